This is an optimization exercise on Yosys and OpenROAD, whose aim is small area, not a production implementation. In this exercise RTL edits were held to simulation tests only and were not proved equivalent to the original. Order is by start time. A run may have started before the one above it ended, and the first run may already hold edits. Some runs may be left out. An edit can pass the tests and still lose a function that they never use. Power and IR drop assume default switching activity.

===== flow/constraint.sdc =====
create_clock -name core_clock -period 13.0 [get_ports {CLK}]
set_input_delay 2.6000 -clock core_clock [delete_from_list [all_inputs] [get_ports {CLK}]]
set_output_delay 2.6000 -clock core_clock [all_outputs]
set_load 0.01 [all_outputs]

===== flow/run.sh =====
#!/bin/bash
# synth_recipe.tcl (not shown) runs the flow's synth.tcl, then flattens the netlist and writes it again
# the make line also repeats each setting of config.mk as NAME=value (left out here)
make -C /OpenROAD-flow-scripts/flow DESIGN_CONFIG=/design/flow/config.mk WORK_HOME=/design/flow/orfs CLKGATE_MAP_FILE= SYNTH_SCRIPT=/design/flow/synth_recipe.tcl finish

===== flow/design.v =====
`timescale 1ns / 1ps
module ALU(
  input [2:0] ALUOp,
  input [31:0] SrcDataA,
  input [31:0] SrcDataB,
  output reg[31:0] result
  );
  reg [31:0] A;
  reg [31:0] B;
  always@(*)
  begin
    A = SrcDataA;
    B = SrcDataB;  
    case(ALUOp)
      3'b000: result <= A + B;
      3'b001: result <= A - B;
      3'b010: result <= (A <B) ? 1:0;
      3'b011: result <= (((A < B) && (A[31] == B[31])) || ((A[31] == 1 && B[31] == 0))) ? 1 : 0;
      3'b100: result <= A<<B;
      3'b101: result <= A>>B;
      3'b110: result <= A|B;
      3'b111: result <= A&B;
    endcase
  end
endmodule
`timescale 1ns / 1ps
module Branch_Control(
  input [1:0]J,
  input ALUOut,
  output reg Flash,
  output reg [1:0] PCSrc
  );
  always@(*) begin
    case(J)
      2'b00: Flash = 1'b0;
      2'b10: Flash = 1'b1;
      2'b11: Flash = ALUOut ? 1'b1 : 1'b0;
      default: Flash = 1'b0;
    endcase
  end
  always@(*) begin
    case(J)
      2'b00: PCSrc = 2'b00;
      2'b10: PCSrc = 2'b10;
      2'b11: PCSrc = ALUOut ? 2'b01 : 2'b00;
      default: PCSrc = 2'b00;
    endcase
  end
endmodule
module BypassContral(
  input [4:0] ID_EX_Reg_RS,
  input [4:0] ID_EX_Reg_RT,
  input [4:0] EX_MEM_Reg_RD,
  input EX_MEM_RegWre,
  input [4:0] MEM_WB_Reg_RD,
  input  MEM_WB_RegWre,
  output [1:0] ForwardA,
  output [1:0] ForwardB
  );
  assign ForwardA = ((EX_MEM_Reg_RD == ID_EX_Reg_RS) && (EX_MEM_Reg_RD != 5'b0)
                      && EX_MEM_RegWre) ? 2'b01 :  
                    ((MEM_WB_Reg_RD == ID_EX_Reg_RS) && (MEM_WB_Reg_RD != 5'b0)
                      && MEM_WB_RegWre) ? 2'b10 :  
                    2'b00;  
  assign ForwardB = ((EX_MEM_Reg_RD == ID_EX_Reg_RT) && (EX_MEM_Reg_RD != 5'b0)
                      && EX_MEM_RegWre) ? 2'b01 :
                    ((MEM_WB_Reg_RD == ID_EX_Reg_RT) && (MEM_WB_Reg_RD != 5'b0)
                      && MEM_WB_RegWre) ? 2'b10 :
                    2'b00;
endmodule
`timescale 1ns / 1ps
module CU(
  input [5:0] OpCode,
  output RegWre,   
  output RegDst,   
  output [1:0] J,
  output MEM_Read,   
  output MEM_Write,   
  output MEMtoReg,   
  output ExtSign,   
  output [2:0] ALUOp
  );
  wire exception;
  assign exception = 
    (OpCode == 6'b000000 ||   
     OpCode == 6'b000001 ||   
     OpCode == 6'b000010 ||   
     OpCode == 6'b000011 ||   
     OpCode == 6'b000100 ||   
     OpCode == 6'b000101 ||   
     OpCode == 6'b000110 ||   
     OpCode == 6'b000111 ||   
     OpCode == 6'b001000 ||   
     OpCode == 6'b001001 ||   
     OpCode == 6'b010000 ||   
     OpCode == 6'b010001 ||   
     OpCode == 6'b100000 ||   
     OpCode == 6'b100001 ||   
     OpCode == 6'b100010 ||   
     OpCode == 6'b100011)     
     ? 1'b0 : 1'b1;
  assign RegWre =
         (exception ||
          OpCode == 6'b010000 ||
          OpCode == 6'b100010 ||
          OpCode == 6'b100011) ? 1'b0 : 1'b1;
  assign RegDst = 
          exception ? 1'b0 :
          (OpCode == 6'b000001 ||
           OpCode == 6'b000011 ||
           OpCode == 6'b100001 ||
           OpCode == 6'b100010 ||
           OpCode == 6'b100011) ? 1'b1 : 1'b0;
  assign J =
          exception ? 2'b00 :
          (OpCode == 6'b100010) ? 2'b10 :
          (OpCode == 6'b100011) ? 2'b11 : 2'b00;
  assign MEM_Read = 
          exception ? 1'b0 :
          (OpCode == 6'b010001) ? 1'b1 : 1'b0;
  assign MEM_Write = 
          exception ? 1'b0 :
          (OpCode == 6'b010000) ? 1'b1 : 1'b0;
  assign MEMtoReg = 
          exception ? 1'b0 :
          (OpCode == 6'b010000 ||
           OpCode == 6'b010001) ? 1'b1 : 1'b0;
  assign ExtSign = 
          exception ? 1'b0 :
          (OpCode == 6'b000001 ||
           OpCode == 6'b000011 ||
           OpCode == 6'b100001) ? 1'b1 : 1'b0;
  assign ALUOp[2:0] = 
          exception ? 3'b000 :
          (OpCode == 6'b000000 ||
           OpCode == 6'b000001 ||
           OpCode == 6'b010000 ||
           OpCode == 6'b010001 ||
           OpCode == 6'b100000 ||
           OpCode == 6'b100001 ||
           OpCode == 6'b100010) ? 3'b000 :
          (OpCode == 6'b000010 ||
           OpCode == 6'b000011) ? 3'b001 :
          (OpCode == 6'b000100 ||
           OpCode == 6'b100011) ? 3'b010 :
          (OpCode == 6'b000101) ? 3'b011 :
          (OpCode == 6'b000110) ? 3'b100 :
          (OpCode == 6'b000111) ? 3'b101 :
          (OpCode == 6'b001000) ? 3'b110 :
          (OpCode == 6'b001001) ? 3'b111 : 3'b000;
endmodule
`timescale 1ns / 1ps
module DataMem(   
  input CLK,
  input RST,
  input read,   
  input write,  
  input [4:0] addr,
  input [31:0] wData,
  output [31:0] rData
  );
  parameter RAM_SIZE = 32;
  reg [31:0] ram [RAM_SIZE-1:0];  
  assign rData = (read && (addr < RAM_SIZE))?ram[addr] : 32'b0;
  integer i;
  always@(posedge CLK or negedge RST)
  begin
    if(~RST)
      begin
        for(i = 0; i < RAM_SIZE; i = i + 1)
          ram[i] <= 32'h00000000;
      end
    else begin
      if(write && (addr < RAM_SIZE))
        begin
          ram[addr] <= wData;
        end
    end
  end
endmodule
`timescale 1ns / 1ps
module EX_MEM_Reg(
   input CLK,
   input RST,
   input [1:0] MEM_Signal,
   input [1:0] MEM_WB_Signal,
   input [31:0] ALUOut,
   input [4:0] EX_Reg_RD,
   output reg EX_MEM_Write_Con,
   output reg EX_MEM_Read_Con,
   output reg [31:0] EX_MEM_ALUOut,
   output reg EX_MEM_MEMtoReg,
   output reg EX_MEM_RegWre,
   output reg [4:0] EX_MEM_Reg_RD
   );
   always@(posedge CLK or negedge RST)
   begin
    if(~RST)
      begin
        EX_MEM_Write_Con <= 0;
        EX_MEM_Read_Con <= 0;
        EX_MEM_ALUOut <= 32'b0;
        EX_MEM_MEMtoReg <= 0;
        EX_MEM_RegWre <= 0;
        EX_MEM_Reg_RD <= 5'b0;
      end
    else
      begin
        EX_MEM_Read_Con <= MEM_Signal[1];
        EX_MEM_Write_Con <= MEM_Signal[0];
        EX_MEM_ALUOut <= ALUOut;
        EX_MEM_MEMtoReg <= MEM_WB_Signal[1];
        EX_MEM_RegWre <= MEM_WB_Signal[0];
        EX_MEM_Reg_RD <= EX_Reg_RD;
      end
   end
endmodule  
`timescale 1ns / 1ps
module Hazard_Detection(
  input [4:0] ID_Reg_RS,
  input [4:0] ID_Reg_RT,
  input [4:0] ID_EX_Addr,
  output stall);
  assign stall = (((ID_Reg_RS == ID_EX_Addr) || (ID_Reg_RT == ID_EX_Addr))
                  && (ID_EX_Addr != 5'b0)) ? 1'b1 : 1'b0;
  endmodule
`timescale 1ns / 1ps
module ID_EX_Reg(
  input CLK,
  input RST,
  input [3:0]MEM_WB_Con,   
  input [2:0] ALUOp,
  input [4:0] ID_Reg_RS,
  input [4:0] ID_Reg_RT,
  input [4:0] ID_Reg_RD,
  input [31:0] ID_immediate,
  input [31:0] DataBusA,
  input [31:0] DataBusB,
  output reg [1:0] MEM_Con,
  output reg [1:0] WB_Con,
  output reg [2:0] ALUCon,
  output reg [4:0] ID_EX_Reg_RS,    
  output reg [4:0] ID_EX_Reg_RT,    
  output reg [4:0] ID_EX_Reg_RD,
  output reg [31:0] ID_EX_Reg_immediate,
  output reg [31:0] ID_EX_DataBusA,
  output reg [31:0] ID_EX_DataBusB
  );
  always@(posedge CLK or negedge RST)
  begin
    if(~RST)
      begin
        MEM_Con <= 2'b0;
        WB_Con <= 3'b0;
        ALUCon <= 3'b0;
        ID_EX_Reg_RS <= 5'b0;
        ID_EX_Reg_RT <= 5'b0;
        ID_EX_Reg_RD <= 5'b0;
        ID_EX_Reg_immediate <= 32'b0;
        ID_EX_DataBusA <= 32'b0;
        ID_EX_DataBusB <= 32'b0;
      end
    else
      begin
        MEM_Con <= MEM_WB_Con[3:2];
        WB_Con <= MEM_WB_Con[1:0];
        ALUCon <= ALUOp;
        ID_EX_Reg_RS <= ID_Reg_RS;
        ID_EX_Reg_RT <= ID_Reg_RT;
        ID_EX_Reg_RD <= ID_Reg_RD;
        ID_EX_Reg_immediate <= ID_immediate;
        ID_EX_DataBusA <= DataBusA;
        ID_EX_DataBusB <= DataBusB;
      end
  end
endmodule   
`timescale 1ns / 1ps
module ID(
  input CLK,
  input RST,
  input Flash,
  input [31:0] InsCode,
  output reg[5:0] op,
  output reg[4:0] rs,
  output reg[4:0] rt,
  output reg[4:0] rd,
  output reg[15:0] ID_immediate
  );
  always@(posedge CLK or negedge RST)
  begin
    if(~RST)
      begin
        op <= 6'b0;
        rs <= 5'b0;
        rt <= 5'b0;
        rd <= 5'b0;
        ID_immediate <= 16'b0;
      end
    else
      begin
        if(~Flash)
          begin
            op <= InsCode[31:26];
            rs <= InsCode[25:21];
            rt <= InsCode[20:16];
            rd <= InsCode[15:11];
            ID_immediate <= InsCode[15:0];
          end
        else
          begin
            op <= 6'b0;
            rs <= 5'b0;
            rt <= 5'b0;
            rd <= 5'b0;
            ID_immediate <= 16'b0;
          end
      end
  end
endmodule
`timescale 1ns / 1ps
module IR(
  input CLK,
  input [31:0] ins,
  output reg[31:0] IRIns
  );
  always@(posedge CLK)
  begin
        IRIns <= ins;
  end
endmodule  
`timescale 1ns / 1ps
module MEM_WB_Reg(
  input CLK,
  input RST,
  input MEM_WB_RegWre,
  input [4:0] MEM_Reg_RD,
  input [31:0] MEM_ALU_DataBus,
  output reg WB_RegWre,
  output reg [31:0] WB_DataBus,
  output reg [4:0] WB_Reg_RD
  );
  always@(posedge CLK or negedge RST)
  begin
    if(~RST)
      begin
        WB_RegWre <= 0;
        WB_DataBus <= 32'b0;
        WB_Reg_RD <= 5'b0;
      end
    else
      begin
        WB_RegWre <= MEM_WB_RegWre;
        WB_Reg_RD <= MEM_Reg_RD;
        WB_DataBus <= MEM_ALU_DataBus;
      end
  end
endmodule
`timescale 1ns / 1ps
module PC(
  input CLK,
  input RST,
  input stall,   
  input [31:0] nextPC,   
  output reg[31:0] currPC
  );
  always@(posedge CLK or negedge RST)
  begin
    if(~RST) begin
      currPC <= 0;
    end
  else
    begin
      if(~stall)
        begin
          currPC <= nextPC;
        end
      else
        begin
          currPC <= currPC;
        end
    end
  end
endmodule
`timescale 1ns / 1ps
module pcAdder (
  input RST,
  input [1:0] PCSrc,   
  input [31:0] offset,  
  input [31:0] currPC,
  output reg [31:0] nextPC
  );
  always@(*)
  begin
    if(~RST)
      begin
        nextPC <= 0;
      end
    else
      begin
        case(PCSrc)
          2'b00: nextPC = currPC + 4;
          2'b01: nextPC = currPC + 4 + offset;
          2'b10: nextPC = {14'b0, offset[15:0], 2'b00};
          default: nextPC = currPC + 4;
        endcase
      end
  end
endmodule
`timescale 1ns / 1ps
module RegFile(
  input CLK,
  input RST,
  input [4:0] rs,
  input [4:0] rt,
  input [4:0] write,   
  input [31:0] writeData,   
  input RegWre,   
  input [4:0] rd,
  input RegDst,
  output [31:0] readData1, 
  output [31:0] readData2,
  output reg [4:0] addr
  );
  reg [31:0] register[31:1];   
  integer i;
  assign readData1 = (rs==5'b0)? 32'b0 : register[rs];
  assign readData2 = (rt==5'b0)? 32'b0 : register[rt];
  always@(negedge CLK or negedge RST)
  begin
    if(~RST)
      begin
        for(i = 1; i < 32; i = i + 1) register[i] <= 32'b0;
      end
    else begin
      if(RegWre && write != 5'b0)
        begin 
          register[write] = writeData;
        end
    end
  end
  always@(*)
  begin
    case(RegDst)
      1'b0: addr <= rd;
      1'b1: addr <= rt;
      default: addr <= rd;
    endcase
  end
endmodule  
`timescale 1ns / 1ps
module Extend_Unit(
  input [15:0] EU_immediate, 
  input ExtSign,   
  output reg [31:0] extended   
  );
  always@(*)
  begin
    if(ExtSign)
      begin
        extended[15:0] = EU_immediate;
        extended[31:16] = EU_immediate[15] ? 16'hffff : 16'h0000;
      end
    else
      begin
        extended = {16'h0000, EU_immediate};
      end
  end
endmodule
`timescale 1ns / 1ps
module MyCPU(
  input CLK,
  input RST,
  output [31:0] nextPC,
  output [31:0] currPC,
  input [31:0] InsData,
  output [31:0] IRIns,
  output [5:0] op,
  output [4:0] rs,
  output [4:0] rt,
  output [4:0] rd,
  output [15:0] ID_immediate,
  output RegWre,
  output RegDst,
  output [1:0] J,
  output MEM_Read,
  output MEM_Write,
  output MEMtoReg,
  output ExtSign,
  output [2:0] ALUOp,
  output [31:0] Reg_DataBusA,
  output [31:0] Reg_DataBusB,
  output [4:0] addr,
  output [31:0] extended,
  output [1:0] MEM_Con,
  output [1:0] WB_Con,
  output [2:0] ALUCon,
  output [4:0] ID_EX_Reg_RS,
  output [4:0] ID_EX_Reg_RT,
  output [4:0] ID_EX_Reg_RD,
  output [31:0] ID_EX_Reg_immediate,
  output [31:0] ID_EX_DataBusA,
  output [31:0] ID_EX_DataBusB,
  output [31:0] result,
  output EX_MEM_Write_Con,
  output EX_MEM_Read_Con,
  output [31:0] EX_MEM_ALUOut,
  output EX_MEM_MEMtoReg,
  output EX_MEM_RegWre,
  output [4:0] EX_MEM_Reg_RD,
  output [31:0] rData,
  output WB_RegWre,
  output [31:0] WB_DataBus,
  output [4:0] WB_Reg_RD,
  output stall,
  output [1:0] ForwardA,
  output [1:0] ForwardB,
  output Flash,
  output [1:0] PCSrc
  );
  pcAdder PCadder(
    .RST(RST),
    .PCSrc(PCSrc),
    .offset(ID_EX_Reg_immediate),
    .currPC(currPC),
    .nextPC(nextPC)
    );
  PC PC(
    .CLK(CLK),
    .RST(RST),
    .stall(stall),
    .nextPC(nextPC),
    .currPC(currPC)
    );
  IR InsRegister(
    .CLK(CLK),
    .ins(InsData),
    .IRIns(IRIns)
    );
  ID InsDecode(
    .CLK(CLK),
    .RST(RST),
    .Flash(Flash),
    .InsCode(IRIns),
    .op(op),
    .rs(rs),
    .rt(rt),
    .rd(rd),
    .ID_immediate(ID_immediate)
    );
  wire [31:0] ReadData2;
  wire [3:0] MEM_WB_ConSignal;
  CU Control(
    .OpCode(op),
    .RegWre(RegWre),
    .RegDst(RegDst),
    .J(J),
    .MEM_Read(MEM_Read),
    .MEM_Write(MEM_Write),
    .MEMtoReg(MEMtoReg),
    .ExtSign(ExtSign),
    .ALUOp(ALUOp)
    );
  RegFile RegFile(
    .CLK(CLK),
    .RST(RST),
    .rs(rs),
    .rt(rt),
    .write(WB_Reg_RD),
    .writeData(WB_DataBus),
    .RegWre(WB_RegWre),
    .rd(rd),
    .RegDst(RegDst),
    .readData1(Reg_DataBusA),
    .readData2(ReadData2),
    .addr(addr)
    );
  Extend_Unit EU(
    .EU_immediate(ID_immediate),
    .ExtSign(ExtSign),
    .extended(extended)
    );
  assign Reg_DataBusB = ExtSign ? extended : ReadData2;
  assign MEM_WB_ConSignal = {MEM_Read, MEM_Write, MEMtoReg, RegWre};   
  wire [4:0] ID_RT;
  assign ID_RT = RegDst ? 5'b00000 : rt;
  ID_EX_Reg ID_EX_Reg(
    .CLK(CLK),
    .RST(RST),
    .MEM_WB_Con(MEM_WB_ConSignal),
    .ALUOp(ALUOp),
    .ID_Reg_RS(rs),
    .ID_Reg_RT(ID_RT),
    .ID_Reg_RD(addr),
    .ID_immediate(extended),
    .DataBusA(Reg_DataBusA),
    .DataBusB(Reg_DataBusB),
    .MEM_Con(MEM_Con),
    .WB_Con(WB_Con),
    .ALUCon(ALUCon),
    .ID_EX_Reg_RS(ID_EX_Reg_RS),
    .ID_EX_Reg_RT(ID_EX_Reg_RT),
    .ID_EX_Reg_RD(ID_EX_Reg_RD),
    .ID_EX_Reg_immediate(ID_EX_Reg_immediate),
    .ID_EX_DataBusA(ID_EX_DataBusA),
    .ID_EX_DataBusB(ID_EX_DataBusB)
    );
  reg [31:0] ALU_SrcA;
  reg [31:0] ALU_SrcB;
  wire [31:0] MEM_ALU_DataBus;
  always@(*)
  begin
    case(ForwardA)
      2'b00: ALU_SrcA = ID_EX_DataBusA;
      2'b01: ALU_SrcA = MEM_ALU_DataBus;
      2'b10: ALU_SrcA = WB_DataBus;
      default: ALU_SrcA = ID_EX_DataBusA;
    endcase
  end
  always@(*)
  begin
    case(ForwardB)
      2'b00: ALU_SrcB = ID_EX_DataBusB;
      2'b01: ALU_SrcB = MEM_ALU_DataBus;
      2'b10: ALU_SrcB = WB_DataBus;
      default: ALU_SrcB = ID_EX_DataBusB;
    endcase
  end
  ALU ALU(
    .ALUOp(ALUCon),
    .SrcDataA(ALU_SrcA),
    .SrcDataB(ALU_SrcB),
    .result(result)
    );
  EX_MEM_Reg EX_MEM_Reg(
    .CLK(CLK),
    .RST(RST),
    .MEM_Signal(MEM_Con),
    .MEM_WB_Signal(WB_Con),
    .ALUOut(result),
    .EX_Reg_RD(ID_EX_Reg_RD),
    .EX_MEM_Write_Con(EX_MEM_Write_Con),
    .EX_MEM_Read_Con(EX_MEM_Read_Con),
    .EX_MEM_ALUOut(EX_MEM_ALUOut),
    .EX_MEM_MEMtoReg(EX_MEM_MEMtoReg),
    .EX_MEM_RegWre(EX_MEM_RegWre),
    .EX_MEM_Reg_RD(EX_MEM_Reg_RD)
    );
  wire [4:0] MEM_Addr;
  assign MEM_Addr = EX_MEM_Write_Con ? EX_MEM_Reg_RD : EX_MEM_ALUOut[4:0];
  DataMem DataMem(
    .CLK(CLK),
    .RST(RST),
    .read(EX_MEM_Read_Con),
    .write(EX_MEM_Write_Con),
    .addr(MEM_Addr),
    .wData(EX_MEM_ALUOut),
    .rData(rData)
    );
  assign MEM_ALU_DataBus = EX_MEM_MEMtoReg ? rData : EX_MEM_ALUOut;
  MEM_WB_Reg MEM_WB_Reg(
    .CLK(CLK),
    .RST(RST),
    .MEM_WB_RegWre(EX_MEM_RegWre),
    .MEM_Reg_RD(EX_MEM_Reg_RD),
    .MEM_ALU_DataBus(MEM_ALU_DataBus),
    .WB_RegWre(WB_RegWre),   
    .WB_DataBus(WB_DataBus),
    .WB_Reg_RD(WB_Reg_RD)
    );
  Hazard_Detection HD(
    .ID_Reg_RS(rs),
    .ID_Reg_RT(ID_RT),
    .ID_EX_Addr(ID_EX_Reg_RD),
    .stall(stall)  
    );
  BypassContral ByPassControl(
    .ID_EX_Reg_RS(ID_EX_Reg_RS),
    .ID_EX_Reg_RT(ID_EX_Reg_RT),
    .EX_MEM_Reg_RD(EX_MEM_Reg_RD),
    .EX_MEM_RegWre(EX_MEM_RegWre),
    .MEM_WB_Reg_RD(WB_Reg_RD),
    .MEM_WB_RegWre(WB_RegWre),
    .ForwardA(ForwardA),
    .ForwardB(ForwardB)
    );
  Branch_Control BranchControl(
    .J(J),
    .ALUOut(result[0]),
    .Flash(Flash),
    .PCSrc(PCSrc)
    );
endmodule

===== flow/config.mk =====
export PLATFORM = sky130hd
export DESIGN_NAME = MyCPU
export DESIGN_NICKNAME = MyCPU
export VERILOG_FILES = /design/flow/design.v
export SDC_FILE = /design/flow/constraint.sdc
export NUM_CORES = 4
export LEC_CHECK = 0
export CAP_MARGIN = 20
export CORE_MARGIN = 2
export CORE_UTILIZATION = 25
export GPL_ROUTABILITY_DRIVEN = 1
export PLACE_DENSITY = 0.35
export SLEW_MARGIN = 20

==> results.yml, run 1 <==
die:
  core_sq_mm: 0.463
  die_w_um: 685
  dieArea_sq_mm: 0.470
  io_pins: 548
  die_height_um: 685
  rows: 250
  start_util_pct: 25.1
power:
  powerDensity_mw_per_mm2: 176
  power.total_w: 0.0250
  power_leakage_nw: 63.2
  ir_worst_vdd_mv: 0.102
min_path:
  hp-class: "reg2reg"
critical_path:
  rr_worst_depth: 4
  r2r_end: "RegFile.register[22][18]"
  critPathRequiredTime_ps: 10400
  timing.rr.start: "MEM_WB_Reg.WB_Reg_RD[2]"
  cp_data_arrival_time_ps: 10280
  worst_setup_path_end_kind: "primary output"
  startpoint: "RegFile.register[31][14]"
  path_max_fanout: 3
  endpoint: "Reg_DataBusB[14]"
  regToRegSetupSlack_ps: 2830
  startpoint_type: "register"
  critPathKind: "reg2out"
yosys:
  synth.cell_area_sq_mm: 0.116
  synth_top_area_share_pct: 27.4
  yosys_warnings: 15
  synthCells: 10300
  ys_seq_elements: 2294
  avgSynthCellArea_sq_um: 11.3
  synth_top_area_cell: "dfrtp_1"
  synth.area.top_cells: "dfrtp_1 27%, dfrtn_1 21%, mux2_2 18%"
  yosys_most_used_dff: "dfrtp_1"
  synth.distinct_cells: 109
  synth_nets: 10500
  synth-edff-count: 0
  yosysSeqAreaShare_pct: 49.3
  async_flop_share_pct: 98.6
final_layout:
  nets: 11000
  fill_cells: 47300
  layout.area.seq_sq_mm: 0.0573
  synthToLayoutAreaGrowth_pct: 22.2
  multi_input_area_sq_mm: 0.0555
  drive_gt1_share_pct: 30.3
cts:
  clk_latency_ps: 960
  holdBufCountCts: 0
  cts_buffers: 295
  cts_tree: "built"
  cts_max_path_buffers: 4
  root_buffer: "clkbuf_16"
  clk_pin_slew_ps: 60
  cts_max_level: 5
  clock_sinks: 2294
sta:
  finClkSkew_ps: 104
  finalWorstSetupSlack_ps: 116
  tightest_slew_ps: 1270
  hold_viol_final: 0
  rsz0062_at_grt: "false"
  finalSetupTns_ps: 0
  max_slew_margin_pct: 15.2
  setup_viol: 0
  maxSlewViolCount: 0
grt:
  grt_pass1_vias: 100000
  grt_pass1_wl_um: 994000
  antenna_found_initial: 103
  grtUsageTotal_pct: 31.1
  gr-total-overflow: 0
  grt_max_degree: 143
detailed_routing:
  post-route-drc-count: 0
  first_iter_violations: 14700
  dr.pass1.iters: 7
  via_per_inst: 5.99
  vias: 104000
  wl_per_cell_um: 43.8
  postRouteAntennaNets: 0
  routed_wl_um: 757000
placement:
  hpwlAfterDp_um: 495000
  dp_slack_ps: 830
  io_buffer_count: 547
  place_congestion: 0.976
job:
  maxCapViolations: 0
status:
  outcome: "timing/DRC/antenna clean"
[cell type report]
type	count	share of cell area, %
clock inverters	95	0.835
clock buffers	433	6.18
repair buffers	1220	7.62
flip-flops and latches	2294	40.4
diodes	41	0.0723
inverters	151	0.399
multi-input cells	6881	39.1
well taps	6174	5.44
[critical path: stages (launching register included)]
cell and delay, ps:
dfrtn_1 360, a22o_1 210, a221oi_1 270, nand3_1 130, nor4_1 700, buf_4 260, o21ai_0 290, clkdlybuf4s50_1 640
[repair_timing]
action / 4_1_cts / 5_1_grt
setup endpoints to repair: 32 / 36
gates resized for setup: 1 / 12
buffers inserted: 0 / 2
[kinds of logic after synthesis]
group                      count (synthesis)  synth area share (%)
adders and majority gates                127                  1.39
xor gates and xnor gates                 114                 0.860
and+or+nand+nor                         1811                  7.66
DFF                                     2294                  49.3
buffers and inverters                   1145                  4.07
AOI/OAI and AO/OA                       2764                  16.9
muxes                                   2065                  19.9
[layer usage]
metal  GRT usage, %  up-vias  part of all wire [%]
met1           41.8    55500                    42
met2           46.7     6408                    43
met5              0        -                 0.020
li1               -    39900                     -
met4           15.8       22                   6.1
met3           6.98     1609                   8.8
[worst min-delay path by stage]
stage,from,to,slack (ps),cells after the start
2_1_floorplan,ID_EX_Reg.WB_Con[1],EX_MEM_Reg.EX_MEM_MEMtoReg,420,0
4_1_cts,InsRegister.IRIns[4],InsDecode.ID_immediate[4],440,1
3_5_place_dp,ID_EX_Reg.WB_Con[1],EX_MEM_Reg.EX_MEM_MEMtoReg,440,0
6_report,InsRegister.IRIns[4],InsDecode.ID_immediate[4],440,1
5_1_grt,InsRegister.IRIns[4],InsDecode.ID_immediate[4],460,1
3_3_place_gp,InsRegister.IRIns[4],InsDecode.ID_immediate[4],450,1
[cell usage after synthesis (all sizes together), types with 20 or more instances]
library cell / count
dfrtp: 1270
o31ai: 31
a2111oi: 31
xor2: 35
buf: 271
a32oi: 20
nand2b: 22
or3: 27
o21bai: 30
mux2: 1900
inv: 147
a21oi: 387
o21a: 26
nor4: 35
o221ai: 36
o211ai: 43
ha: 124
a222oi: 115
o22ai: 67
nand2: 623
nor2b: 27
nand3: 190
a211oi: 24
nor3: 107
dfxtp: 32
a21o: 38
dfrtn: 992
and3: 28
nand4: 173
xnor2: 79
a31oi: 43
mux2i: 165
nor2: 373
o21ai: 581
and2: 69
a22o: 268
clkbuf: 723
a22oi: 613
a221oi: 245
[sequential cells by signal, summed over array words and instances, names as in the netlist, 6 cells and up]
name                           count
DataMem.ram                     1024
RegFile.register                 992
EX_MEM_Reg.EX_MEM_ALUOut          32
ID_EX_Reg.ID_EX_DataBusA          32
ID_EX_Reg.ID_EX_DataBusB          32
InsRegister.IRIns                 32
MEM_WB_Reg.WB_DataBus             32
PC.currPC                         32
ID_EX_Reg.ID_EX_Reg_immediate     17
InsDecode.ID_immediate            15
InsDecode.op                       6
[where the power goes]
part / switching, W / leakage (nW) / internal (W)
Combinational: 0.00529 / 27.0 / 0.00210
Sequential: 0.000996 / 31.2 / 0.00795
Clock: 0.00357 / 4.92 / 0.00510
[layout by cell type, fill, tap and decap left out, types with 52 or more instances in the layout]
master,netlist,routed
a21oi_1,385,379
a221oi_1,245,244
a222oi_1,115,115
a22o_1,268,268
a22oi_1,610,598
and2_1,68,66
buf_4,70,651
clkbuf_1,723,64
clkbuf_16,0,306
clkbuf_8,0,63
clkdlybuf4s50_1,0,546
clkinv_2,0,52
dfrtn_1,992,992
dfrtp_1,1270,1247
ha_1,124,124
inv_1,145,144
mux2_2,1900,1899
mux2i_1,164,163
nand2_1,617,583
nand3_1,190,186
nand4_1,173,173
nor2_1,367,268
nor2_4,2,93
nor3_1,107,99
o21ai_0,561,546
o22ai_1,67,64
xnor2_1,79,79
[stage by stage]
step           cell area, sq um  instances  util (%)  hold WS (ps)
6_report                 142000      17300      30.7           443
5_1_grt                  142000      17300      30.6           462
4_1_cts                  142000      17200      30.6           442
3_5_place_dp             132000      16700      28.5           436
3_3_place_gp             132000      16700      28.4           447
2_1_floorplan            116000      10300         -           416
==> run 2: changes to the inputs <==
==> flow/design.v (replaced) <==
`timescale 1ns / 1ps
module MyCPU(
  input CLK,
  input RST,
  output [31:0] nextPC,
  output [31:0] currPC,
  input [31:0] InsData,
  output [31:0] IRIns,
  output [5:0] op,
  output [4:0] rs,
  output [4:0] rt,
  output [4:0] rd,
  output [15:0] ID_immediate,
  output RegWre,
  output RegDst,
  output [1:0] J,
  output MEM_Read,
  output MEM_Write,
  output MEMtoReg,
  output ExtSign,
  output [2:0] ALUOp,
  output [31:0] Reg_DataBusA,
  output [31:0] Reg_DataBusB,
  output [4:0] addr,
  output [31:0] extended,
  output [1:0] MEM_Con,
  output [1:0] WB_Con,
  output [2:0] ALUCon,
  output [4:0] ID_EX_Reg_RS,
  output [4:0] ID_EX_Reg_RT,
  output [4:0] ID_EX_Reg_RD,
  output [31:0] ID_EX_Reg_immediate,
  output [31:0] ID_EX_DataBusA,
  output [31:0] ID_EX_DataBusB,
  output [31:0] result,
  output EX_MEM_Write_Con,
  output EX_MEM_Read_Con,
  output [31:0] EX_MEM_ALUOut,
  output EX_MEM_MEMtoReg,
  output EX_MEM_RegWre,
  output [4:0] EX_MEM_Reg_RD,
  output [31:0] rData,
  output WB_RegWre,
  output [31:0] WB_DataBus,
  output [4:0] WB_Reg_RD,
  output stall,
  output [1:0] ForwardA,
  output [1:0] ForwardB,
  output Flash,
  output [1:0] PCSrc
  );
  integer i;
  reg [31:0] pc_q;
  reg [31:0] ir_q;
  assign currPC = pc_q;
  assign IRIns = ir_q;
  always @(posedge CLK) ir_q <= InsData;
  reg [5:0] op_q;
  reg [4:0] rs_q, rt_q;
  reg [15:0] imm_q;
  assign op = op_q;
  assign rs = rs_q;
  assign rt = rt_q;
  assign rd = imm_q[15:11];
  assign ID_immediate = imm_q;
  always @(posedge CLK or negedge RST)
    if (!RST) begin
      op_q <= 6'b0; rs_q <= 5'b0; rt_q <= 5'b0; imm_q <= 16'b0;
    end else if (Flash) begin
      op_q <= 6'b0; rs_q <= 5'b0; rt_q <= 5'b0; imm_q <= 16'b0;
    end else begin
      op_q <= ir_q[31:26]; rs_q <= ir_q[25:21]; rt_q <= ir_q[20:16]; imm_q <= ir_q[15:0];
    end
  wire op_add  = op_q == 6'b000000;
  wire op_addi = op_q == 6'b000001;
  wire op_sub  = op_q == 6'b000010;
  wire op_subi = op_q == 6'b000011;
  wire op_cmp  = op_q == 6'b000100;
  wire op_cmps = op_q == 6'b000101;
  wire op_sl   = op_q == 6'b000110;
  wire op_sr   = op_q == 6'b000111;
  wire op_or   = op_q == 6'b001000;
  wire op_and  = op_q == 6'b001001;
  wire op_mw   = op_q == 6'b010000;
  wire op_mr   = op_q == 6'b010001;
  wire op_mov  = op_q == 6'b100000;
  wire op_movi = op_q == 6'b100001;
  wire op_jmp  = op_q == 6'b100010;
  wire op_jb   = op_q == 6'b100011;
  assign RegWre = op_add | op_addi | op_sub | op_subi | op_cmp | op_cmps | op_sl | op_sr |
                  op_or | op_and | op_mr | op_mov | op_movi;
  assign RegDst = op_addi | op_subi | op_movi | op_jmp | op_jb;
  assign J = {op_jmp | op_jb, op_jb};
  assign MEM_Read = op_mr;
  assign MEM_Write = op_mw;
  assign MEMtoReg = op_mw | op_mr;
  assign ExtSign = op_addi | op_subi | op_movi;
  assign ALUOp[2] = op_sl | op_sr | op_or | op_and;
  assign ALUOp[1] = op_cmp | op_jb | op_cmps | op_or | op_and;
  assign ALUOp[0] = op_sub | op_subi | op_cmps | op_sr | op_and;
  assign addr = RegDst ? rt_q : imm_q[15:11];
  wire [4:0] ID_RT = RegDst ? 5'b0 : rt_q;
  assign extended = {{16{ExtSign & imm_q[15]}}, imm_q};
  reg [1:0] memc_q, wbc_q;
  reg [2:0] aluc_q;
  reg [4:0] exrs_q, exrt_q, exrd_q;
  reg [16:0] eximm_q;
  reg [31:0] exa_q, exb_q;
  assign MEM_Con = memc_q;
  assign WB_Con = {memc_q[1] | memc_q[0], wbc_q[0]};
  assign ALUCon = aluc_q;
  assign ID_EX_Reg_RS = exrs_q;
  assign ID_EX_Reg_RT = exrt_q;
  assign ID_EX_Reg_RD = exrd_q;
  assign ID_EX_Reg_immediate = {{15{eximm_q[16]}}, eximm_q};
  assign ID_EX_DataBusA = exa_q;
  assign ID_EX_DataBusB = exb_q;
  always @(posedge CLK or negedge RST)
    if (!RST) begin
      memc_q <= 2'b0; wbc_q <= 2'b0; aluc_q <= 3'b0;
      exrs_q <= 5'b0; exrt_q <= 5'b0; exrd_q <= 5'b0;
      eximm_q <= 17'b0; exa_q <= 32'b0; exb_q <= 32'b0;
    end else begin
      memc_q <= {MEM_Read, MEM_Write};
      wbc_q <= {MEMtoReg, RegWre};
      aluc_q <= ALUOp;
      exrs_q <= rs_q;
      exrt_q <= ID_RT;
      exrd_q <= addr;
      eximm_q <= extended[16:0];
      exa_q <= Reg_DataBusA;
      exb_q <= Reg_DataBusB;
    end
  wire [31:0] rf [1:31];
  reg [31:1] rf_v;
  wire wb_we = WB_RegWre & (WB_Reg_RD != 5'b0);
  wire [31:1] rf_we;
  genvar w, b;
  generate for (w = 1; w < 32; w = w + 1) begin : rfw
    assign rf_we[w] = wb_we & (WB_Reg_RD == w);
    wire enb = ~rf_we[w];
    reg [31:0] q;
    wire [31:0] nq;
    for (b = 0; b < 32; b = b + 1) begin : bt
      cell_hold h(.en(rf_we[w]), .d(WB_DataBus[b]), .enb(enb), .q(q[b]), .y(nq[b]));
    end
    always @(posedge CLK) q <= nq;
    assign rf[w] = q;
  end endgenerate
  always @(posedge CLK or negedge RST)
    if (!RST) rf_v <= 31'b0;
    else rf_v <= rf_v | rf_we;
  wire bypA = wb_we & (WB_Reg_RD == rs_q);
  wire bypB = wb_we & (WB_Reg_RD == rt_q);
  wire [32:0] selA, selB;
  assign selA[0] = bypA;
  assign selA[32] = 1'b0;
  assign selB[0] = ~ExtSign & bypB;
  assign selB[32] = ExtSign;
  generate for (w = 1; w < 32; w = w + 1) begin : rsel
    assign selA[w] = ~bypA & rf_v[w] & (rs_q == w);
    assign selB[w] = ~ExtSign & ~bypB & rf_v[w] & (rt_q == w);
  end endgenerate
  generate for (b = 0; b < 32; b = b + 1) begin : rdb
    wire [32:0] col;
    assign col[0] = WB_DataBus[b];
    assign col[32] = extended[b];
    for (w = 1; w < 32; w = w + 1) begin : c
      assign col[w] = rf[w][b];
    end
    cell_mux32 ma(.s(selA[31:0]), .d(col[31:0]), .y(Reg_DataBusA[b]));
    cell_mux33 mb(.s(selB), .d(col), .y(Reg_DataBusB[b]));
  end endgenerate
  wire fwA1 = (EX_MEM_Reg_RD == exrs_q) && (EX_MEM_Reg_RD != 5'b0) && EX_MEM_RegWre;
  wire fwA2 = (WB_Reg_RD == exrs_q) && (WB_Reg_RD != 5'b0) && WB_RegWre;
  wire fwB1 = (EX_MEM_Reg_RD == exrt_q) && (EX_MEM_Reg_RD != 5'b0) && EX_MEM_RegWre;
  wire fwB2 = (WB_Reg_RD == exrt_q) && (WB_Reg_RD != 5'b0) && WB_RegWre;
  assign ForwardA = {~fwA1 & fwA2, fwA1};
  assign ForwardB = {~fwB1 & fwB2, fwB1};
  wire [31:0] MEM_ALU_DataBus;
  wire [31:0] A = fwA1 ? MEM_ALU_DataBus : fwA2 ? WB_DataBus : exa_q;
  wire [31:0] B = fwB1 ? MEM_ALU_DataBus : fwB2 ? WB_DataBus : exb_q;
  wire [2:0] c = aluc_q;
  wire sub = ~c[2] & (c[1] | c[0]);
  wire [31:0] Bx = B ^ {32{sub}};
  wire [31:0] ag = A & Bx;
  wire [31:0] ap = A ^ Bx;
  reg [31:0] G, P;
  integer l, k;
  always @(*) begin
    G = ag;
    P = ap;
    G[0] = ag[0] | (ap[0] & sub);
    for (l = 1; l < 32; l = l * 2)
      for (k = 2 * l - 1; k < 32; k = k + 2 * l) begin
        G[k] = G[k] | (P[k] & G[k - l]);
        P[k] = P[k] & P[k - l];
      end
    for (l = 8; l >= 1; l = l / 2)
      for (k = 3 * l - 1; k < 32; k = k + 2 * l) begin
        G[k] = G[k] | (P[k] & G[k - l]);
        P[k] = P[k] & P[k - l];
      end
  end
  wire [31:0] sum = ap ^ {G[30:0], sub};
  wire lt_u = ~G[31];
  wire lt_s = (A[31] ^ B[31]) ? A[31] : lt_u;
  wire big = |B[31:5];
  wire [31:0] Arev, shl, shrev;
  genvar g;
  generate for (g = 0; g < 32; g = g + 1) begin : rv
    assign Arev[g] = A[31 - g];
    assign shrev[g] = shl[31 - g];
  end endgenerate
  assign shl = (c[0] ? Arev : A) << B[4:0];
  wire s_sum = ~c[2] & ~c[1];
  wire s_ltu = ~c[2] & c[1] & ~c[0];
  wire s_lts = ~c[2] & c[1] & c[0];
  wire s_shl = c[2] & ~c[1] & ~c[0] & ~big;
  wire s_shr = c[2] & ~c[1] & c[0] & ~big;
  wire s_lg = c[2] & c[1];
  wire s_or = c[2] & c[1] & ~c[0];
  assign result = ({32{s_sum}} & sum) | ({32{s_shl}} & shl) | ({32{s_shr}} & shrev) |
                  ({32{s_lg}} & ag) | ({32{s_or}} & ap) |
                  {31'b0, (s_ltu & lt_u) | (s_lts & lt_s)};
  assign Flash = J[1] & (~J[0] | result[0]);
  assign PCSrc = {J[1] & ~J[0], J[1] & J[0] & result[0]};
  assign stall = ((rs_q == exrd_q) || (ID_RT == exrd_q)) && (exrd_q != 5'b0);
  wire [31:0] pc4 = {pc_q[31:2] + 30'd1, pc_q[1:0]};
  wire sgn = eximm_q[16];
  wire [31:0] pcb;
  wire [8:0] bc;
  assign bc[0] = 1'b0;
  generate for (g = 0; g < 8; g = g + 1) begin : lo
    assign pcb[g] = pc4[g] ^ eximm_q[g] ^ bc[g];
    assign bc[g + 1] = (pc4[g] & eximm_q[g]) | (bc[g] & (pc4[g] | eximm_q[g]));
  end endgenerate
  wire [8:0] b0, b1;
  wire [7:0] s0, s1;
  assign b0[0] = 1'b0;
  assign b1[0] = 1'b1;
  generate for (g = 0; g < 8; g = g + 1) begin : mid
    assign s0[g] = pc4[g + 8] ^ eximm_q[g + 8] ^ b0[g];
    assign b0[g + 1] = (pc4[g + 8] & eximm_q[g + 8]) | (b0[g] & (pc4[g + 8] | eximm_q[g + 8]));
    assign s1[g] = pc4[g + 8] ^ eximm_q[g + 8] ^ b1[g];
    assign b1[g + 1] = (pc4[g + 8] & eximm_q[g + 8]) | (b1[g] & (pc4[g + 8] | eximm_q[g + 8]));
  end endgenerate
  assign pcb[15:8] = bc[8] ? s1 : s0;
  wire c16 = bc[8] ? b1[8] : b0[8];
  wire [15:0] hi = pc4[31:16];
  wire [16:0] ic, dc;
  assign ic[0] = 1'b1;
  assign dc[0] = 1'b1;
  generate for (g = 0; g < 16; g = g + 1) begin : hd
    assign ic[g + 1] = ic[g] & hi[g];
    assign dc[g + 1] = dc[g] & ~hi[g];
  end endgenerate
  wire up = c16 & ~sgn;
  wire dn = ~c16 & sgn;
  assign pcb[31:16] = hi ^ ({16{up}} & ic[15:0]) ^ ({16{dn}} & dc[15:0]);
  wire nb = RST & PCSrc[0];
  wire nj = RST & PCSrc[1];
  wire n4 = RST & ~PCSrc[0] & ~PCSrc[1];
  assign nextPC = ({32{nb}} & pcb) | ({32{nj}} & {14'b0, eximm_q[15:0], 2'b00}) | ({32{n4}} & pc4);
  always @(posedge CLK or negedge RST)
    if (!RST) pc_q <= 32'b0;
    else if (!stall) pc_q <= nextPC;
  reg exm_w, exm_r, exm_rw;
  reg [31:0] exm_out;
  reg [4:0] exm_rd;
  assign EX_MEM_Write_Con = exm_w;
  assign EX_MEM_Read_Con = exm_r;
  assign EX_MEM_ALUOut = exm_out;
  assign EX_MEM_MEMtoReg = exm_w | exm_r;
  assign EX_MEM_RegWre = exm_rw;
  assign EX_MEM_Reg_RD = exm_rd;
  always @(posedge CLK or negedge RST)
    if (!RST) begin
      exm_w <= 1'b0; exm_r <= 1'b0; exm_rw <= 1'b0; exm_out <= 32'b0; exm_rd <= 5'b0;
    end else begin
      exm_r <= memc_q[1];
      exm_w <= memc_q[0];
      exm_rw <= wbc_q[0];
      exm_out <= result;
      exm_rd <= exrd_q;
    end
  wire [31:0] dm [0:31];
  reg [31:0] dm_v;
  wire [31:0] dm_we;
  generate for (w = 0; w < 32; w = w + 1) begin : dmw
    assign dm_we[w] = exm_w & (exm_rd == w);
    wire enb = ~dm_we[w];
    reg [31:0] q;
    wire [31:0] nq;
    for (b = 0; b < 32; b = b + 1) begin : bt
      cell_hold h(.en(dm_we[w]), .d(exm_out[b]), .enb(enb), .q(q[b]), .y(nq[b]));
    end
    always @(posedge CLK) q <= nq;
    assign dm[w] = q;
  end endgenerate
  always @(posedge CLK or negedge RST)
    if (!RST) dm_v <= 32'b0;
    else dm_v <= dm_v | dm_we;
  wire [31:0] selM;
  generate for (w = 0; w < 32; w = w + 1) begin : msel
    assign selM[w] = exm_r & dm_v[w] & (exm_out[4:0] == w);
  end endgenerate
  generate for (b = 0; b < 32; b = b + 1) begin : rdm
    wire [31:0] col;
    for (w = 0; w < 32; w = w + 1) begin : c
      assign col[w] = dm[w][b];
    end
    cell_mux32 mm(.s(selM), .d(col), .y(rData[b]));
  end endgenerate
  assign MEM_ALU_DataBus = EX_MEM_MEMtoReg ? rData : exm_out;
  reg wb_rw;
  reg [31:0] wb_d;
  reg [4:0] wb_rd;
  assign WB_RegWre = wb_rw;
  assign WB_DataBus = wb_d;
  assign WB_Reg_RD = wb_rd;
  always @(posedge CLK or negedge RST)
    if (!RST) begin
      wb_rw <= 1'b0; wb_d <= 32'b0; wb_rd <= 5'b0;
    end else begin
      wb_rw <= exm_rw;
      wb_rd <= exm_rd;
      wb_d <= MEM_ALU_DataBus;
    end
endmodule
module cell_hold(input en, input d, input enb, input q, output y);
  assign y = (en & d) | (enb & q);
endmodule
module cell_aoi222(input a1, input a2, input b1, input b2, input c1, input c2, output y);
  assign y = ~((a1 & a2) | (b1 & b2) | (c1 & c2));
endmodule
module cell_aoi22(input a1, input a2, input b1, input b2, output y);
  assign y = ~((a1 & a2) | (b1 & b2));
endmodule
module cell_nand11(input [10:0] x, output y);
  assign y = ~(&x);
endmodule
module cell_mux32(input [31:0] s, input [31:0] d, output y);
  wire [10:0] t;
  genvar i;
  generate for (i = 0; i < 10; i = i + 1) begin : g
    cell_aoi222 u(.a1(s[3*i]), .a2(d[3*i]), .b1(s[3*i+1]), .b2(d[3*i+1]), .c1(s[3*i+2]), .c2(d[3*i+2]), .y(t[i]));
  end endgenerate
  cell_aoi22 u10(.a1(s[30]), .a2(d[30]), .b1(s[31]), .b2(d[31]), .y(t[10]));
  cell_nand11 n(.x(t), .y(y));
endmodule
module cell_mux33(input [32:0] s, input [32:0] d, output y);
  wire [10:0] t;
  genvar i;
  generate for (i = 0; i < 11; i = i + 1) begin : g
    cell_aoi222 u(.a1(s[3*i]), .a2(d[3*i]), .b1(s[3*i+1]), .b2(d[3*i+1]), .c1(s[3*i+2]), .c2(d[3*i+2]), .y(t[i]));
  end endgenerate
  cell_nand11 n(.x(t), .y(y));
endmodule
==> flow/flow/run.sh (new file) <==
#!/bin/bash
set -euo pipefail
W=$(pwd)
{
  cat <<EOF
proc abc {args} {
  set i [lsearch -exact \$args -script]
  if {\$i >= 0} { lset args [expr {\$i + 1}] $W/flow/nf.abc }
  yosys abc {*}\$args
}
EOF
  cat synth_recipe.tcl
} > my_synth.tcl
bash standard.sh SYNTH_SCRIPT=$W/my_synth.tcl "BUFFER_PORTS_ARGS=-buffer_cell sky130_fd_sc_hd__buf_1" finish > standard.log 2>&1
==> flow/flow/nf.abc (new file) <==
strash
&get -n
&dch
&nf -R 1000
&put
==> flow/standard.sh (new file) <==
#!/bin/bash
# synth_recipe.tcl (not shown) runs the flow's synth.tcl, then flattens the netlist and writes it again
# the make line also repeats each setting of config.mk as NAME=value (left out here)
make -C /OpenROAD-flow-scripts/flow DESIGN_CONFIG=/design/flow/config.mk WORK_HOME=/design/flow/orfs CLKGATE_MAP_FILE= SYNTH_SCRIPT=/design/flow/synth_recipe.tcl "${@:-finish}"
==> flow/config.mk (replaced) <==
export PLATFORM = sky130hd
export DESIGN_NAME = MyCPU
export DESIGN_NICKNAME = MyCPU
export VERILOG_FILES = /design/flow/design.v
export SDC_FILE = /design/flow/constraint.sdc
export NUM_CORES = 4
export LEC_CHECK = 0
export ABC_AREA = 1
export CAP_MARGIN = 20
export CORE_MARGIN = 2
export CORE_UTILIZATION = 40
export GPL_ROUTABILITY_DRIVEN = 1
export PLACE_DENSITY = 0.45
export SLEW_MARGIN = 20
export SYNTH_HIERARCHICAL = 1
export SYNTH_MINIMUM_KEEP_SIZE = 0
removed: flow/run.sh
==> results.yml, run 2 <==
cts:
  cts_max_path_buffers: 4
  root_buffer: "clkbuf_16"
  clk_pin_slew_ps: 60
  cts_buffers: 280
  clk_latency_ps: 960
  clock_sinks: 2355
  cts_tree: "built"
  holdBufCountCts: 0
  cts_max_level: 5
yosys:
  synth_nets: 7707
  yosysMostFrequentCell: "dfxtp_1"
  synthMuxAreaShare_pct: 2.24
  synth_top_family_by_area: "compound AO/OA/AOI/OAI gates"
  async_flop_share_pct: 13.0
  synth.cell_area_sq_mm: 0.0905
  synth-edff-count: 0
  synth_compound_area_share_pct: 33.2
  synth.distinct_cells: 51
  yosys_warnings: 7
  synth-xor-area-share_pct: 1.30
  synth_top_area_share_pct: 45.3
  synthAdderAreaFrac_pct: 1.18
  netlist_top_cells_count: "2048 x dfxtp_1, 2017 x a22o_1, 994 x a222oi_1, 314 x nand4_1, 307 x dfrtp_1"
  avgSynthCellArea_sq_um: 11.9
  yosysSeqAreaShare_pct: 53.8
  synth.area.top_cells: "dfxtp_1 45%, a22o_1 20%, a222oi_1 11%"
  yosys.area_share.simple_pct: 6.89
  synth_top_area_cell: "dfxtp_1"
  yosys_most_used_dff: "dfxtp_1"
  synthCells: 7606
  ys_seq_elements: 2355
grt:
  grtUsageMet2_pct: 60.0
  grt_util_met3_pct: 10.3
  grt_max_degree: 68
  use_met1_pct: 52.0
  grt_pass1_wl_um: 664000
  antenna_found_initial: 29
  grtUsageTotal_pct: 40.4
  busiest_layer: "met2"
  grt_pass1_vias: 79800
  gr-total-overflow: 0
final_layout:
  layout_common_cells: "2048 x dfxtp_1, 2017 x a22o_1, 994 x a222oi_1, 545 x buf_1, 376 x buf_4"
  nets: 8809
  regMostFlops: "dmw.q"
  synthToLayoutAreaGrowth_pct: 19.0
  layout_commonest_cell: "dfxtp_1"
  fill_cells: 20600
  stdcell_area_sq_mm: 0.108
  drive_gt1_share_pct: 10.6
  largest_reg_flops: 1024
  top_regs: "dmw.q x1024, rfw.q x992"
placement:
  dpl_cell_area_sq_mm: 0.0987
  dp_slack_ps: 600
  place_congestion: 0.928
  io_buffer_count: 547
  hpwlAfterDp_um: 318000
die:
  dieArea_sq_mm: 0.230
  die_height_um: 480
  io_pins: 548
  rows: 174
  die_w_um: 480
  start_util_pct: 40.2
  core_sq_mm: 0.225
sta:
  rsz0062_at_grt: "false"
  finalCritPeriodShare_pct: 96.6
  tightest_slew_ps: 1270
  maxSlewViolCount: 0
  hold_viol_final: 0
  finalWorstSetupSlack_ps: 439
  finClkSkew_ps: 73.9
  max_slew_margin_pct: 15.2
  setup_viol: 0
  period_needed_ps: 12560
  finalSetupTns_ps: 0
  clock.fmax_mhz: 79.6
detailed_routing:
  postRouteAntennaNets: 0
  wl_per_cell_um: 41.2
  dr.pass1.iters: 14
  routed_wl_um: 490000
  first_iter_violations: 17700
  vias: 86100
  post-route-drc-count: 0
  via_per_inst: 7.24
power:
  ir_worst_vdd_mv: 0.115
  power_leakage_nw: 41.7
  powerDensity_mw_per_mm2: 164
  power.total_w: 0.0176
critical_path:
  startpoint_type: "register"
  critPathKind: "reg2out"
  path_max_fanout: 23
  max_stage_delay_ps: 590
  critPathRequiredTime_ps: 10400
  cpMaxStageDelayCell: "dfrtp_4"
  critPathTopFamily: "compound AO/OA/AOI/OAI gates"
  worst_setup_path_end_kind: "primary output"
  cp_data_arrival_time_ps: 9960
  cp.buffers_inverters: 8
status:
  outcome: "timing/DRC/antenna clean"
job:
  maxCapViolations: 0
min_path:
  hp-class: "reg2reg"
==> run 2: kinds of logic after synthesis <==
| group | count (synthesis) |
|---|---|
| buffers and inverters | 245 |
| XOR/XNOR | 134 |
| AND/OR/NAND/NOR | 1224 |
| AO/OA/AOI/OAI | 3387 |
| flip-flops | 2355 |
| adder cells (fa/ha/maj) | 67 |
| multiplexers | 194 |
==> run 2: what timing repair did <==
| item | 4_1_cts | 5_1_grt |
|---|---|---|
| pin swaps | 0 | 3 |
| buffers inserted | 0 | 3 |
| endpoints found under the hold margin | 0 | 0 |
| setup endpoints to repair | 32 | 41 |
| resized for setup | 7 | 30 |
==> run 2: modules after synthesis, one instance, submodules excluded, excerpt <==
module       flip-flops and latches  cells  copies in the design  area (sq um)
cell_aoi22                        0      1                    64          7.51
cell_hold                         0      1                  2016          8.76
cell_aoi222                       0      1                   992          10.0
MyCPU                          2355   4150                     1         60300
cell_nand11                       0      4                    96          22.5
==> run 2: per-stage QoR <==
stage	hold slack, ps	utilization, %	instances
3_3_place_gp	382	43.9	11400
2_1_floorplan	355	-	7606
5_1_grt	407	47.9	11900
6_report	398	47.9	11900
4_1_cts	397	47.8	11900
3_5_place_dp	376	43.9	11400
==> run 2: where the power goes <==
group	leakage, nW	internal, W	switching (W)
Clock	4.36	0.00454	0.00318
Sequential	20.5	0.00765	0.000438
Combinational	16.8	0.000516	0.00129
Total	41.7	0.0127	0.00491
==> run 2: layout make-up <==
cell class                 count  area, sq um  share of cell area [%]
timing repair buffer         925         4940                    4.58
tap                         2992         3740                    3.47
clock inverter                49          518                   0.481
sequential                  2355        48700                    45.2
inverter                     140          526                   0.488
antenna                       12         30.0                  0.0279
multi-input combinational   5006        40900                    38.0
clock buffer                 421         8310                    7.72
==> run 2: per-layer routing <==
layer	routed length (um)	share of wire, %
met3	53600	11
met5	105	0.021
met1	188000	38
met4	36900	7.5
met2	211000	43
==> run 2: worst paths after layout <==
kind / startpoint / end / slack, ps / cells past startpoint
worst min-delay path: wbc_q / exm_rw / 400 / 0
min in group asynchronous: RST / exa_q[5] / 1650 / 1
worst max-delay path: exm_out[0] / nextPC[3] / 440 / 39
worst min register to register: wbc_q / exm_rw / 400 / 0
worst max register to register: exm_out[0] / pc_q[16] / 3820 / 38
max in group asynchronous: RST / rf_v[19] / 8220 / 4
==> run 3: changes to the inputs <==
--- a/flow/config.mk
+++ b/flow/config.mk
@@ -9,6 +9,9 @@
 export CAP_MARGIN = 20
 export CORE_MARGIN = 2
 export CORE_UTILIZATION = 40
+export CTS_BUF_LIST = sky130_fd_sc_hd__clkbuf_16
+export CTS_CLUSTER_DIAMETER = 80
+export CTS_CLUSTER_SIZE = 20
 export GPL_ROUTABILITY_DRIVEN = 1
 export PLACE_DENSITY = 0.45
 export SLEW_MARGIN = 20
==> results.yml, run 3 <==
die:
  die_w_um: 480
  core_sq_mm: 0.225
  die_height_um: 480
  rows: 174
  start_util_pct: 40.2
  io_pins: 548
  dieArea_sq_mm: 0.230
yosys:
  async_flop_share_pct: 13.0
  synthCells: 7606
  synth.cell_area_sq_mm: 0.0905
  yosysSeqAreaShare_pct: 53.8
  yosys_warnings: 7
  synth-edff-count: 0
  ys_seq_elements: 2355
  yosysMostFrequentCell: "dfxtp_1"
  synth_nets: 7707
  synth_top_area_share_pct: 45.3
  yosys_most_used_dff: "dfxtp_1"
  synth.distinct_cells: 51
  avgSynthCellArea_sq_um: 11.9
  synth_top_area_cell: "dfxtp_1"
  netlist_top_cells_count: "2048 x dfxtp_1, 2017 x a22o_1, 994 x a222oi_1, 314 x nand4_1, 307 x dfrtp_1"
  synth.area.top_cells: "dfxtp_1 45%, a22o_1 20%, a222oi_1 11%"
final_layout:
  largest_reg_flops: 1024
  drive_gt1_share_pct: 8.51
  post-route-util_pct: 46.0
  layout_common_cells: "2048 x dfxtp_1, 2017 x a22o_1, 994 x a222oi_1, 545 x buf_1, 374 x buf_4"
  fill_cells: 20900
  regMostFlops: "dmw.q"
  synthToLayoutAreaGrowth_pct: 14.2
  layout.area.seq_sq_mm: 0.0487
  nets: 8674
  layout_commonest_cell: "dfxtp_1"
  multi_input_area_sq_mm: 0.0409
  top_regs: "dmw.q x1024, rfw.q x992"
placement:
  io_buffer_count: 547
  place_congestion: 0.928
  hpwlAfterDp_um: 318000
cts:
  root_buffer: "clkbuf_16"
  cts_buffers: 147
  cts_tree: "built"
  clk_pin_slew_ps: 80
  clock_sinks: 2355
  cts_max_level: 4
  clk_latency_ps: 840
  cts_max_path_buffers: 3
detailed_routing:
  dr.pass1.iters: 14
  via_per_inst: 7.28
  vias: 85000
  first_iter_violations: 17800
  postRouteAntennaNets: 0
  wl_per_cell_um: 41.7
  routed_wl_um: 486000
  post-route-drc-count: 0
critical_path:
  max_stage_delay_ps: 600
  cp_data_arrival_time_ps: 9880
  regToRegSetupSlack_ps: 3850
  cpMaxStageDelayCell: "dfrtp_4"
  path_max_fanout: 23
  crit_top_cell: "nor2_1"
  critPathKind: "reg2out"
  worst_setup_path_end_kind: "primary output"
  startpoint_type: "register"
  critPathRequiredTime_ps: 10400
sta:
  maxSlewViolCount: 0
  max_slew_margin_pct: 15.8
  finClkSkew_ps: 29.9
  hold_viol_final: 0
  setup_viol: 0
  rsz0062_at_grt: "false"
  clock.fmax_mhz: 80.1
  finalCritPeriodShare_pct: 96.0
  tightest_slew_ps: 1260
  finalSetupTns_ps: 0
  period_needed_ps: 12480
status:
  outcome: "timing/DRC/antenna clean"
job:
  maxCapViolations: 0
grt:
  gr-total-overflow: 0
  antenna_found_initial: 28
  grt_max_degree: 68
  grt_pass1_wl_um: 660000
  grtUsageTotal_pct: 40.2
  grt_pass1_vias: 78700
power:
  powerDensity_mw_per_mm2: 144
  ir_worst_vdd_mv: 0.119
  power_leakage_nw: 39.7
min_path:
  hp-class: "reg2reg"
==> run 3: final cells by class <==
cell class / instances / area share [%]
Tap cell: 2992 / 3.62
Sequential cell: 2355 / 47.1
Inverter: 140 / 0.508
Clock buffer: 152 / 3.68
Antenna cell: 20 / 0.0484
Timing Repair Buffer: 923 / 4.76
Clock inverter: 85 / 0.645
Multi-Input combinational cell: 5006 / 39.6
==> run 3: power breakdown <==
| part | switching (W) | total, W | internal, W |
|---|---|---|---|
| logic | 0.00129 | 0.00181 | 0.000515 |
| clock network | 0.00274 | 0.00498 | 0.00224 |
| registers | 0.000438 | 0.00808 | 0.00764 |
| total | 0.00447 | 0.0149 | 0.0104 |
==> run 3: logic make-up after synthesis <==
| group | Yosys count | share of synthesized area [%] |
|---|---|---|
| AO/OA/AOI/OAI | 3387 | 33.2 |
| XOR/XNOR | 134 | 1.30 |
| adder cells (fa/ha/maj) | 67 | 1.18 |
| buffers and inverters | 245 | 1.45 |
| flip-flops | 2355 | 53.8 |
| multiplexers | 194 | 2.24 |
| AND/OR/NAND/NOR | 1224 | 6.89 |
==> run 3: modules after synthesis, one instance, submodules excluded, excerpt <==
module / cells / area, sq um
MyCPU: 4150 / 60300
cell_aoi22: 1 / 7.51
cell_aoi222: 1 / 10.0
cell_hold: 1 / 8.76
cell_nand11: 4 / 22.5
==> run 3: per-layer routing <==
metal	share of wire (%)	track usage (%)	wire, um
met5	0.016	0	79
met4	7.6	25.7	37100
met3	11	9.96	52800
met2	43	59.4	209000
met1	39	52.2	187000
==> run 3: what timing repair did <==
item / 4_1_cts / 5_1_grt
buffers inserted: 0 / 1
gates resized for setup: 7 / 24
hold buffers: 0 / 0
endpoints found under the setup margin: 32 / 36
==> run 3: per-stage QoR <==
step                worst slack, ps  std cells  cell area (sq um)  power (W)  hold WS (ps)
CTS                            43.9      11700             103000     0.0148           404
detailed placement              600      11400              98700    0.00995           376
global route                   12.6      11700             103000     0.0152           412
finish                          520      11700             103000     0.0149           400
global placement                765      11400              98700    0.00994           382
floorplan                       692       7606              90500    0.00894           355
==> run 3: worst paths after layout <==
kind	depth (start not counted)	endpoint	startpoint
hold reg to reg	0	exm_rw	wbc_q
hold / removal	0	exm_rw	wbc_q
setup / recovery	34	nextPC[4]	exm_out[0]
min in group asynchronous	1	exa_q[5]	RST
setup reg to reg	35	pc_q[1]	exm_out[0]
max in group asynchronous	4	rf_v[19]	RST
==> run 3: critical path, delay by kind of cell (launching register included) <==
kind	cells	cell delay, ps
compound gates	10	2790
fa+ha+maj	1	400
flops	1	600
simple gates	15	3410
xor+xnor	1	140
mux	1	450
buf+inv	6	1180
==> run 4: changes to the inputs <==
==> flow/config.mk (replaced) <==
export PLATFORM = sky130hd
export DESIGN_NAME = MyCPU
export DESIGN_NICKNAME = MyCPU
export VERILOG_FILES = /design/flow/design.v
export SDC_FILE = /design/flow/constraint.sdc
export NUM_CORES = 4
export LEC_CHECK = 0
export ABC_AREA = 1
export CAP_MARGIN = 10
export CORE_MARGIN = 2
export CORE_UTILIZATION = 40
export CTS_BUF_LIST = sky130_fd_sc_hd__clkbuf_16
export CTS_CLUSTER_DIAMETER = 100
export CTS_CLUSTER_SIZE = 24
export GPL_ROUTABILITY_DRIVEN = 1
export PLACE_DENSITY = 0.45
export SLEW_MARGIN = 10
export SYNTH_HIERARCHICAL = 1
export SYNTH_MINIMUM_KEEP_SIZE = 0
==> results.yml, run 4 <==
die:
  rows: 174
  io_pins: 548
  die_w_um: 480
  die_height_um: 480
  start_util_pct: 40.2
  core_sq_mm: 0.225
  dieArea_sq_mm: 0.230
min_path:
  whs_path_depth: 0
  min_to: "exm_w"
  hp-class: "reg2reg"
  worstHoldStart: "memc_q[0]"
yosys:
  synth.cell_area_sq_mm: 0.0905
  yosysSeqAreaShare_pct: 53.8
  async_flop_share_pct: 13.0
  yosys_most_used_dff: "dfxtp_1"
  netlist_top_cells_count: "2048 x dfxtp_1, 2017 x a22o_1, 994 x a222oi_1, 314 x nand4_1, 307 x dfrtp_1"
  yosys_warnings: 7
  synth-edff-count: 0
  synth_top_area_share_pct: 45.3
  avgSynthCellArea_sq_um: 11.9
  synth_nets: 7707
  synth_top_area_cell: "dfxtp_1"
  ys_seq_elements: 2355
  synth.distinct_cells: 51
  synthCells: 7606
  synth.area.top_cells: "dfxtp_1 45%, a22o_1 20%, a222oi_1 11%"
  yosysMostFrequentCell: "dfxtp_1"
cts:
  clk_pin_slew_ps: 100
  clk_latency_ps: 840
  root_buffer: "clkbuf_16"
  cts_max_path_buffers: 3
  cts_tree: "built"
  cts_max_level: 3
  clock_sinks: 2355
  holdBufCountCts: 0
  cts_buffers: 114
final_layout:
  layout_common_cells: "2048 x dfxtp_1, 2017 x a22o_1, 994 x a222oi_1, 545 x buf_1, 374 x buf_4"
  layout_commonest_cell: "dfxtp_1"
  largest_reg_flops: 1024
  stdcell_count: 11600
  synthToLayoutAreaGrowth_pct: 12.9
  top_regs: "dmw.q x1024, rfw.q x992"
  drive_gt1_share_pct: 7.87
  nets: 8640
  regMostFlops: "dmw.q"
  stdcell_area_sq_mm: 0.102
  post-route-util_pct: 45.4
sta:
  finClkSkew_ps: 58.2
  period_needed_ps: 12520
  clock.fmax_mhz: 79.9
  finalCritPeriodShare_pct: 96.3
  maxSlewViolCount: 0
  tightest_slew_ps: 1280
  max_slew_margin_pct: 14.0
  whs_ps: 426
  hold_viol_final: 0
  setup_viol: 0
job:
  maxCapViolations: 0
grt:
  gr-total-overflow: 0
  grtUsageTotal_pct: 40.0
  antenna_found_initial: 37
  grt_pass1_vias: 78100
  grt_pass1_wl_um: 657000
  grt_max_degree: 68
detailed_routing:
  vias: 84600
  first_iter_violations: 17300
  post-route-drc-count: 0
  postRouteAntennaNets: 0
  wl_per_cell_um: 41.7
  routed_wl_um: 485000
  via_per_inst: 7.28
  dr.pass1.iters: 14
power:
  powerDensity_mw_per_mm2: 138
  ir_worst_vdd_mv: 0.131
  power_leakage_nw: 39.1
critical_path:
  path_max_fanout: 23
  cp_data_arrival_time_ps: 9920
  cpMaxStageDelayCell: "dfrtp_4"
  max_stage_delay_ps: 620
  rr_worst_depth: 38
  cp.buffers_inverters: 8
  regToRegSetupSlack_ps: 3810
  critPathTopFamily: "compound AO/OA/AOI/OAI gates"
  critPathRequiredTime_ps: 10400
  timing.rr.start: "exm_out[0]"
  critPathKind: "reg2out"
  r2r_end: "pc_q[16]"
  worst_setup_path_end_kind: "primary output"
  startpoint_type: "register"
placement:
  io_buffer_count: 547
  dpl_cell_area_sq_mm: 0.0987
  hpwlAfterDp_um: 318000
  dpl.cell_count: 11400
  place_congestion: 0.928
status:
  outcome: "timing/DRC/antenna clean"
-- run 4: cell counts after synthesis --
Identical to the previous run, type by type.
-- run 4: logic make-up after synthesis --
group | Yosys count | share of synthesized area [%]
compound gates | 3387 | 33.2
flops | 2355 | 53.8
simple gates | 1224 | 6.89
buf+inv | 245 | 1.45
mux | 194 | 2.24
xor+xnor | 134 | 1.30
fa+ha+maj | 67 | 1.18
-- run 4: layout make-up --
type,count,area (sq um)
clock inverter,60,412
multi-input combinational,5006,40900
antenna,23,57.6
inverter,140,526
timing repair buffer,922,4900
tap,2992,3740
clock buffer,116,2900
sequential,2355,48700
fill,21000,123000
-- run 4: metal layers --
layer | wire length [um] | track usage, % | vias to the layer above
met5 | 120 | 0.0829 | -
met2 | 207000 | 59.0 | 5966
met3 | 50700 | 9.42 | 1152
li1 | - | - | 34500
met1 | 188000 | 52.1 | 42900
met4 | 38700 | 26.8 | 18
-- run 4: worst max-delay path by stage --
| stage | from | endpoint | slack [ps] | cells after the start |
|---|---|---|---|---|
| 6_report | exm_out[0] | nextPC[3] | 480 | 39 |
| 2_1_floorplan | exm_out[2] | nextPC[3] | 690 | 37 |
| 3_3_place_gp | exm_out[0] | nextPC[3] | 760 | 41 |
| 3_5_place_dp | exm_out[0] | nextPC[3] | 650 | 41 |
| 5_1_grt | exm_out[0] | nextPC[2] | -10 | 37 |
| 4_1_cts | exm_out[0] | nextPC[3] | 90 | 41 |
-- run 4: where the power goes --
| part | total [W] | leakage, nW | internal (W) | switching [W] |
|---|---|---|---|---|
| Clock | 0.00424 | 1.74 | 0.00168 | 0.00256 |
| Sequential | 0.00808 | 20.5 | 0.00764 | 0.000437 |
| Combinational | 0.00180 | 16.8 | 0.000515 | 0.00128 |
-- run 4: repair_timing --
| item | 4_1_cts | 5_1_grt |
|---|---|---|
| endpoints found under the setup margin | 32 | 35 |
| gates resized for setup | 12 | 17 |
| buffers inserted | 0 | 1 |
-- run 4: modules after synthesis (local to each module, per instance), a selection --
module       flops+latches  times used
cell_aoi22               0          64
cell_nand11              0          96
cell_aoi222              0         992
MyCPU                 2355           1
cell_hold                0        2016
-- run 4: stage by stage --
stage               power [W]  setup WS, ps  setup TNS [ps]
finish                 0.0141           483               0
CTS                    0.0141          87.6               0
global route           0.0145         -11.3           -31.2
detailed placement    0.00995           653               0
floorplan             0.00894           692               0
global placement      0.00994           765               0
==> run 5: changes to the inputs <==
--- a/flow/design.v
+++ b/flow/design.v
@@ -131,6 +131,7 @@
       exa_q <= Reg_DataBusA;
       exb_q <= Reg_DataBusB;
     end
+  wire [31:0] MEM_ALU_DataBus;
   wire [31:0] rf [1:31];
   reg [31:1] rf_v;
   wire wb_we = WB_RegWre & (WB_Reg_RD != 5'b0);
@@ -150,34 +151,52 @@
   always @(posedge CLK or negedge RST)
     if (!RST) rf_v <= 31'b0;
     else rf_v <= rf_v | rf_we;
-  wire bypA = wb_we & (WB_Reg_RD == rs_q);
-  wire bypB = wb_we & (WB_Reg_RD == rt_q);
-  wire [32:0] selA, selB;
-  assign selA[0] = bypA;
-  assign selA[32] = 1'b0;
-  assign selB[0] = ~ExtSign & bypB;
-  assign selB[32] = ExtSign;
+  reg ph_p, ph_n;
+  always @(posedge CLK or negedge RST)
+    if (!RST) ph_p <= 1'b0;
+    else ph_p <= ~ph_p;
+  always @(negedge CLK or negedge RST)
+    if (!RST) ph_n <= 1'b0;
+    else ph_n <= ph_p;
+  wire ph = ph_p ^ ph_n;
+  wire [4:0] ra = ph ? rt_q : ir_q[25:21];
+  wire mem_we = EX_MEM_RegWre & (EX_MEM_Reg_RD != 5'b0);
+  wire ext = ph & ExtSign;
+  wire hitM = ~ph & mem_we & (EX_MEM_Reg_RD == ra);
+  wire hitW = wb_we & (WB_Reg_RD == ra);
+  wire [33:0] sel;
+  assign sel[0] = ~ext & ~hitM & hitW;
+  assign sel[32] = ext;
+  assign sel[33] = ~ext & hitM;
   generate for (w = 1; w < 32; w = w + 1) begin : rsel
-    assign selA[w] = ~bypA & rf_v[w] & (rs_q == w);
-    assign selB[w] = ~ExtSign & ~bypB & rf_v[w] & (rt_q == w);
+    assign sel[w] = ~ext & ~hitM & ~hitW & rf_v[w] & (ra == w);
   end endgenerate
+  wire [31:0] rport;
   generate for (b = 0; b < 32; b = b + 1) begin : rdb
-    wire [32:0] col;
+    wire [33:0] col;
     assign col[0] = WB_DataBus[b];
     assign col[32] = extended[b];
+    assign col[33] = MEM_ALU_DataBus[b];
     for (w = 1; w < 32; w = w + 1) begin : c
       assign col[w] = rf[w][b];
     end
-    cell_mux32 ma(.s(selA[31:0]), .d(col[31:0]), .y(Reg_DataBusA[b]));
-    cell_mux33 mb(.s(selB), .d(col), .y(Reg_DataBusB[b]));
+    cell_mux34 m(.s(sel), .d(col), .y(rport[b]));
   end endgenerate
+  reg [31:0] rdA_q, rdB_q;
+  always @(posedge CLK or negedge RST)
+    if (!RST) rdA_q <= 32'b0;
+    else rdA_q <= Flash ? 32'b0 : rport;
+  always @(negedge CLK or negedge RST)
+    if (!RST) rdB_q <= 32'b0;
+    else rdB_q <= rport;
+  assign Reg_DataBusA = rdA_q;
+  assign Reg_DataBusB = rdB_q;
   wire fwA1 = (EX_MEM_Reg_RD == exrs_q) && (EX_MEM_Reg_RD != 5'b0) && EX_MEM_RegWre;
   wire fwA2 = (WB_Reg_RD == exrs_q) && (WB_Reg_RD != 5'b0) && WB_RegWre;
   wire fwB1 = (EX_MEM_Reg_RD == exrt_q) && (EX_MEM_Reg_RD != 5'b0) && EX_MEM_RegWre;
   wire fwB2 = (WB_Reg_RD == exrt_q) && (WB_Reg_RD != 5'b0) && WB_RegWre;
   assign ForwardA = {~fwA1 & fwA2, fwA1};
   assign ForwardB = {~fwB1 & fwB2, fwB1};
-  wire [31:0] MEM_ALU_DataBus;
   wire [31:0] A = fwA1 ? MEM_ALU_DataBus : fwA2 ? WB_DataBus : exa_q;
   wire [31:0] B = fwB1 ? MEM_ALU_DataBus : fwB2 ? WB_DataBus : exb_q;
   wire [2:0] c = aluc_q;
@@ -357,3 +376,18 @@
   end endgenerate
   cell_nand11 n(.x(t), .y(y));
 endmodule
+module cell_mux34(input [33:0] s, input [33:0] d, output y);
+  wire [11:0] t;
+  genvar i;
+  generate for (i = 0; i < 11; i = i + 1) begin : g
+    cell_aoi222 u(.a1(s[3*i]), .a2(d[3*i]), .b1(s[3*i+1]), .b2(d[3*i+1]), .c1(s[3*i+2]), .c2(d[3*i+2]), .y(t[i]));
+  end endgenerate
+  cell_nand2 u11(.a(s[33]), .b(d[33]), .y(t[11]));
+  cell_nand12 n(.x(t), .y(y));
+endmodule
+module cell_nand2(input a, input b, output y);
+  assign y = ~(a & b);
+endmodule
+module cell_nand12(input [11:0] x, output y);
+  assign y = ~(&x);
+endmodule
==> flow/config.mk (replaced) <==
export PLATFORM = sky130hd
export DESIGN_NAME = MyCPU
export DESIGN_NICKNAME = MyCPU
export VERILOG_FILES = /design/flow/design.v
export SDC_FILE = /design/flow/constraint.sdc
export NUM_CORES = 4
export LEC_CHECK = 0
export ABC_AREA = 1
export CAP_MARGIN = 20
export CORE_MARGIN = 2
export CORE_UTILIZATION = 40
export CTS_BUF_LIST = sky130_fd_sc_hd__clkbuf_16
export CTS_CLUSTER_DIAMETER = 80
export CTS_CLUSTER_SIZE = 20
export GPL_ROUTABILITY_DRIVEN = 1
export PLACE_DENSITY = 0.45
export SLEW_MARGIN = 20
export SYNTH_HIERARCHICAL = 1
export SYNTH_MINIMUM_KEEP_SIZE = 0
==> results.yml, run 5 <==
yosys:
  async_flop_share_pct: 15.4
  synth-edff-count: 0
  yosys_most_used_dff: "dfxtp_1"
  synth.area.top_cells: "dfxtp_1 47%, a22o_1 20%, dfrtp_1 9.7%"
  synth_top_area_cell: "dfxtp_1"
  netlist_top_cells_count: "2048 x dfxtp_1, 2024 x a22o_1, 693 x a222oi_1, 340 x dfrtp_1, 280 x nand2_1"
  ys_seq_elements: 2421
  avgSynthCellArea_sq_um: 12.2
  yosys_warnings: 7
  synth_top_area_share_pct: 46.6
  yosysMostFrequentCell: "dfxtp_1"
  synth.distinct_cells: 47
  synth_nets: 7332
  synth.cell_area_sq_mm: 0.0880
  yosysSeqAreaShare_pct: 57.2
  synthCells: 7231
detailed_routing:
  via_per_inst: 6.83
  dr.pass1.iters: 13
  vias: 76100
  first_iter_violations: 12200
  post-route-drc-count: 0
  routed_wl_um: 425000
  postRouteAntennaNets: 0
  wl_per_cell_um: 38.1
die:
  io_pins: 548
  core_sq_mm: 0.219
  start_util_pct: 40.2
  die_w_um: 473
  dieArea_sq_mm: 0.224
  die_height_um: 473
  rows: 172
cts:
  cts_buffers: 147
  cts_max_path_buffers: 3
  cts_tree: "built"
  cts_max_level: 4
  clock_sinks: 2421
  root_buffer: "clkbuf_16"
  clk_pin_slew_ps: 90
  holdBufCountCts: 0
  clk_latency_ps: 840
power:
  power_switching_w: 0.00440
  power_frac_seq_pct: 54.9
  powerDensity_mw_per_mm2: 151
  power.total_w: 0.0151
  power.internal_w: 0.0107
  clkPwrFrac_pct: 32.7
  sw_frac_of_total_pct: 29.0
  ir_worst_vdd_mv: 0.112
  p_comb_share_pct: 12.5
  power_leakage_nw: 39.5
final_layout:
  layout_common_cells: "2048 x dfxtp_1, 2024 x a22o_1, 693 x a222oi_1, 544 x buf_1, 361 x buf_4"
  layout_commonest_cell: "dfxtp_1"
  stdcell_count: 11100
  largest_reg_flops: 1024
  regMostFlops: "dmw.q"
  drive_gt1_share_pct: 7.66
  fill_cells: 20300
  nets: 8286
  top_regs: "dmw.q x1024, rfw.q x992"
  synthToLayoutAreaGrowth_pct: 14.1
grt:
  grt_pass1_vias: 71200
  antenna_found_initial: 31
  gr-total-overflow: 0
  grt_pass1_wl_um: 586000
  grt_max_degree: 104
  grtUsageTotal_pct: 36.4
critical_path:
  startpoint_type: "register"
  rr_worst_depth: 14
  timing.rr.start: "exm_out[0]"
  max_stage_delay_ps: 590
  critPathKind: "reg2out"
  regToRegSetupSlack_ps: 670
  critPathRequiredTime_ps: 10400
  worst_setup_path_end_kind: "primary output"
  path_max_fanout: 65
  cpMaxStageDelayCell: "dfrtp_4"
  cp_data_arrival_time_ps: 9990
  r2r_end: "rdB_q[29]"
placement:
  place_congestion: 0.966
  dpl.cell_count: 10900
  hpwlAfterDp_um: 284000
  io_buffer_count: 547
job:
  maxCapViolations: 0
min_path:
  whs_path_depth: 0
  hp-class: "reg2reg"
  min_to: "exa_q[4]"
  worstHoldStart: "rdA_q[4]"
sta:
  finalCritPeriodShare_pct: 96.8
  hold_viol_final: 0
  period_needed_ps: 12590
  tightest_slew_ps: 1330
  rsz0062_at_grt: "false"
  maxSlewViolCount: 0
  max_slew_margin_pct: 10.4
  setup_viol: 0
  finClkSkew_ps: 104
  finalSetupTns_ps: 0
  clock.fmax_mhz: 79.4
status:
  outcome: "timing/DRC/antenna clean"
run 5: cell count changes after synthesis, moves of 33 or more:
cell,before,now
a222oi_1,994,693
and2_0,46,85
dfrtp_1,307,340
nor2_1,247,194
dfrtn_1,0,33
mux2i_1,124,84
or3_1,6,39
nand4_1,314,216
a21oi_1,75,128
run 5: how the worst max path moves through the flow:
stage,cells past startpoint,from,to
2_1_floorplan,33,exm_rd[0],nextPC[3]
3_3_place_gp,39,exm_out[4],nextPC[2]
3_5_place_dp,39,exm_out[4],nextPC[8]
4_1_cts,41,exm_out[4],nextPC[14]
5_1_grt,40,exm_out[0],nextPC[30]
6_report,40,exm_out[0],nextPC[16]
run 5: per-stage QoR:
stage	worst slack (ps)	hold slack (ps)	util [%]	area, sq um
6_report	413	375	45.8	100000
5_1_grt	18.8	385	45.8	100000
4_1_cts	1.27	379	45.7	100000
3_5_place_dp	-82.2	359	43.7	95800
3_3_place_gp	25.1	360	43.7	95800
2_1_floorplan	31.6	355	-	88000
run 5: area by class of cell:
cell class / count / area [sq um] / area share [%]
Inverter: 162 / 608 / 0.606
Clock buffer: 154 / 3850 / 3.84
Timing Repair Buffer: 910 / 4830 / 4.82
Tap cell: 2871 / 3590 / 3.58
Antenna cell: 12 / 30.0 / 0.0299
Multi-Input combinational cell: 4543 / 36500 / 36.4
Sequential cell: 2421 / 50400 / 50.2
Clock inverter: 74 / 547 / 0.545
run 5: kinds of logic (layout without fill, tap and decap cells):
family	count (synthesis)	count (layout)	share of synthesized area [%]
AO/OA/AOI/OAI	3150	3150	31.0
other	0	12	0
AND/OR/NAND/NOR	1069	1069	6.18
multiplexers	122	122	1.44
XOR/XNOR	135	135	1.34
flip-flops	2421	2421	57.2
buffers and inverters	267	1300	1.59
adder cells (fa/ha/maj)	67	67	1.21
run 5: what timing repair did:
item / in CTS / in global routing
gates resized for setup: 8 / 26
setup endpoints to repair: 32 / 33
hold endpoints to repair: 0 / 0
gates cloned: 0 / 0
pin swaps: 0 / 3
buffers inserted: 0 / 2
run 5: power by group through the flow:
stage	Sequential [W]	Combinational [W]	Clock (W)
2_1_floorplan	0.00852	0.000746	0
3_3_place_gp	0.00844	0.00182	0
3_5_place_dp	0.00845	0.00184	0
4_1_cts	0.00828	0.00184	0.00500
5_1_grt	0.00834	0.00196	0.00528
6_report	0.00830	0.00189	0.00494
run 5: per-module statistics from Yosys (local to each module, per instance), excerpt:
module	flip-flops and latches	cell area, sq um	copies in the design	cells inside
cell_nand2	0	3.75	32	1
cell_aoi222	0	10.0	672	1
cell_hold	0	8.76	2016	1
MyCPU	2421	61700	1	4223
cell_aoi22	0	7.51	32	1
cell_nand11	0	22.5	32	4
cell_nand12	0	25.0	32	4
run 5: layer usage:
layer | part of all wire [%] | global-route usage (%) | wire, um
met1 | 40 | 47.9 | 170000
met2 | 46 | 57.3 | 195000
met3 | 7.8 | 5.65 | 33300
met4 | 6.3 | 19.6 | 26800
met5 | 0.023 | 0 | 97
run 5: critical path, delay by kind of cell, from the launching register on:
| kind | cells | cell delay (ps) |
|---|---|---|
| compound gates | 13 | 2810 |
| flops | 1 | 590 |
| xor+xnor | 1 | 160 |
| buf+inv | 7 | 1610 |
| simple gates | 17 | 3170 |
| fa+ha+maj | 1 | 320 |
| mux | 1 | 410 |
==> run 6: changes to the inputs <==
==> flow/config.mk (replaced) <==
export PLATFORM = sky130hd
export DESIGN_NAME = MyCPU
export DESIGN_NICKNAME = MyCPU
export VERILOG_FILES = /design/flow/design.v
export SDC_FILE = /design/flow/constraint.sdc
export NUM_CORES = 4
export LEC_CHECK = 0
export ABC_AREA = 1
export CAP_MARGIN = 10
export CORE_MARGIN = 2
export CORE_UTILIZATION = 40
export CTS_BUF_LIST = sky130_fd_sc_hd__clkbuf_16
export CTS_CLUSTER_DIAMETER = 100
export CTS_CLUSTER_SIZE = 24
export GPL_ROUTABILITY_DRIVEN = 1
export PLACE_DENSITY = 0.45
export SLEW_MARGIN = 10
export SYNTH_HIERARCHICAL = 1
export SYNTH_MINIMUM_KEEP_SIZE = 0
==> results.yml, run 6 <==
final_layout:
  drive_gt1_share_pct: 7.19
  layout_common_cells: "2048 x dfxtp_1, 2024 x a22o_1, 693 x a222oi_1, 544 x buf_1, 365 x buf_4"
  fill_cells: 20300
  regMostFlops: "dmw.q"
  layout.area.seq_sq_mm: 0.0504
  multi_input_area_sq_mm: 0.0365
  top_regs: "dmw.q x1024, rfw.q x992"
  stdcell_area_sq_mm: 0.0993
  largest_reg_flops: 1024
  post-route-util_pct: 45.3
  synthToLayoutAreaGrowth_pct: 12.9
  nets: 8259
  layout_commonest_cell: "dfxtp_1"
grt:
  grt_pass1_wl_um: 584000
  grtUsageTotal_pct: 36.2
  antenna_found_initial: 25
  gr-total-overflow: 0
  grt_max_degree: 104
  grt_pass1_vias: 70900
power:
  power_leakage_nw: 39.1
  p_comb_share_pct: 13.1
  ir_worst_vdd_mv: 0.124
  power_frac_seq_pct: 57.3
  powerDensity_mw_per_mm2: 146
  power_switching_w: 0.00428
  clkPwrFrac_pct: 29.6
  sw_frac_of_total_pct: 29.6
  power.internal_w: 0.0102
critical_path:
  crit_top_cell: "buf_4"
  startpoint: "exm_out[1]"
  regToRegSetupSlack_ps: 710
  endpoint: "nextPC[14]"
  r2r_end: "rdB_q[17]"
  timing.rr.start: "exm_out[1]"
  cpMaxStageDelayCell: "dfrtp_4"
  critPathRequiredTime_ps: 10400
  critPathKind: "reg2out"
  path_max_fanout: 31
  max_stage_delay_ps: 590
  cp_data_arrival_time_ps: 10000
  rr_worst_depth: 13
  startpoint_type: "register"
  worst_setup_path_end_kind: "primary output"
yosys:
  synth-edff-count: 0
  async_flop_share_pct: 15.4
  synth_top_area_cell: "dfxtp_1"
  avgSynthCellArea_sq_um: 12.2
  synth_nets: 7332
  synth.cell_area_sq_mm: 0.0880
  netlist_top_cells_count: "2048 x dfxtp_1, 2024 x a22o_1, 693 x a222oi_1, 340 x dfrtp_1, 280 x nand2_1"
  yosys_most_used_dff: "dfxtp_1"
  yosysSeqAreaShare_pct: 57.2
  ys_seq_elements: 2421
  synth.distinct_cells: 47
  synth.area.top_cells: "dfxtp_1 47%, a22o_1 20%, dfrtp_1 9.7%"
  synthCells: 7231
  yosysMostFrequentCell: "dfxtp_1"
  synth_top_area_share_pct: 46.6
  yosys_warnings: 7
cts:
  cts_max_level: 3
  cts_buffers: 115
  cts_max_path_buffers: 3
  clk_latency_ps: 840
  clock_sinks: 2421
  clk_pin_slew_ps: 110
  root_buffer: "clkbuf_16"
  cts_tree: "built"
die:
  dieArea_sq_mm: 0.224
  die_height_um: 473
  rows: 172
  core_sq_mm: 0.219
  io_pins: 548
  start_util_pct: 40.2
  die_w_um: 473
detailed_routing:
  via_per_inst: 6.82
  vias: 75700
  post-route-drc-count: 0
  dr.pass1.iters: 10
  first_iter_violations: 12300
  routed_wl_um: 424000
  postRouteAntennaNets: 0
  wl_per_cell_um: 38.2
placement:
  place_congestion: 0.966
  io_buffer_count: 547
  hpwlAfterDp_um: 284000
  dpl_cell_area_sq_mm: 0.0958
sta:
  finClkSkew_ps: 108
  period_needed_ps: 12600
  maxSlewViolCount: 0
  rsz0062_at_grt: "false"
  finalCritPeriodShare_pct: 96.9
  max_slew_margin_pct: 11.8
  clock.fmax_mhz: 79.4
  setup_viol: 0
  finalSetupTns_ps: 0
  tightest_slew_ps: 1310
  hold_viol_final: 0
min_path:
  hp-class: "reg2reg"
  whs_path_depth: 0
status:
  outcome: "timing/DRC/antenna clean"
job:
  maxCapViolations: 0
-- run 6: critical path: cells and delay by family, from the launching register on --
kind,cells,cell delay [ps]
multiplexers,1,580
adder cells (fa/ha/maj),1,380
AO/OA/AOI/OAI,8,1800
AND/OR/NAND/NOR,16,3440
buffers and inverters,11,2180
flip-flops,1,590
XOR/XNOR,1,160
-- run 6: power groups by stage --
stage	Combinational, W	Clock (W)	Sequential, W
after global placement	0.00182	0	0.00844
after CTS	0.00184	0.00435	0.00828
final	0.00189	0.00428	0.00830
after global routing	0.00197	0.00460	0.00834
after floorplan	0.000746	0	0.00852
after detailed placement	0.00184	0	0.00845
-- run 6: repair_timing --
action                     CTS  global route
buffers inserted             0             4
pin swaps                    0             3
setup endpoints to repair   34            33
hold buffers                 0             0
gates resized for setup      9            23
-- run 6: cells by family after synthesis --
kind of cell / count (synthesis) / share of synthesized area (%)
AOI/OAI and AO/OA: 3150 / 31.0
xor gates and xnor gates: 135 / 1.34
adders and majority gates: 67 / 1.21
buffers and inverters: 267 / 1.59
DFF: 2421 / 57.2
muxes: 122 / 1.44
and+or+nand+nor: 1069 / 6.18
-- run 6: per-stage QoR --
step	cells	hold slack (ps)	power (W)	setup slack [ps]
after floorplan	7231	355	0.00926	31.6
after global placement	10900	360	0.0103	25.1
after detailed placement	10900	359	0.0103	-156
after CTS	11100	385	0.0145	53.2
after global routing	11100	392	0.0149	8.63
final	11100	374	0.0145	403
-- run 6: routing by layer --
metal,GRT usage (%),vias up,share of wire (%)
li1,-,31900,-
met5,0,-,0.011
met2,57.5,4192,46
met4,19.0,6,6.1
met3,5.60,638,7.8
met1,47.5,38900,40
-- run 6: final cells by class --
| cell class | instances | area share, % |
|---|---|---|
| antenna | 14 | 0.0353 |
| timing repair buffer | 915 | 4.91 |
| tap | 2871 | 3.62 |
| clock inverter | 61 | 0.435 |
| clock buffer | 117 | 2.95 |
| sequential | 2421 | 50.7 |
| inverter | 162 | 0.612 |
| multi-input combinational | 4543 | 36.7 |
-- run 6: worst min path at each step --
stage | slack, ps | endpoint | start
after detailed placement | 360 | exa_q[4] | rdA_q[4]
after global routing | 390 | exa_q[4] | rdA_q[4]
after floorplan | 350 | exm_rw | wbc_q
after global placement | 360 | exa_q[4] | rdA_q[4]
final | 370 | exa_q[4] | rdA_q[4]
after CTS | 390 | exa_q[5] | rdA_q[5]
-- run 6: modules after synthesis, one instance, submodules excluded, a selection --
module	cells inside	flip-flops and latches	cell area [sq um]	times used
MyCPU	4223	2421	61700	1
cell_aoi22	1	0	7.51	32
cell_aoi222	1	0	10.0	672
cell_hold	1	0	8.76	2016
cell_nand11	4	0	22.5	32
cell_nand12	4	0	25.0	32
cell_nand2	1	0	3.75	32
==> run 7: changes to the inputs <==
--- a/flow/design.v
+++ b/flow/design.v
@@ -164,12 +164,13 @@
   wire ext = ph & ExtSign;
   wire hitM = ~ph & mem_we & (EX_MEM_Reg_RD == ra);
   wire hitW = wb_we & (WB_Reg_RD == ra);
+  wire kill = ~ph & Flash;    
   wire [33:0] sel;
-  assign sel[0] = ~ext & ~hitM & hitW;
+  assign sel[0] = ~kill & ~ext & ~hitM & hitW;
   assign sel[32] = ext;
-  assign sel[33] = ~ext & hitM;
+  assign sel[33] = ~kill & ~ext & hitM;
   generate for (w = 1; w < 32; w = w + 1) begin : rsel
-    assign sel[w] = ~ext & ~hitM & ~hitW & rf_v[w] & (ra == w);
+    assign sel[w] = ~kill & ~ext & ~hitM & ~hitW & rf_v[w] & (ra == w);
   end endgenerate
   wire [31:0] rport;
   generate for (b = 0; b < 32; b = b + 1) begin : rdb
@@ -185,7 +186,7 @@
   reg [31:0] rdA_q, rdB_q;
   always @(posedge CLK or negedge RST)
     if (!RST) rdA_q <= 32'b0;
-    else rdA_q <= Flash ? 32'b0 : rport;
+    else rdA_q <= rport;
   always @(negedge CLK or negedge RST)
     if (!RST) rdB_q <= 32'b0;
     else rdB_q <= rport;
--- a/flow/config.mk
+++ b/flow/config.mk
@@ -6,7 +6,7 @@
 export NUM_CORES = 4
 export LEC_CHECK = 0
 export ABC_AREA = 1
-export CAP_MARGIN = 10
+export CAP_MARGIN = 20
 export CORE_MARGIN = 2
 export CORE_UTILIZATION = 40
 export CTS_BUF_LIST = sky130_fd_sc_hd__clkbuf_16
@@ -14,6 +14,6 @@
 export CTS_CLUSTER_SIZE = 24
 export GPL_ROUTABILITY_DRIVEN = 1
 export PLACE_DENSITY = 0.45
-export SLEW_MARGIN = 10
+export SLEW_MARGIN = 20
 export SYNTH_HIERARCHICAL = 1
 export SYNTH_MINIMUM_KEEP_SIZE = 0
==> results.yml, run 7 <==
detailed_routing:
  dr.pass1.iters: 10
  first_iter_violations: 12200
  routed_wl_um: 439000
  wl_per_cell_um: 35.6
  vias: 80300
  postRouteAntennaNets: 0
  post-route-drc-count: 0
  via_per_inst: 6.52
critical_path:
  critPathRequiredTime_ps: 7080
  worst_setup_path_end_kind: "register"
  startpoint: "exm_out[0]"
  path_max_fanout: 8
  critPathKind: "reg2reg"
  max_stage_delay_ps: 790
  timing.rr.start: "exm_out[0]"
  startpoint_type: "register"
  cpMaxStageDelayCell: "a222oi_1"
  cp_data_arrival_time_ps: 9350
power:
  powerDensity_mw_per_mm2: 135
  ir_worst_vdd_mv: 0.125
  power_leakage_nw: 45.7
  power.total_w: 0.0150
cts:
  holdBufCountCts: 0
  cts_max_level: 3
  clk_pin_slew_ps: 100
  cts_tree: "built"
  root_buffer: "clkbuf_16"
  cts_buffers: 118
  cts_max_path_buffers: 3
  clock_sinks: 2421
  clk_latency_ps: 840
final_layout:
  stdcell_count: 12300
  multi_input_area_sq_mm: 0.0373
  layout_common_cells: "2048 x dfxtp_1, 2021 x a22o_1, 1429 x buf_4, 694 x a222oi_1, 546 x buf_1"
  top_regs: "dmw.q x1024, rfw.q x992"
  layout.area.seq_sq_mm: 0.0504
  nets: 9453
  largest_reg_flops: 1024
  synthToLayoutAreaGrowth_pct: 25.6
  layout_commonest_cell: "dfxtp_1"
  drive_gt1_share_pct: 20.3
  fill_cells: 19900
  regMostFlops: "dmw.q"
sta:
  max_slew_margin_pct: 29.4
  finClkSkew_ps: 109
  finalSetupTns_ps: -68440
  setup_viol: 32
  rsz0062_at_grt: "true"
  tightest_slew_ps: 1050
  maxSlewViolCount: 0
  hold_viol_final: 0
  finalWorstSetupSlack_ps: -2260
yosys:
  synth-edff-count: 0
  synthCells: 7221
  yosysMostFrequentCell: "dfxtp_1"
  synth_nets: 7322
  yosys_warnings: 7
  yosys_most_used_dff: "dfxtp_1"
  synth_top_area_share_pct: 46.6
  netlist_top_cells_count: "2048 x dfxtp_1, 2021 x a22o_1, 694 x a222oi_1, 340 x dfrtp_1, 301 x nand2_1"
  synth.area.top_cells: "dfxtp_1 47%, a22o_1 20%, dfrtp_1 9.7%"
  synth_top_area_cell: "dfxtp_1"
  synth.cell_area_sq_mm: 0.0879
  async_flop_share_pct: 15.4
  synth.distinct_cells: 45
  avgSynthCellArea_sq_um: 12.2
  ys_seq_elements: 2421
  yosysSeqAreaShare_pct: 57.3
grt:
  grt_max_degree: 70
  grtUsageTotal_pct: 37.5
  gr-total-overflow: 0
  grt_pass1_vias: 76300
  grt_pass1_wl_um: 606000
  antenna_found_initial: 23
die:
  die_height_um: 473
  io_pins: 548
  dieArea_sq_mm: 0.224
  core_sq_mm: 0.219
  start_util_pct: 40.1
  rows: 172
  die_w_um: 473
min_path:
  worstHoldStart: "rdA_q[5]"
  hp-class: "reg2reg"
status:
  outcome: "complete, but fails checks"
  check.faults: "setup timing"
placement:
  hpwlAfterDp_um: 304000
  io_buffer_count: 547
  place_congestion: 0.959
  dpl.cell_count: 12000
job:
  maxCapViolations: 0
run 7: cell types whose count changed in the layout (fill, tap and decap cells not counted), sizes merged, moves of 21 or more:
cell	change
nand2	+21
buf	+1195
nor2	+25
mux2i	+29
and3	-30
and2	-37
nor3	+27
run 7: worst max-delay path, delay by kind of cell, from the launching register on:
kind | cells | cell delay (ps)
compound gates | 15 | 3270
xor+xnor | 1 | 170
fa+ha+maj | 1 | 400
buf+inv | 8 | 1040
flops | 1 | 550
mux | 1 | 330
simple gates | 20 | 2730
run 7: kinds of logic (layout without fill, tap and decap cells):
family	count (synthesis)	after routing	share of synthesized area [%]
AO/OA/AOI/OAI	3104	3104	30.7
XOR/XNOR	130	130	1.30
adder cells (fa/ha/maj)	67	67	1.21
buffers and inverters	269	2466	1.60
flip-flops	2421	2421	57.3
multiplexers	160	160	1.89
other	0	15	0
AND/OR/NAND/NOR	1070	1074	6.01
run 7: worst paths after layout:
kind	end	slack, ps	depth (start not counted)
max	rdB_q[22]	-2260	46
min	exa_q[5]	390	0
max reg2reg	rdB_q[22]	-2260	46
min reg2reg	exa_q[5]	390	0
max in group asynchronous	rdB_q[17]	3580	2
min in group asynchronous	pc_q[31]	1780	1
run 7: routing by layer:
metal  track usage, %  vias to the layer above  wire, um
li1                 -                    34300         -
met1             47.0                    40900    170000
met3             5.65                      852     31400
met2             58.7                     4250    198000
met4             27.7                       16     38400
met5                0                        -       113
run 7: cell type report:
cell class / count / share of cell area, %
Antenna cell: 15 / 0.0340
Clock buffer: 124 / 2.81
Clock inverter: 66 / 0.408
Inverter: 164 / 0.565
Multi-Input combinational cell: 4535 / 33.8
Sequential cell: 2421 / 45.6
Tap cell: 2871 / 3.25
Timing Repair Buffer: 2112 / 13.6
run 7: repair_timing:
action / CTS / global route
resized for setup: 85 / 72
pin swaps: 131 / 125
buffers inserted: 84 / 20
endpoints found under the setup margin: 32 / 35
cloned: 8 / 1
run 7: Yosys stat by module (local to each module, per instance), a selection:
module / cell area, sq um / flip-flops and latches / cells inside / copies in the design
MyCPU: 61600 / 2421 / 4213 / 1
cell_nand12: 25.0 / 0 / 4 / 32
cell_nand11: 22.5 / 0 / 4 / 32
cell_aoi222: 10.0 / 0 / 1 / 672
cell_hold: 8.76 / 0 / 1 / 2016
cell_aoi22: 7.51 / 0 / 1 / 32
cell_nand2: 3.75 / 0 / 1 / 32
run 7: where the power goes:
group / internal, W / switching [W] / leakage [nW]
Sequential: 0.00791 / 0.000366 / 21.5
Combinational: 0.000792 / 0.00151 / 22.3
Clock: 0.00178 / 0.00260 / 1.88
Total: 0.0105 / 0.00448 / 45.7
run 7: stage by stage:
stage / hold slack, ps / worst slack [ps] / area, sq um / util (%)
final: 391 / -2260 / 110000 / 50.4
after global routing: 398 / -2480 / 110000 / 50.4
after CTS: 393 / -2190 / 110000 / 50.2
after detailed placement: 371 / -2930 / 105000 / 48.0
after global placement: 365 / -2960 / 105000 / 48.0
after floorplan: 355 / -4380 / 88300 / -

==> port drivers added, routing unchanged <==
In the flow no input, the clock included, has a driving cell. The finished layouts below were timed again as built, in two steps.
Step 1: set_driving_cell puts a clkbuf_16 on CLK and a buf_2 on each other input, an assumption about the parent block.
Step 2 times the ports against the registers' clock, not the clock port: input delays grow and output delays shrink by t, the midpoint of the rising clock arrivals with the driver on.
a / b / c = ideal / step 1 / step 2; a / b = the first two.
run | shift t [ns] | setup slack, ns | latest minus earliest clock arrival (ns) | worst register clock-pin slew, ns
run 2 | 1.018 | 0.439 / 0.339 / 1.358 | 0.074 / 0.075 | 0.07 / 0.07
run 3 | 0.924 | 0.520 / 0.419 / 1.343 | 0.031 / 0.032 | 0.10 / 0.10
run 4 | 0.918 | 0.483 / 0.380 / 1.298 | 0.065 / 0.064 | 0.11 / 0.11
After both steps every run listed still meets setup and hold.
